Source: an optimization exercise on an open RTL-to-GDS flow (aim: small area, a short achievable clock period and few clock cycles). Production flows keep margins and buffers that such runs may drop. In this exercise RTL edits were held to simulation tests only and were not proved equivalent to the original. Order is by start time. A run may have started before the one above it ended, and the first run may already hold edits. The series may have gaps, and a smaller design here may also do less where the tests do not look.

[flow/config.mk]
export PLATFORM = sky130hd
export DESIGN_NAME = parameterized_fft
export DESIGN_NICKNAME = parameterized_fft
export VERILOG_FILES = /design/flow/design.v
export SDC_FILE = /design/flow/constraint.sdc
export NUM_CORES = 4
export LEC_CHECK = 0
export CAP_MARGIN = 20
export CORE_MARGIN = 2
export CORE_UTILIZATION = 40
export SLEW_MARGIN = 20
[flow/constraint.sdc]
create_clock -name core_clock -period 25.0 [get_ports {clk}]
set_input_delay 5.0000 -clock core_clock [delete_from_list [all_inputs] [get_ports {clk}]]
set_output_delay 5.0000 -clock core_clock [all_outputs]
set_load 0.01 [all_outputs]
[flow/design.v]
module parameterized_fft #(
    parameter DATA_WIDTH = 16,
    parameter FFT_POINTS = 8,   
    parameter LOG2_FFT_POINTS = $clog2(FFT_POINTS)
)(
    input wire clk,
    input wire rst_n,
    input wire start,
    input wire [DATA_WIDTH-1:0] data_in_real,
    input wire [DATA_WIDTH-1:0] data_in_imag,
    input wire data_valid_in,
    output reg data_ready,
    output reg [(DATA_WIDTH*FFT_POINTS)-1:0] data_out_real,
    output reg [(DATA_WIDTH*FFT_POINTS)-1:0] data_out_imag,
    output reg data_valid_out,
    output reg busy
);
    localparam IDLE = 2'd0;
    localparam LOAD = 2'd1;
    localparam COMPUTE = 2'd2;
    localparam OUTPUT = 2'd3;
    reg [1:0] state;
    reg signed [DATA_WIDTH-1:0] samples_real [0:FFT_POINTS-1];
    reg signed [DATA_WIDTH-1:0] samples_imag [0:FFT_POINTS-1];
    reg [LOG2_FFT_POINTS-1:0] sample_count;
    reg [LOG2_FFT_POINTS-1:0] stage;
    reg [LOG2_FFT_POINTS-1:0] butterfly_count;
    reg [LOG2_FFT_POINTS-1:0] group;
    reg [LOG2_FFT_POINTS-1:0] butterfly_in_group;
    reg [LOG2_FFT_POINTS-1:0] idx1;
    reg [LOG2_FFT_POINTS-1:0] idx2;
    reg [LOG2_FFT_POINTS-1:0] twiddle_idx;
    reg signed [DATA_WIDTH-1:0] temp_real;
    reg signed [DATA_WIDTH-1:0] temp_imag;
    reg signed [2*DATA_WIDTH:0] prod_real;
    reg signed [2*DATA_WIDTH:0] prod_imag;
    reg signed [DATA_WIDTH:0] sum_real;
    reg signed [DATA_WIDTH:0] sum_imag;
    reg signed [DATA_WIDTH:0] diff_real;
    reg signed [DATA_WIDTH:0] diff_imag;
    localparam signed [DATA_WIDTH:0] SAT_MAX = (1 << (DATA_WIDTH-1)) - 1;
    localparam signed [DATA_WIDTH:0] SAT_MIN = -(1 << (DATA_WIDTH-1));
    wire signed [DATA_WIDTH-1:0] twiddle_real [0:FFT_POINTS/2-1];
    wire signed [DATA_WIDTH-1:0] twiddle_imag [0:FFT_POINTS/2-1];
    function [DATA_WIDTH-1:0] get_sample;
        input [(DATA_WIDTH*FFT_POINTS)-1:0] array;
        input [LOG2_FFT_POINTS-1:0] index;
        reg [31:0] full_index;
        begin
            full_index = {28'b0, index} + 1;
            get_sample = array[(full_index*DATA_WIDTH)-1 -: DATA_WIDTH];
        end
    endfunction
    task set_sample;
        inout [(DATA_WIDTH*FFT_POINTS)-1:0] array;
        input [LOG2_FFT_POINTS-1:0] index;
        input [DATA_WIDTH-1:0] value;
        reg [31:0] full_index;
        begin
            full_index = {28'b0, index} + 1;
            array[(full_index*DATA_WIDTH)-1 -: DATA_WIDTH] = value;
        end
    endtask
    integer i;
    assign twiddle_real[0] = 16'h7FFF;   
    assign twiddle_imag[0] = 16'h0000;   
    assign twiddle_real[1] = 16'h5A82;   
    assign twiddle_imag[1] = 16'hA57E;   
    assign twiddle_real[2] = 16'h0000;   
    assign twiddle_imag[2] = 16'h8000;   
    assign twiddle_real[3] = 16'hA57E;   
    assign twiddle_imag[3] = 16'hA57E;   
    /*verilator lint_off BLKSEQ*/
    function [LOG2_FFT_POINTS-1:0] bit_reverse;
        input [LOG2_FFT_POINTS-1:0] in;
        reg [LOG2_FFT_POINTS-1:0] out;
        integer j;
        begin
            out = 0;  
            for (j = 0; j < LOG2_FFT_POINTS; j = j + 1) begin
                out[LOG2_FFT_POINTS-1-j] = in[j];
            end
            bit_reverse = out;
        end
    endfunction
    /*verilator lint_on BLKSEQ*/
    function [DATA_WIDTH-1:0] sat;
        input signed [DATA_WIDTH:0] v;
        begin
            if (v > SAT_MAX)
                sat = SAT_MAX[DATA_WIDTH-1:0];
            else if (v < SAT_MIN)
                sat = SAT_MIN[DATA_WIDTH-1:0];
            else
                sat = v[DATA_WIDTH-1:0];
        end
    endfunction
    always @(*) begin
        group = {29'b0, butterfly_count} >> stage;
        butterfly_in_group = {29'b0, butterfly_count} & ((32'b1 << stage) - 1);
        idx1 = ({29'b0, group} << (stage + 1)) + {29'b0, butterfly_in_group};
        idx2 = ({29'b0, group} << (stage + 1)) + {29'b0, butterfly_in_group} + (32'b1 << stage);
        twiddle_idx = ({29'b0, butterfly_in_group} << (LOG2_FFT_POINTS-1)) >> stage;
        prod_real = samples_real[idx2] * twiddle_real[twiddle_idx[LOG2_FFT_POINTS-2:0]] -
                    samples_imag[idx2] * twiddle_imag[twiddle_idx[LOG2_FFT_POINTS-2:0]];
        prod_imag = samples_real[idx2] * twiddle_imag[twiddle_idx[LOG2_FFT_POINTS-2:0]] +
                    samples_imag[idx2] * twiddle_real[twiddle_idx[LOG2_FFT_POINTS-2:0]];
        temp_real = prod_real >>> (DATA_WIDTH-1);
        temp_imag = prod_imag >>> (DATA_WIDTH-1);
        sum_real  = samples_real[idx1] + temp_real;
        sum_imag  = samples_imag[idx1] + temp_imag;
        diff_real = samples_real[idx1] - temp_real;
        diff_imag = samples_imag[idx1] - temp_imag;
    end
    always @(posedge clk or negedge rst_n) begin
        if (!rst_n) begin
            state <= IDLE;
            sample_count <= 0;
            stage <= 0;
            butterfly_count <= 0;
            busy <= 0;
            data_ready <= 1;
            data_valid_out <= 0;
            for (i = 0; i < FFT_POINTS; i = i + 1) begin
                samples_real[i] <= 0;
                samples_imag[i] <= 0;
            end
            data_out_real <= 0;
            data_out_imag <= 0;
        end
        else begin
            case (state)
                IDLE: begin
                    if (start) begin
                        state <= LOAD;
                        sample_count <= 0;
                        busy <= 1;
                        data_ready <= 1;
                        data_valid_out <= 0;
                    end
                end
                LOAD: begin
                    if (data_valid_in) begin
                        samples_real[bit_reverse(sample_count)] <= data_in_real;
                        samples_imag[bit_reverse(sample_count)] <= data_in_imag;
                        if (sample_count == {LOG2_FFT_POINTS{1'b1}}) begin   
                            sample_count <= 0;
                            state <= COMPUTE;
                            stage <= 0;
                            butterfly_count <= 0;
                            data_ready <= 0;
                        end
                        else begin
                            sample_count <= sample_count + 1'b1;
                        end
                    end
                end
                COMPUTE: begin
                    if ({29'b0, stage} < LOG2_FFT_POINTS) begin
                        if ({29'b0, butterfly_count} < (FFT_POINTS >> 1)) begin
                            samples_real[idx1] <= sat(sum_real);
                            samples_imag[idx1] <= sat(sum_imag);
                            samples_real[idx2] <= sat(diff_real);
                            samples_imag[idx2] <= sat(diff_imag);
                            butterfly_count <= butterfly_count + 1'b1;
                        end
                        else begin
                            stage <= stage + 1'b1;
                            butterfly_count <= 0;
                        end
                    end
                    else begin
                        state <= OUTPUT;
                        sample_count <= 0;
                    end
                end
                OUTPUT: begin
                    for (i = 0; i < FFT_POINTS; i = i + 1) begin
                        data_out_real[(i+1)*DATA_WIDTH-1 -: DATA_WIDTH] <= samples_real[i];
                        data_out_imag[(i+1)*DATA_WIDTH-1 -: DATA_WIDTH] <= samples_imag[i];
                    end
                    data_valid_out <= 1;
                    busy <= 0;
                    state <= IDLE;
                    data_ready <= 1;
                end
            endcase
        end
    end
endmodule 
[flow/run.sh]
#!/bin/bash
# synth_recipe.tcl (not shown) runs the flow's synth.tcl, then flattens the netlist and writes it again
# the make line also repeats each setting of config.mk as NAME=value (left out here)
make -C /OpenROAD-flow-scripts/flow DESIGN_CONFIG=/design/flow/config.mk WORK_HOME=/design/flow/orfs CLKGATE_MAP_FILE= SYNTH_SCRIPT=/design/flow/synth_recipe.tcl finish
==> run_results.csv, run 1 <==
group,metric,value,unit
status,status,"complete, no violations",
critical_path,cpMostUsedCell,"inv_1",
synth,synth_ff_type,"dfrtp_1",
cts,numCtsBuffers,55,
synth,syn_inst,6265,
final_layout,drive_above_1_share,0.09900,
critical_path,crit_fanout,29,
critical_path,r2r_cells,57,
cts,ctsHoldBuffers,0,
critical_path,cp_slowest_stage_delay,0.93,ns
drt,drt-initial-drc-count,5302,
sta,rsz0062_at_grt,"false",
sta,tns,0,ns
critical_path,crit_type,"reg -> reg",
floorplan,dieArea,0.1546,mm^2
sta,worst_slew_pin_slew,1.321,ns
sta,max-slew-margin-rel,0.1157,
critical_path,end_kind,"flop",
min_path,min_from,"data_out_imag[57]",
drt,dr_wl_met3,21.84,mm
synth,synth.distinct_cells,96,
sta,finalCriticalPeriod,18.83,ns
critical_path,cp-startpoint,"stage[0]",
synth,syn-num-nets,7620,
sta,clock_skew,0.06196,ns
global_route,grt_pass1_vias,50523,
floorplan,dieWidth,393.2,um
final_layout,nNetsFinal,7803,
synth,async_reset_ff_frac,1.000,
flow_run,drv_cap,0,
floorplan,die_h,393.2,um
min_path,whs_path_depth,1,
synth,ys_warn_count,3,
floorplan,row_count,142,
drt,drt-pass1-iter-count,8,
global_route,track_usage,0.2983,
final_layout,syn_to_final_growth,12.53,%
critical_path,cp-start-kind,"flop",
synth,synth_edf_count,0,
drt,dr_wl_met2,99.78,mm
cts,clk_pin_slew,0.07,ns
critical_path,slowest_stage,"o31ai_1",
drt,detail_route.wl_per_cell,26.71,um
global_route,grt-ovfl-total,0,
cts,cts_tree,"done",
synth,ys_seq_elements,526,
drt,ant_nets,0,
floorplan,core_area,0.1501,mm^2
critical_path,required,25.52,ns
floorplan,start_util,0.4036,
cts,cts-root-buf,"clkbuf_16",
cts,clock_path_buffers,3,
final_layout,fin_util,0.4542,
sta,slew_viol_final,0,
cts,cts_sinks,526,
critical_path,r2r-start,"stage[0]",
cts,clk_latency,0.70,ns
drt,vias_per_cell,5.733,
placed_design,io_buffer_count,294,
synth,synth_area,0.06059,mm^2
sta,post-route-period-util,0.7534,
sta,finalSetupViolations,0,
min_path,min_path_type,"reg -> reg",
drt,m1WireLength,92.07,mm
cts,cts_setup_buffers,0,
global_route,antenna_found_initial,17,
global_route,grt_max_degree,161,
synth,yosysSeqAreaShare,0.2173,
drt,top_layer,"met5",
drt,vias,48805,
synth,synth_area_per_cell,9.671,um^2
floorplan,io-pin-count,295,
critical_path,crit_arrival,19.35,ns
final_layout,fill_cells,14338,
drt,routed_wl,227.4,mm
sta,finalHoldViolCount,0,
sta,fmax,53.09,MHz
drt,drc,0,
global_route,grt_first_pass_wirelength,339.2,mm
placed_design,detailed_place_hpwl,176.5,mm
cts,h-tree-depth,2,
cts,cts_resized,0,
placed_design,gp_congestion,0.9827,
per-layer routing:
metal	vias to the layer above	track usage
met4	2	0.1457
met2	2645	0.4568
li1	20854	-
met3	674	0.06193
met5	-	0
met1	24630	0.4021
synthesized netlist by cell type (all sizes together) (15+ instances only):
master	n	share of area
and3	27	0.0028
buf	52	0.0039
dfrtp	525	0.22
ha	494	0.10
a21o	27	0.0033
nand2b	57	0.0059
a21oi	242	0.020
o21ai	341	0.028
nand4	16	0.0017
o22a	19	0.0027
nand3	53	0.0044
o22ai	29	0.0030
xnor2	125	0.019
mux2	271	0.050
fa	825	0.27
o221ai	132	0.019
or3	15	0.0015
o31ai	19	0.0024
a31oi	55	0.0058
o21bai	25	0.0031
mux2i	57	0.0094
a41oi	17	0.0026
a211oi	26	0.0034
clkbuf	225	0.014
or2	49	0.0051
nor2	356	0.022
nor2b	30	0.0031
inv	1205	0.075
a221oi	65	0.0094
nor3	44	0.0039
and2	42	0.0044
o21a	30	0.0037
nand2	532	0.033
xor2	45	0.0066
mux4	36	0.013
o211ai	20	0.0025
a22o	19	0.0027
cell type report:
| type | count | area [um^2] | share of cell area |
|---|---|---|---|
| clock buffers | 66 | 1518 | 0.02226 |
| multi-input cells | 4257 | 42090 | 0.6172 |
| flip-flops and latches | 526 | 13160 | 0.1931 |
| repair buffers | 403 | 3781 | 0.05545 |
| clock inverters | 38 | 585.6 | 0.008588 |
| diodes | 2 | 5.005 | 0.00007340 |
| inverters | 1205 | 4523 | 0.06633 |
| well taps | 2016 | 2522 | 0.03699 |
state kept, by name, indices dropped and copies added, names as in the netlist:
signal,flops
sample_count,3
samples_real,128
data_valid_out,1
data_out_real,128
stage,3
data_out_imag,128
busy,1
data_ready,1
butterfly_count,3
state,2
samples_imag,128
worst max-delay path, delay by kind of cell, from the launching register on:
kind / cells / cell delay, ns
AO/OA/AOI/OAI: 15 / 5.30
flip-flops: 1 / 0.63
XOR/XNOR: 4 / 1.96
adder cells (fa/ha/maj): 14 / 6.14
AND/OR/NAND/NOR: 11 / 2.70
buffers and inverters: 13 / 1.86
cell families after synthesis:
logic type,count (synthesis),synth area share
buffers and inverters,1482,0.09245
adder cells (fa/ha/maj),1327,0.3759
AND/OR/NAND/NOR,1241,0.09059
AO/OA/AOI/OAI,1154,0.1254
flip-flops,526,0.2173
multiplexers,364,0.07316
XOR/XNOR,170,0.02513
other,1,0.00006189
through the flow:
| stage | hold slack, ns | area [um^2] | cells | setup slack (ns) |
|---|---|---|---|---|
| floorplan | 0.4792 | 60590 | 6265 | 10.11 |
| global placement | 0.4897 | 66000 | 8403 | 5.296 |
| detailed placement | 0.4942 | 66050 | 8406 | 6.254 |
| CTS | 0.5095 | 68150 | 8510 | 6.179 |
| global route | 0.5254 | 68180 | 8511 | 5.091 |
| finish | 0.5063 | 68190 | 8513 | 6.166 |
layout by cell type (no fill, tap or decap), types with 54 or more instances in the layout:
master,synthesis,routed
a21oi_1,240,238
a221oi_1,65,65
buf_4,3,105
clkbuf_16,0,55
clkdlybuf4s50_1,0,293
dfrtp_1,525,525
fa_1,825,823
ha_1,494,489
inv_1,1203,1202
mux2_2,271,271
mux2i_1,57,54
nand2_1,530,530
nand2b_1,57,57
nor2_1,355,352
o21ai_0,319,318
o221ai_1,132,132
xnor2_1,123,121
worst paths after layout:
path                                 endpoint  slack (ns)
max in group asynchronous    data_out_imag[1]       18.23
hold reg to reg             data_out_imag[57]        0.51
hold / removal              data_out_imag[57]        0.51
min in group asynchronous   data_out_real[82]        4.43
setup / recovery           samples_imag[0][6]        6.17
setup reg to reg           samples_imag[0][6]        6.17
Testbench counts, summed over its fixed seeds: cycles 8,328.
Power of run 1 is left out: the tool's default activity adds up to more than one toggle a clock period on the data nets, which glitch-free logic cannot reach.
==> inputs of run 2 (changes only) <==
==> flow/design.v (replaced) <==
module parameterized_fft #(
    parameter DATA_WIDTH = 16,
    parameter FFT_POINTS = 8,
    parameter LOG2_FFT_POINTS = $clog2(FFT_POINTS)
)(
    input wire clk,
    input wire rst_n,
    input wire start,
    input wire [DATA_WIDTH-1:0] data_in_real,
    input wire [DATA_WIDTH-1:0] data_in_imag,
    input wire data_valid_in,
    output reg data_ready,
    output wire [(DATA_WIDTH*FFT_POINTS)-1:0] data_out_real,
    output wire [(DATA_WIDTH*FFT_POINTS)-1:0] data_out_imag,
    output reg data_valid_out,
    output reg busy
);
    reg [15:0] sr [0:7];
    reg [15:0] si [0:7];
    genvar gk;
    generate for (gk = 0; gk < 8; gk = gk + 1) begin : g_out
        assign data_out_real[16*gk +: 16] = sr[gk];
        assign data_out_imag[16*gk +: 16] = si[gk];
    end endgenerate
    function [15:0] sat;
        input [16:0] v;
        sat = (v[16] ^ v[15]) ? {v[16], {15{~v[16]}}} : v[15:0];
    endfunction
    reg loading;             
    reg [2:0] cnt;           
    reg [1:0] pre;           
    reg [4:0] seq;           
    wire take = loading & data_valid_in;
    always @(posedge clk or negedge rst_n) begin
        if (!rst_n) begin
            loading <= 1'b0;
            cnt <= 3'd0;
            pre <= 2'd0;
            seq <= 5'd0;
            busy <= 1'b0;
            data_ready <= 1'b1;
            data_valid_out <= 1'b0;
        end else begin
            pre <= 2'd0;
            seq <= {seq[3:0], 1'b0};
            if (start) begin
                loading <= 1'b1;
                cnt <= 3'd0;
                busy <= 1'b1;
                data_valid_out <= 1'b0;
                seq <= 5'd0;
            end else if (take) begin
                cnt <= cnt + 3'd1;
                if (cnt == 3'd4) pre <= 2'd1;
                if (cnt == 3'd5) pre <= 2'd2;
                if (cnt == 3'd6) pre <= 2'd3;
                if (cnt == 3'd7) begin
                    loading <= 1'b0;
                    data_ready <= 1'b0;
                    seq <= 5'd1;
                end
            end
            if (seq[4]) begin
                busy <= 1'b0;
                data_ready <= 1'b1;
                data_valid_out <= 1'b1;
            end
        end
    end
    reg [2:0] ua, ub;
    reg u_w2;
    always @(*) begin
        ua = 3'd0; ub = 3'd1; u_w2 = 1'b0;
        case (1'b1)
            seq[0]: begin ua = 3'd0; ub = 3'd2; end
            seq[1]: begin ua = 3'd4; ub = 3'd6; end
            seq[2]: begin ua = 3'd0; ub = 3'd4; end
            seq[3]: begin ua = 3'd2; ub = 3'd6; u_w2 = 1'b1; end
            default: begin
                case (pre)
                    2'd2: begin ua = 3'd4; ub = 3'd5; end
                    2'd3: begin ua = 3'd2; ub = 3'd3; end
                    default: begin ua = 3'd0; ub = 3'd1; end
                endcase
            end
        endcase
    end
    wire u_en = seq[0] | seq[1] | seq[2] | seq[3] | (pre != 2'd0);
    reg [2:0] va, vb;
    reg v_w0, v_w2;
    always @(*) begin
        va = 3'd6; vb = 3'd7; v_w0 = 1'b1; v_w2 = 1'b0;
        case (1'b1)
            seq[1]: begin va = 3'd5; vb = 3'd7; v_w0 = 1'b0; v_w2 = 1'b1; end
            seq[2]: begin va = 3'd1; vb = 3'd3; v_w0 = 1'b0; v_w2 = 1'b1; end
            seq[3]: begin va = 3'd1; vb = 3'd5; v_w0 = 1'b0; end
            seq[4]: begin va = 3'd3; vb = 3'd7; v_w0 = 1'b0; end
            default: ;
        endcase
    end
    wire v_en = seq[0] | seq[1] | seq[2] | seq[3] | seq[4];
    function [63:0] bfly;
        input [15:0] ar, ai, br, bi;
        input w0, w2;
        reg [15:0] tr, ti;
        reg cr, ci, sw;
        reg [16:0] s1r, s1i, s2r, s2i;
        reg [15:0] o1r, o1i, o2r, o2i;
        begin
            tr = w2 ? bi : ((w0 & ~br[15] & (|br)) ? br - 16'd1 : br);
            ti = w2 ? br : ((w0 & ~bi[15] & (|bi)) ? bi - 16'd1 : bi);
            cr = ~w2 & w0 & (br == 16'h8000);
            ci = ~w2 & w0 & (bi == 16'h8000);
            sw = w2 & (br != 16'h8000);
            s1r = {ar[15], ar} + {tr[15], tr} + {16'd0, cr};
            s2r = {ar[15], ar} + {~tr[15], ~tr} + {16'd0, ~cr};
            s1i = {ai[15], ai} + {ti[15], ti} + {16'd0, ci};
            s2i = {ai[15], ai} + {~ti[15], ~ti} + {16'd0, ~ci};
            o1r = sat(s1r); o2r = sat(s2r);
            o1i = sw ? sat(s2i) : sat(s1i);
            o2i = sw ? sat(s1i) : sat(s2i);
            bfly = {o1r, o1i, o2r, o2i};
        end
    endfunction
    wire [63:0] uo = bfly(sr[ua], si[ua], sr[ub], si[ub], 1'b1, u_w2);
    wire [63:0] vo = bfly(sr[va], si[va], sr[vb], si[vb], v_w0, v_w2);
    localparam [33:0] C = 34'd23170;
    wire [15:0] pr = seq[2] ? sr[5] : sr[7];
    wire [15:0] pi = seq[2] ? si[5] : si[7];
    wire [16:0] pa = {pr[15], pr} + {pi[15], pi};        
    wire [16:0] pb = {pi[15], pi} - {pr[15], pr};        
    wire [16:0] m1 = seq[2] ? pa : pb;
    wire [16:0] m2 = seq[2] ? pb : pa;
    wire [33:0] p1 = {{17{m1[16]}}, m1} * C;
    wire [33:0] p2 = {{17{m2[16]}}, m2} * C;
    wire [15:0] t_re = p1[30:15];
    wire [15:0] p2n = ~p2[30:15] + {15'd0, (p2[14:0] == 15'd0)};
    wire [15:0] t_im = seq[2] ? p2[30:15] : p2n;
    wire p_en = seq[2] | seq[3];
    wire [2:0] pslot = seq[2] ? 3'd5 : 3'd7;
    wire [2:0] nslot = {cnt[0], cnt[1], cnt[2]};
    integer k;
    always @(posedge clk) begin
        for (k = 0; k < 8; k = k + 1) begin
            if (take && nslot == k[2:0]) begin
                sr[k] <= data_in_real; si[k] <= data_in_imag;
            end
            if (u_en && ua == k[2:0]) begin sr[k] <= uo[63:48]; si[k] <= uo[47:32]; end
            if (u_en && ub == k[2:0]) begin sr[k] <= uo[31:16]; si[k] <= uo[15:0]; end
            if (v_en && va == k[2:0]) begin sr[k] <= vo[63:48]; si[k] <= vo[47:32]; end
            if (v_en && vb == k[2:0]) begin sr[k] <= vo[31:16]; si[k] <= vo[15:0]; end
            if (p_en && pslot == k[2:0]) begin sr[k] <= t_re; si[k] <= t_im; end
        end
    end
endmodule
==> run_results.csv, run 2 <==
group,metric,value,unit
sta,finalSetupViolations,0,
placed_design,io_buffer_count,294,
placed_design,gp_congestion,1.074,
critical_path,cpMostUsedCell,"o21ai_0",
cts,clk_pin_slew,0.06,ns
global_route,grt-ovfl-total,0,
critical_path,crit_fanout,35,
cts,numCtsBuffers,37,
placed_design,detailed_place_hpwl,147.2,mm
drt,drt-pass1-iter-count,8,
cts,cts_sinks,270,
critical_path,slowest_stage,"nor3_2",
global_route,grt_max_degree,79,
critical_path,required,25.28,ns
final_layout,syn_to_final_growth,14.29,%
cts,cts_setup_buffers,0,
sta,finalHoldViolCount,0,
floorplan,dieWidth,311.8,um
final_layout,drive_above_1_share,0.06364,
cts,cts-root-buf,"clkbuf_16",
critical_path,r2r-start,"seq[2]",
sta,clock_skew,0.03192,ns
floorplan,start_util,0.4047,
synth,synth.distinct_cells,104,
final_layout,nNetsFinal,5320,
synth,syn_inst,4682,
global_route,met2_usage,0.5428,
critical_path,crit_type,"reg -> reg",
drt,drt-initial-drc-count,5941,
critical_path,end_kind,"flop",
final_layout,final_cell_mix,"nand2_1, o21ai_0, nor2_1, ha_1, a21oi_1",
sta,fmax,89.78,MHz
sta,fin_hold_ws,0.4914,ns
global_route,grt_pass1_vias,36844,
cts,cts_tree,"done",
drt,detail_route.wl_per_cell,30.98,um
sta,fin_ws,13.86,ns
critical_path,cp-startpoint,"seq[2]",
critical_path,cp-start-kind,"flop",
min_path,min_from,"data_valid_out",
global_route,met1_usage,0.5116,
sta,slew_viol_final,0,
global_route,grt_first_pass_wirelength,267.3,mm
floorplan,row_count,112,
status,status,"complete, no violations",
critical_path,cp_slowest_stage_delay,0.99,ns
synth,yosysMostFrequentCell,"nand2_1",
cts,clk_latency,0.59,ns
synth,synth_area_per_cell,8.092,um^2
synth,ys_warn_count,3,
cts,cts_resized,0,
drt,routed_wl,188.5,mm
critical_path,crit_family,"compound AO/OA/AOI/OAI gates",
sta,post-route-period-util,0.4455,
global_route,antenna_found_initial,14,
synth,synth_edf_count,256,
floorplan,die_h,311.8,um
floorplan,core_area,0.09361,mm^2
synth,synth_area_leaders,"edfxtp_1, ha_1, fa_1",
min_path,min_path_type,"reg -> reg",
synth,async_reset_ff_frac,0.05185,
drt,vias,40245,
sta,worst_slew_pin_slew,1.215,ns
drt,vias_per_cell,6.616,
synth,synth_top_area_frac,0.2029,
sta,rsz0062_at_grt,"false",
flow_run,drv_cap,0,
sta,tns,0,ns
sta,max-slew-margin-rel,0.1814,
critical_path,crit_arrival,11.42,ns
global_route,gr-usage-met3,0.09211,
synth,yosysSeqAreaShare,0.2122,
floorplan,dieArea,0.09719,mm^2
synth,netlist_top_cells_count,"nand2_1, o21ai_0, nor2_1",
cts,clock_path_buffers,3,
synth,synth_ff_type,"edfxtp_1",
drt,drc,0,
final_layout,layout_commonest_cell,"nand2_1",
synth,ys_seq_elements,270,
sta,finalCriticalPeriod,11.14,ns
global_route,busiest_layer,"met2",
cts,ctsHoldBuffers,0,
placed_design,pre_cts_ws,14.37,ns
critical_path,cp_num_buf_inv,3,
synth,yosysTopAreaCell,"edfxtp_1",
cts,h-tree-depth,2,
critical_path,critical_path.cell_chain,"buf_4 -> nor2_4 -> nor2_2 -> buf_4 -> a2bb2oi_1 -> nor2b_1 -> and4b_1 -> a311oi_2 -> nand3b_1 -> xor2_1 -> o21ai_0 -> ha_1 -> o21bai_1 -> o21ai_0 -> a31oi_1 -> a211o_1 -> nor3_2 -> a21oi_1 -> o21ai_0 -> a2111oi_2 -> buf_2 -> a21oi_1",
floorplan,io-pin-count,295,
synth,synth_area,0.03789,mm^2
drt,ant_nets,0,
synth,syn-num-nets,5206,
global_route,track_usage,0.3726,
final_layout,top_regs,"si x128, sr x128, seq x5",
[run 2: cell types whose count changed in the layout (fill, tap and decap cells not counted), sizes merged, moves of 62 or more]
cell    change
fa        -685
edfxtp    +256
mux2i      +62
a22oi      +78
o221ai     -92
a21oi      +69
mux2      -228
ha        -146
o21ai      +80
dfrtp     -512
inv       -938
[run 2: path summary, 6_finish.rpt]
| kind | to | slack (ns) | cells after the start |
|---|---|---|---|
| min | data_valid_out | 0.49 | 1 |
| max reg2reg | si[5][1] | 13.86 | 22 |
| max in group asynchronous | seq[2] | 19.55 | 1 |
| min in group asynchronous | data_valid_out | 4.87 | 1 |
| max | si[5][1] | 13.86 | 22 |
| min reg2reg | data_valid_out | 0.49 | 1 |
[run 2: final cells by class]
| cell class | instances | area, um^2 |
|---|---|---|
| antenna | 5 | 12.51 |
| clock buffer | 56 | 1059 |
| clock inverter | 11 | 83.83 |
| fill | 9414 | 50310 |
| inverter | 272 | 1021 |
| multi-input combinational | 3814 | 27770 |
| sequential | 270 | 8051 |
| tap | 1254 | 1569 |
| timing repair buffer | 401 | 3736 |
[run 2: kinds of logic (layout without fill, tap and decap cells)]
logic type      Yosys count  after routing  synth area share
compound gates         1529           1529            0.2671
simple gates           1394           1394            0.1701
buf+inv                 598            740           0.06106
fa+ha+maj               508            508            0.1942
flops                   270            270            0.2122
xor+xnor                221            221           0.05109
mux                     162            162           0.04432
other cells               0              5                 0
[run 2: stage by stage]
| stage | utilization | instances | cell area [um^2] |
|---|---|---|---|
| 2_1_floorplan | - | 4682 | 37890 |
| 5_1_grt | 0.4624 | 6078 | 43290 |
| 3_3_place_gp | 0.4498 | 6007 | 42110 |
| 3_5_place_dp | 0.4501 | 6009 | 42130 |
| 4_1_cts | 0.4623 | 6076 | 43270 |
| 6_report | 0.4626 | 6083 | 43300 |
[run 2: metal layers]
layer / vias to the layer above / part of all wire
li1: 17392 / -
met1: 19468 / 0.41
met2: 2805 / 0.41
met3: 556 / 0.12
met4: 24 / 0.061
met5: - / 0.00079
Testbench counts for the RTL of run 2, summed over its fixed seeds: cycles 4,488.
Power of run 2 is not shown: the default activity estimate is doubtful for this run.
==> inputs of run 3 (changes only) <==
==> flow/design.v (replaced) <==
module parameterized_fft #(
    parameter DATA_WIDTH = 16,
    parameter FFT_POINTS = 8,
    parameter LOG2_FFT_POINTS = $clog2(FFT_POINTS)
)(
    input wire clk,
    input wire rst_n,
    input wire start,
    input wire [DATA_WIDTH-1:0] data_in_real,
    input wire [DATA_WIDTH-1:0] data_in_imag,
    input wire data_valid_in,
    output reg data_ready,
    output wire [(DATA_WIDTH*FFT_POINTS)-1:0] data_out_real,
    output wire [(DATA_WIDTH*FFT_POINTS)-1:0] data_out_imag,
    output reg data_valid_out,
    output reg busy
);
    reg [15:0] sr [0:7];
    reg [15:0] si [0:7];
    reg [15:0] xr, xi;
    genvar gk;
    generate for (gk = 0; gk < 8; gk = gk + 1) begin : g_out
        assign data_out_real[16*gk +: 16] = sr[gk];
        assign data_out_imag[16*gk +: 16] = si[gk];
    end endgenerate
    function [15:0] sat;
        input [16:0] v;
        sat = (v[16] ^ v[15]) ? {v[16], {15{~v[16]}}} : v[15:0];
    endfunction
    reg loading;             
    reg [2:0] cnt;           
    reg got;                 
    reg [2:0] gcnt;          
    reg [5:1] seq;           
    wire take = loading & data_valid_in;
    always @(posedge clk) begin
        xr <= data_in_real;
        xi <= data_in_imag;
        gcnt <= cnt;
    end
    always @(posedge clk or negedge rst_n) begin
        if (!rst_n) begin
            loading <= 1'b0;
            cnt <= 3'd0;
            got <= 1'b0;
            seq <= 5'd0;
            busy <= 1'b0;
            data_ready <= 1'b1;
            data_valid_out <= 1'b0;
        end else begin
            got <= take;
            seq <= {seq[4:1], k1};
            if (start) begin
                loading <= 1'b1;
                cnt <= 3'd0;
                busy <= 1'b1;
                data_valid_out <= 1'b0;
            end else if (take) begin
                cnt <= cnt + 3'd1;
                if (cnt == 3'd7) begin
                    loading <= 1'b0;
                    data_ready <= 1'b0;
                end
            end
            if (seq[5]) begin
                busy <= 1'b0;
                data_ready <= 1'b1;
                data_valid_out <= 1'b1;
            end
        end
    end
    wire k1 = got & (gcnt == 3'd7);
    wire [2:0] pre = {got & (gcnt == 3'd6), got & (gcnt == 3'd5), got & (gcnt == 3'd4)};
    wire [3:0] ld = {4{got & ~gcnt[2]}} & {gcnt[1:0] == 2'd3, gcnt[1:0] == 2'd2, gcnt[1:0] == 2'd1, gcnt[1:0] == 2'd0};
    function [63:0] bfly;
        input [15:0] ar, ai, br, bi;
        input w0, w2;
        reg [15:0] tr, ti;
        reg cr, ci, sw;
        reg [16:0] s1r, s1i, s2r, s2i;
        reg [15:0] o1r, o1i, o2r, o2i;
        begin
            tr = w2 ? bi : ((w0 & ~br[15] & (|br)) ? br - 16'd1 : br);
            ti = w2 ? br : ((w0 & ~bi[15] & (|bi)) ? bi - 16'd1 : bi);
            cr = ~w2 & w0 & (br == 16'h8000);
            ci = ~w2 & w0 & (bi == 16'h8000);
            sw = w2 & (br != 16'h8000);
            s1r = {ar[15], ar} + {tr[15], tr} + {16'd0, cr};
            s2r = {ar[15], ar} + {~tr[15], ~tr} + {16'd0, ~cr};
            s1i = {ai[15], ai} + {ti[15], ti} + {16'd0, ci};
            s2i = {ai[15], ai} + {~ti[15], ~ti} + {16'd0, ~ci};
            o1r = sat(s1r); o2r = sat(s2r);
            o1i = sw ? sat(s2i) : sat(s1i);
            o2i = sw ? sat(s1i) : sat(s2i);
            bfly = {o1r, o1i, o2r, o2i};
        end
    endfunction
    wire u_k1 = k1, u_k2 = seq[1], u_k3 = seq[2], u_k4 = seq[3];
    wire u_en = u_k1 | u_k2 | u_k3 | u_k4 | (|pre);
    wire [15:0] uar = (pre[0] | u_k1 | u_k3) ? sr[0] : ((pre[1] | u_k2) ? sr[4] : sr[2]);
    wire [15:0] uai = (pre[0] | u_k1 | u_k3) ? si[0] : ((pre[1] | u_k2) ? si[4] : si[2]);
    wire [15:0] ubr = u_k1 ? sr[2] : ((u_k2 | u_k4) ? sr[6] : (u_k3 ? sr[4] : xr));
    wire [15:0] ubi = u_k1 ? si[2] : ((u_k2 | u_k4) ? si[6] : (u_k3 ? si[4] : xi));
    wire [63:0] uo = bfly(uar, uai, ubr, ubi, 1'b1, u_k4);
    wire [7:0] u_top = {1'b0, 1'b0, 1'b0, pre[1] | u_k2, 1'b0, pre[2] | u_k4, 1'b0, pre[0] | u_k1 | u_k3};
    wire [7:0] u_bot = {1'b0, u_k2 | u_k4, pre[1], u_k3, pre[2], u_k1, pre[0], 1'b0};
    wire v_k1 = k1, v_k2 = seq[1], v_k3 = seq[2], v_k5 = seq[4], v_k6 = seq[5];
    wire v_en = v_k1 | v_k2 | v_k3 | v_k5 | v_k6;
    wire [15:0] var_ = v_k1 ? sr[6] : (v_k2 ? sr[5] : ((v_k3 | v_k5) ? sr[1] : sr[3]));
    wire [15:0] vai  = v_k1 ? si[6] : (v_k2 ? si[5] : ((v_k3 | v_k5) ? si[1] : si[3]));
    wire [15:0] vbr = v_k1 ? xr : ((v_k2 | v_k6) ? sr[7] : (v_k3 ? sr[3] : sr[5]));
    wire [15:0] vbi = v_k1 ? xi : ((v_k2 | v_k6) ? si[7] : (v_k3 ? si[3] : si[5]));
    wire [63:0] vo = bfly(var_, vai, vbr, vbi, v_k1, v_k2 | v_k3);
    wire [7:0] v_top = {1'b0, v_k1, v_k2, 1'b0, v_k6, 1'b0, v_k3 | v_k5, 1'b0};
    wire [7:0] v_bot = {v_k1 | v_k2 | v_k6, 1'b0, v_k5, 1'b0, v_k3, 1'b0, 1'b0, 1'b0};
    reg [16:0] ma, mb;
    reg mw3;
    wire pa_w3 = seq[3];
    wire [15:0] pre_ = pa_w3 ? sr[7] : sr[5];
    wire [15:0] pim = pa_w3 ? si[7] : si[5];
    wire [15:0] px = pa_w3 ? ~pre_ : pre_;
    wire [15:0] py = pa_w3 ? ~pim : pim;
    always @(posedge clk) begin
        if (seq[2] | seq[3]) begin
            ma <= {pim[15], pim} + {px[15], px} + {16'd0, pa_w3};
            mb <= {~pre_[15], ~pre_} + {py[15], py} + 17'd1;
            mw3 <= pa_w3;
        end
    end
    wire [30:0] ea = {{14{ma[16]}}, ma};
    wire [30:0] eb = {{14{mb[16]}}, mb};
    wire [30:0] kc = mw3 ? 31'd23170 : 31'd0;
    wire [30:0] p1 = (ea << 14) + (ea << 12) + (ea << 11) + (ea << 9) + (ea << 7) + (ea << 1);
    wire [30:0] p2 = (eb << 14) + (eb << 12) + (eb << 11) + (eb << 9) + (eb << 7) + (eb << 1) + kc;
    wire [7:0] p_dst = {seq[4], 1'b0, seq[3], 5'b0};
    wire [7:0] ld_dst = {1'b0, ld[3], 1'b0, ld[1], 1'b0, ld[2], 1'b0, ld[0]};
    integer k;
    always @(posedge clk) begin
        for (k = 0; k < 8; k = k + 1) begin
            if (ld_dst[k]) begin sr[k] <= xr; si[k] <= xi; end
            if (u_top[k]) begin sr[k] <= uo[63:48]; si[k] <= uo[47:32]; end
            if (u_bot[k]) begin sr[k] <= uo[31:16]; si[k] <= uo[15:0]; end
            if (v_top[k]) begin sr[k] <= vo[63:48]; si[k] <= vo[47:32]; end
            if (v_bot[k]) begin sr[k] <= vo[31:16]; si[k] <= vo[15:0]; end
            if (p_dst[k]) begin sr[k] <= p1[30:15]; si[k] <= p2[30:15]; end
        end
    end
endmodule
==> run_results.csv, run 3 <==
group,metric,value,unit
status,status,"complete, no violations",
synth,synth_area_per_cell,8.439,um^2
sta,fmax,114.5,MHz
synth,yosysTopAreaCell,"edfxtp_1",
sta,worst_slew_pin_slew,1.225,ns
placed_design,detailed_place_hpwl,126.3,mm
critical_path,crit_fanout,49,
synth,synth_area_leaders,"edfxtp_1, ha_1, fa_1",
drt,detail_route.wl_per_cell,29.35,um
sta,tns,0,ns
cts,clock_path_buffers,3,
floorplan,dieWidth,305.4,um
final_layout,fill_cells,8877,
critical_path,cp-start-kind,"flop",
sta,rsz0062_at_grt,"false",
floorplan,dieArea,0.09329,mm^2
final_layout,nNetsFinal,4873,
final_layout,regArea,0.009779,mm^2
sta,finalHoldViolCount,0,
synth,async_reset_ff_frac,0.03835,
floorplan,io-pin-count,295,
synth,ys_seq_elements,339,
sta,slew_viol_final,0,
drt,drt-pass1-iter-count,6,
final_layout,layout_commonest_cell,"nor2_1",
critical_path,crit_type,"reg -> reg",
flow_run,drv_cap,0,
global_route,grt_pass1_vias,32548,
cts,cts_sinks,339,
global_route,track_usage,0.3461,
synth,yosysSeqAreaShare,0.2687,
critical_path,crit_arrival,9.12,ns
floorplan,row_count,110,
cts,cts_resized,0,
critical_path,critical_path.cell_chain,"or2_4 -> o21ai_0 -> mux2i_2 -> o211ai_2 -> or3_4 -> o21a_1 -> xnor2_1 -> o21a_1 -> inv_1 -> fa_1 -> fa_1 -> nor2b_1 -> o21ai_1 -> o211ai_1 -> a311o_1 -> a21oi_1 -> a21oi_1 -> maj3_1 -> nor2_1 -> a211oi_1 -> a221o_1",
floorplan,start_util,0.4038,
sta,post-route-period-util,0.3494,
global_route,grt_first_pass_wirelength,236.4,mm
cts,clk_latency,0.63,ns
global_route,grt_max_degree,138,
cts,cts-root-buf,"clkbuf_16",
drt,drt-initial-drc-count,4754,
global_route,antenna_found_initial,13,
cts,numCtsBuffers,44,
global_route,grt-ovfl-total,0,
synth,synth.distinct_cells,127,
drt,routed_wl,166.4,mm
drt,vias,35472,
critical_path,end_kind,"flop",
floorplan,core_area,0.09001,mm^2
synth,synth_ff_type,"edfxtp_1",
synth,synth_area,0.03635,mm^2
drt,vias_per_cell,6.256,
critical_path,slowest_stage,"a21oi_1",
cts,ctsHoldBuffers,0,
synth,syn-num-nets,4728,
sta,finalSetupViolations,0,
placed_design,gp_congestion,0.9992,
cts,h-tree-depth,2,
synth,synth_top_area_frac,0.2404,
cts,cts_tree,"done",
placed_design,io_buffer_count,294,
final_layout,drive_above_1_share,0.06729,
synth,synth_edf_count,291,
cts,clk_pin_slew,0.07,ns
final_layout,top_regs,"si x128, sr x128",
final_layout,final_cell_mix,"nor2_1, nand2_1, a21oi_1",
synth,syn_inst,4307,
sta,max-slew-margin-rel,0.1597,
synth,yosysMostFrequentCell,"nor2_1",
critical_path,cp_slowest_stage_delay,0.84,ns
drt,drc,0,
critical_path,required,25.38,ns
drt,ant_nets,0,
synth,ys_warn_count,3,
min_path,min_path_type,"reg -> reg",
final_layout,fin_util,0.4638,
floorplan,die_h,305.4,um
cts,cts_setup_buffers,0,
sta,finalCriticalPeriod,8.734,ns
synth,netlist_top_cells_count,"nor2_1, nand2_1, a21oi_1",
final_layout,syn_to_final_growth,14.85,%
sta,clock_skew,0.04387,ns
final_layout,multi_input_area,0.02453,mm^2
-- run 3: routing by layer --
layer	wire, um	global-route usage	vias up
li1	-	-	15591
met1	67900	0.4802	17020
met2	67510	0.4936	2408
met3	21170	0.09692	437
met4	9747	0.1649	16
met5	110	0	-
-- run 3: kinds of logic (layout without fill, tap and decap cells) --
group / count (synthesis) / in the layout / share of synthesized area
AND/OR/NAND/NOR: 1323 / 1323 / 0.1624
other: 0 / 6 / 0
buffers and inverters: 526 / 707 / 0.06148
AO/OA/AOI/OAI: 1277 / 1277 / 0.2244
XOR/XNOR: 203 / 203 / 0.04912
adder cells (fa/ha/maj): 423 / 423 / 0.1705
flip-flops: 339 / 339 / 0.2687
multiplexers: 216 / 216 / 0.06344
-- run 3: layout make-up --
class	count	share of cell area
Clock buffer	58	0.02961
Inverter	271	0.02449
Antenna cell	6	0.0003597
Clock inverter	24	0.006834
Sequential cell	339	0.2343
Timing Repair Buffer	354	0.08159
Tap cell	1176	0.03525
Multi-Input combinational cell	3442	0.5876
-- run 3: critical path: cells and delay by family, from the launching register on --
family                     cells  cell delay, ns
adders and majority gates      3            1.59
xor gates and xnor gates       1            0.21
muxes                          1            0.64
buffers and inverters          1            0.08
DFF                            1            0.81
and+or+nand+nor                4            1.62
AOI/OAI and AO/OA             11            3.45
-- run 3: final timing paths --
path,slack [ns],startpoint,endpoint,cells past startpoint
setup / recovery,16.27,seq[3],sr[5][11],21
hold / removal,0.40,cnt[1],gcnt[1],0
setup reg to reg,16.27,seq[3],sr[5][11],21
hold reg to reg,0.40,cnt[1],gcnt[1],0
max in group asynchronous,19.34,rst_n,seq[3],1
min in group asynchronous,4.93,rst_n,cnt[0],1
-- run 3: through the flow --
stage / hold slack, ns / cells / area, um^2 / setup slack (ns)
floorplan: 0.3709 / 4307 / 36350 / 18.64
global placement: 0.3849 / 5582 / 40190 / 16.48
detailed placement: 0.3918 / 5582 / 40200 / 16.41
CTS: 0.4035 / 5664 / 41730 / 16.34
global route: 0.4218 / 5666 / 41740 / 16.07
finish: 0.3963 / 5670 / 41750 / 16.27
Testbench counts for the RTL of run 3, summed over its fixed seeds: cycles 4,808.
Power of run 3 is not shown: the default activity estimate is doubtful for this run.
==> inputs of run 4 (changes only) <==
==> flow/design.v (replaced) <==
module parameterized_fft #(
    parameter DATA_WIDTH = 16,
    parameter FFT_POINTS = 8,
    parameter LOG2_FFT_POINTS = $clog2(FFT_POINTS)
)(
    input wire clk,
    input wire rst_n,
    input wire start,
    input wire [DATA_WIDTH-1:0] data_in_real,
    input wire [DATA_WIDTH-1:0] data_in_imag,
    input wire data_valid_in,
    output reg data_ready,
    output wire [(DATA_WIDTH*FFT_POINTS)-1:0] data_out_real,
    output wire [(DATA_WIDTH*FFT_POINTS)-1:0] data_out_imag,
    output reg data_valid_out,
    output reg busy
);
    reg [15:0] sr [0:7];
    reg [15:0] si [0:7];
    reg [15:0] xr, xi;
    reg h5r, h5i, h7r, h7i;
    genvar gk;
    generate for (gk = 0; gk < 8; gk = gk + 1) begin : g_out
        assign data_out_real[16*gk +: 16] = sr[gk];
        assign data_out_imag[16*gk +: 16] = si[gk];
    end endgenerate
    reg loading;             
    reg [2:0] cnt;           
    reg got;                 
    reg [2:0] gcnt;          
    reg [5:1] seq;           
    wire take = loading & data_valid_in;
    always @(posedge clk) begin
        xr <= data_in_real;
        xi <= data_in_imag;
        gcnt <= cnt;
    end
    wire k1 = got & (gcnt == 3'd7);
    always @(posedge clk or negedge rst_n) begin
        if (!rst_n) begin
            loading <= 1'b0;
            cnt <= 3'd0;
            got <= 1'b0;
            seq <= 5'd0;
            busy <= 1'b0;
            data_ready <= 1'b1;
            data_valid_out <= 1'b0;
        end else begin
            got <= take;
            seq <= {seq[4:1], k1};
            if (start) begin
                loading <= 1'b1;
                cnt <= 3'd0;
                busy <= 1'b1;
                data_valid_out <= 1'b0;
            end else if (take) begin
                cnt <= cnt + 3'd1;
                if (cnt == 3'd7) begin
                    loading <= 1'b0;
                    data_ready <= 1'b0;
                end
            end
            if (seq[5]) begin
                busy <= 1'b0;
                data_ready <= 1'b1;
                data_valid_out <= 1'b1;
            end
        end
    end
    wire k2 = seq[1], k3 = seq[2], k4 = seq[3], k5 = seq[4], k6 = seq[5];
    wire pre0 = got & (gcnt == 3'd4);
    wire pre1 = got & (gcnt == 3'd5);
    wire pre2 = got & (gcnt == 3'd6);
    wire ld0 = got & (gcnt == 3'd0);
    wire ld1 = got & (gcnt == 3'd1);
    wire ld2 = got & (gcnt == 3'd2);
    wire ld3 = got & (gcnt == 3'd3);
    function [15:0] sat;
        input [16:0] v;
        sat = (v[16] ^ v[15]) ? {v[16], {15{~v[16]}}} : v[15:0];
    endfunction
    wire u_sa0 = pre0 | k3 | k4, u_sa4 = pre1 | k2, u_sa2 = pre2;    
    wire u_sb6 = k2, u_sb2 = k3, u_sb4 = k4;                          
    wire [15:0] uar = u_sa0 ? sr[0] : u_sa4 ? sr[4] : u_sa2 ? sr[2] : sr[6];
    wire [15:0] uai = u_sa0 ? si[0] : u_sa4 ? si[4] : u_sa2 ? si[2] : si[6];
    wire [15:0] ubr = u_sb6 ? sr[6] : u_sb2 ? sr[2] : u_sb4 ? sr[4] : xr;
    wire [15:0] ubi = u_sb6 ? si[6] : u_sb2 ? si[2] : u_sb4 ? si[4] : xi;
    wire [15:0] utr = (~ubr[15] & (|ubr)) ? ubr - 16'd1 : ubr;
    wire [15:0] uti = (~ubi[15] & (|ubi)) ? ubi - 16'd1 : ubi;
    wire ucr = (ubr == 16'h8000), uci = (ubi == 16'h8000);
    wire [16:0] us1r = {uar[15], uar} + {utr[15], utr} + {16'd0, ucr};
    wire [16:0] us2r = {uar[15], uar} + {~utr[15], ~utr} + {16'd0, ~ucr};
    wire [16:0] us1i = {uai[15], uai} + {uti[15], uti} + {16'd0, uci};
    wire [16:0] us2i = {uai[15], uai} + {~uti[15], ~uti} + {16'd0, ~uci};
    wire [15:0] u1r = sat(us1r), u1i = sat(us1i), u2r = sat(us2r), u2i = sat(us2i);
    wire [7:0] u_top = {1'b0, k1, 1'b0, pre1 | k2, 1'b0, pre2, 1'b0, pre0 | k3 | k4};
    wire [7:0] u_bot = {k1, k2, pre1, k4, pre2, k3, pre0, 1'b0};
    wire v_w2 = k1 | k2 | k4;
    wire [15:0] var_ = (k1 | k6) ? sr[1] : k2 ? sr[5] : k3 ? si[5] : k4 ? sr[2] : sr[3];
    wire [15:0] vai  = (k1 | k6) ? si[1] : k2 ? si[5] : k3 ? si[7] : k4 ? si[2] : si[3];
    wire [15:0] vbr = k1 ? sr[3] : k2 ? sr[7] : (k3 | k6) ? sr[5] : k4 ? sr[6] : si[5];
    wire [15:0] vbi = k1 ? si[3] : k3 ? sr[7] : k4 ? si[6] : k6 ? si[5] : si[7];
    wire [15:0] vtr = v_w2 ? vbi : vbr;
    wire [15:0] vti = v_w2 ? vbr : vbi;
    wire vsw = v_w2 & (vbr != 16'h8000);
    wire [16:0] vs1r = {var_[15], var_} + {vtr[15], vtr};
    wire [16:0] vs2r = {var_[15], var_} - {vtr[15], vtr};
    wire [16:0] vs1i = {vai[15], vai} + {vti[15], vti};
    wire [16:0] vs2i = {vai[15], vai} - {vti[15], vti};
    wire [15:0] v1r = k3 ? vs1r[15:0] : sat(vs1r);
    wire [15:0] v2r = k3 ? vs2r[15:0] : sat(vs2r);
    wire [15:0] v1i = k3 ? vs1i[15:0] : (vsw ? sat(vs2i) : sat(vs1i));
    wire [15:0] v2i = k3 ? vs2i[15:0] : (vsw ? sat(vs1i) : sat(vs2i));
    wire [7:0] v_top = {1'b0, 1'b0, k2 | k3, 1'b0, k5, k4, k1 | k6, 1'b0};
    wire [7:0] v_bot = {k2 | k3 | k5, k4, k6, 1'b0, k1, 1'b0, 1'b0, 1'b0};
    wire [16:0] mx = k4 ? {h7i, si[7]} : {h5r, sr[5]};
    wire [16:0] myv = k4 ? {h5i, si[5]} : {h7r, sr[7]};
    wire [16:0] my = myv ^ {17{k4}};              
    wire [30:0] ex = {{14{mx[16]}}, mx};
    wire [30:0] ey = {{14{my[16]}}, my};
    wire [30:0] kc = k4 ? 31'd23170 : 31'd0;
    wire [30:0] px = (ex << 14) + (ex << 12) + (ex << 11) + (ex << 9) + (ex << 7) + (ex << 1);
    wire [30:0] py = (ey << 14) + (ey << 12) + (ey << 11) + (ey << 9) + (ey << 7) + (ey << 1) + kc;
    wire [15:0] tx = px[30:15], ty = py[30:15];
    integer k;
    always @(posedge clk) begin
        if (k3) begin
            h5r <= vs1r[16]; h5i <= vs1i[16]; h7r <= vs2r[16]; h7i <= vs2i[16];
        end
        for (k = 0; k < 8; k = k + 1) begin
            if (u_top[k]) begin sr[k] <= u1r; si[k] <= u1i; end
            if (u_bot[k]) begin sr[k] <= u2r; si[k] <= u2i; end
            if (v_top[k]) begin sr[k] <= v1r; si[k] <= v1i; end
            if (v_bot[k]) begin sr[k] <= v2r; si[k] <= v2i; end
        end
        if (ld0) begin sr[0] <= xr; si[0] <= xi; end
        if (ld1) begin sr[4] <= xr; si[4] <= xi; end
        if (ld2) begin sr[2] <= xr; si[2] <= xi; end
        if (ld3) begin sr[6] <= xr; si[6] <= xi; end
        if (k4) begin si[5] <= tx; si[7] <= ty; end
        if (k5) begin sr[5] <= tx; si[5] <= ty; end
    end
endmodule
==> run_results.csv, run 4 <==
group,metric,value,unit
flow_run,drv_cap,0,
cts,cts_resized,0,
drt,detail_route.wl_per_cell,30.91,um
drt,dr_wl_met3,22.69,mm
placed_design,gp_congestion,1.072,
sta,max-slew-margin-rel,0.1263,
critical_path,critical_path.cell_chain,"buf_12 -> mux2i_1 -> nor2_1 -> a21oi_1 -> nor2_1 -> a21oi_1 -> ha_1 -> and4_1 -> nand4_1 -> nand2_1 -> xor2_1 -> fa_1 -> fa_1 -> nor2_1 -> o311a_1 -> o21ai_0 -> o41ai_1 -> a31oi_1 -> mux2_2 -> o41ai_2 -> o21ai_0 -> o211ai_1 -> and3_1",
critical_path,slowest_stage,"o41ai_2",
final_layout,syn_to_final_growth,15.81,%
sta,tns,0,ns
sta,finalCriticalPeriod,8.393,ns
cts,cts_sinks,308,
cts,cts-root-buf,"clkbuf_16",
global_route,antenna_found_initial,10,
critical_path,cp_slowest_stage_delay,1.02,ns
global_route,grt_first_pass_wirelength,243.3,mm
sta,worst_slew_pin_slew,1.297,ns
final_layout,multi_input_area,0.02339,mm^2
floorplan,dieArea,0.08845,mm^2
critical_path,r2r-end,"si[5][13]",
synth,synth.distinct_cells,98,
status,status,"complete, no violations",
floorplan,dieWidth,297.4,um
critical_path,end_kind,"flop",
floorplan,io-pin-count,295,
synth,async_reset_ff_frac,0.04221,
min_path,min_from,"cnt[2]",
critical_path,crit_type,"reg -> reg",
critical_path,cpMostUsedCell,"nor2_1",
placed_design,detailed_place_hpwl,133.9,mm
final_layout,final_cell_mix,"nor2_1, nand2_1, a21oi_1",
synth,synth_edf_count,260,
sta,finalSetupViolations,0,
synth,yosysSeqAreaShare,0.2566,
critical_path,r2r-start,"seq[3]",
cts,cts_setup_buffers,0,
synth,ys_warn_count,3,
critical_path,crit_fanout,131,
cts,clk_latency,0.62,ns
sta,finalHoldViolCount,0,
synth,yosysTopAreaCell,"edfxtp_1",
final_layout,regArea,0.008848,mm^2
synth,synth_area_leaders,"edfxtp_1, ha_1, fa_1",
floorplan,core_area,0.08528,mm^2
drt,drt-pass1-iter-count,8,
drt,vias,35490,
min_path,whs_path_depth,0,
synth,synth_top_area_frac,0.2267,
sta,fmax,119.1,MHz
final_layout,drive_above_1_share,0.05778,
global_route,grt_max_degree,132,
sta,post-route-period-util,0.3357,
min_path,hold_end,"gcnt[2]",
drt,dr_wl_met2,69.41,mm
floorplan,start_util,0.4038,
final_layout,top_regs,"si x128, sr x128",
cts,clock_path_buffers,3,
synth,syn_inst,4276,
cts,ctsHoldBuffers,0,
floorplan,die_h,297.4,um
synth,netlist_top_cells_count,"nor2_1, nand2_1, a21oi_1",
drt,vias_per_cell,6.343,
drt,m1WireLength,69.51,mm
global_route,grt-ovfl-total,0,
drt,drc,0,
synth,synth_area,0.03443,mm^2
critical_path,cp-start-kind,"flop",
drt,routed_wl,172.9,mm
synth,yosysMostFrequentCell,"nor2_1",
cts,h-tree-depth,2,
final_layout,layout_commonest_cell,"nor2_1",
cts,cts_tree,"done",
final_layout,nNetsFinal,4794,
final_layout,fill_cells,8416,
drt,ant_nets,0,
sta,rsz0062_at_grt,"false",
critical_path,r2r_cells,23,
synth,synth_ff_type,"edfxtp_1",
drt,top_layer,"met5",
placed_design,io_buffer_count,294,
sta,clock_skew,0.02885,ns
critical_path,required,25.48,ns
synth,ys_seq_elements,308,
synth,synth_area_per_cell,8.053,um^2
global_route,track_usage,0.3767,
critical_path,rrSetupSlack,16.61,ns
critical_path,crit_arrival,8.87,ns
min_path,min_path_type,"reg -> reg",
cts,clk_pin_slew,0.06,ns
sta,slew_viol_final,0,
drt,drt-initial-drc-count,5273,
cts,numCtsBuffers,42,
synth,syn-num-nets,4655,
global_route,grt_pass1_vias,32268,
floorplan,row_count,107,
## run 4: metrics by stage
step / util / setup slack (ns) / std cells / hold WS [ns] / cell area (um^2)
3_5_place_dp: 0.4495 / 16.80 / 5515 / 0.4024 / 38330
6_report: 0.4676 / 16.61 / 5595 / 0.4131 / 39880
4_1_cts: 0.4674 / 16.74 / 5592 / 0.4155 / 39860
5_1_grt: 0.4675 / 16.09 / 5593 / 0.4316 / 39870
3_3_place_gp: 0.4495 / 16.78 / 5515 / 0.3919 / 38330
2_1_floorplan: - / 17.61 / 4276 / 0.3487 / 34430
## run 4: worst max-delay path by stage
| stage | start | end | slack [ns] | cells past startpoint |
|---|---|---|---|---|
| finish | seq[3] | si[5][13] | 16.61 | 23 |
| global route | seq[3] | sr[4][12] | 16.09 | 22 |
| CTS | seq[3] | si[5][5] | 16.74 | 22 |
| detailed placement | seq[3] | si[5][13] | 16.80 | 23 |
| global placement | seq[1] | si[5][4] | 16.78 | 20 |
| floorplan | seq[3] | si[5][14] | 17.61 | 31 |
## run 4: kinds of logic after synthesis
kind of cell | share of synthesized area
compound gates | 0.2390
xor+xnor | 0.03943
flops | 0.2566
simple gates | 0.1641
fa+ha+maj | 0.1591
mux | 0.07533
buf+inv | 0.06653
## run 4: final cells by class
class                           instances  area share
Sequential cell                       308      0.2219
Antenna cell                            3   0.0001883
Tap cell                             1144     0.03589
Multi-Input combinational cell       3382      0.5866
Inverter                              317     0.02984
Clock buffer                           47     0.02683
Timing Repair Buffer                  364     0.08729
Clock inverter                         30     0.01152
## run 4: worst max-delay path: cells and delay by family, from the launching register on
family / cells / cell delay [ns]
and+or+nand+nor: 7 / 1.13
muxes: 2 / 0.79
buffers and inverters: 1 / 0.63
adders and majority gates: 3 / 1.24
AOI/OAI and AO/OA: 9 / 3.34
xor gates and xnor gates: 1 / 0.14
DFF: 1 / 0.84
## run 4: layer usage
layer	vias to the layer above	GRT usage
met5	-	0
met4	10	0.2035
met3	466	0.1142
met2	2543	0.5257
met1	16971	0.5170
li1	15500	-
Testbench counts for the RTL of run 4, summed over its fixed seeds: cycles 4,808.
Power of run 4 is not shown: the default activity estimate is doubtful for this run.
==> inputs of run 5 (changes only) <==
==> flow/design.v (replaced) <==
module parameterized_fft #(
    parameter DATA_WIDTH = 16,
    parameter FFT_POINTS = 8,
    parameter LOG2_FFT_POINTS = $clog2(FFT_POINTS)
)(
    input wire clk,
    input wire rst_n,
    input wire start,
    input wire [DATA_WIDTH-1:0] data_in_real,
    input wire [DATA_WIDTH-1:0] data_in_imag,
    input wire data_valid_in,
    output reg data_ready,
    output wire [(DATA_WIDTH*FFT_POINTS)-1:0] data_out_real,
    output wire [(DATA_WIDTH*FFT_POINTS)-1:0] data_out_imag,
    output reg data_valid_out,
    output reg busy
);
    reg [15:0] sr [0:7];
    reg [15:0] si [0:7];
    reg [15:0] xr, xi;
    reg h5r, h5i, h7r, h7i;
    genvar gk;
    generate for (gk = 0; gk < 8; gk = gk + 1) begin : g_out
        assign data_out_real[16*gk +: 16] = sr[gk];
        assign data_out_imag[16*gk +: 16] = si[gk];
    end endgenerate
    reg loading;             
    reg [2:0] cnt;           
    reg got;                 
    reg [2:0] gcnt;          
    reg [5:1] seq;           
    wire take = loading & data_valid_in;
    always @(posedge clk) begin
        xr <= data_in_real;
        xi <= data_in_imag;
        gcnt <= cnt;
    end
    wire k1 = got & (gcnt == 3'd7);
    always @(posedge clk or negedge rst_n) begin
        if (!rst_n) begin
            loading <= 1'b0;
            cnt <= 3'd0;
            got <= 1'b0;
            seq <= 5'd0;
            busy <= 1'b0;
            data_ready <= 1'b1;
            data_valid_out <= 1'b0;
        end else begin
            got <= take;
            seq <= {seq[4:1], k1};
            if (start) begin
                loading <= 1'b1;
                cnt <= 3'd0;
                busy <= 1'b1;
                data_valid_out <= 1'b0;
            end else if (take) begin
                cnt <= cnt + 3'd1;
                if (cnt == 3'd7) begin
                    loading <= 1'b0;
                    data_ready <= 1'b0;
                end
            end
            if (seq[5]) begin
                busy <= 1'b0;
                data_ready <= 1'b1;
                data_valid_out <= 1'b1;
            end
        end
    end
    wire k2 = seq[1], k3 = seq[2], k4 = seq[3], k5 = seq[4], k6 = seq[5];
    wire pre0 = got & (gcnt == 3'd4);
    wire pre1 = got & (gcnt == 3'd5);
    wire pre2 = got & (gcnt == 3'd6);
    wire ld0 = got & (gcnt == 3'd0);
    wire ld1 = got & (gcnt == 3'd1);
    wire ld2 = got & (gcnt == 3'd2);
    wire ld3 = got & (gcnt == 3'd3);
    function [15:0] sat;
        input [16:0] v;
        sat = (v[16] ^ v[15]) ? {v[16], {15{~v[16]}}} : v[15:0];
    endfunction
    wire [15:0] u_ar =
        (pre0 | k3 | k4) ? sr[6] :
        (pre1 | k2) ? sr[3] :
        (pre2) ? sr[0] :
        sr[7];
    wire [15:0] u_ai =
        (pre0 | k3 | k4) ? si[6] :
        (pre1 | k2) ? si[3] :
        (pre2) ? si[0] :
        si[7];
    wire [15:0] u_br =
        (pre0 | pre1 | pre2 | k1) ? xr :
        (k2 | k4) ? sr[0] :
        sr[5];
    wire [15:0] u_bi =
        (pre0 | pre1 | pre2 | k1) ? xi :
        (k2 | k4) ? si[0] :
        si[5];
    wire [15:0] v_ar =
        (k1 | k6) ? sr[1] :
        (k2 | k4) ? sr[2] :
        (k3) ? si[2] :
        sr[7];
    wire [15:0] v_ai =
        (k1 | k6) ? si[1] :
        (k2 | k4) ? si[2] :
        (k3) ? si[3] :
        si[7];
    wire [15:0] v_br =
        (k1 | k2 | k4) ? sr[4] :
        (k3) ? sr[2] :
        (k5) ? si[5] :
        sr[5];
    wire [15:0] v_bi =
        (k1 | k2 | k4) ? si[4] :
        (k3) ? sr[3] :
        (k5) ? si[3] :
        si[5];
    wire [15:0] utr = (~u_br[15] & (|u_br)) ? u_br - 16'd1 : u_br;
    wire [15:0] uti = (~u_bi[15] & (|u_bi)) ? u_bi - 16'd1 : u_bi;
    wire ucr = (u_br == 16'h8000), uci = (u_bi == 16'h8000);
    wire [16:0] us1r = {u_ar[15], u_ar} + {utr[15], utr} + {16'd0, ucr};
    wire [16:0] us2r = {u_ar[15], u_ar} + {~utr[15], ~utr} + {16'd0, ~ucr};
    wire [16:0] us1i = {u_ai[15], u_ai} + {uti[15], uti} + {16'd0, uci};
    wire [16:0] us2i = {u_ai[15], u_ai} + {~uti[15], ~uti} + {16'd0, ~uci};
    wire [15:0] u1r = sat(us1r), u1i = sat(us1i), u2r = sat(us2r), u2i = sat(us2i);
    wire v_w2 = k1 | k2 | k4;
    wire [15:0] vtr = v_w2 ? v_bi : v_br;
    wire [15:0] vti = v_w2 ? v_br : v_bi;
    wire vsw = v_w2 & (v_br != 16'h8000);
    wire [16:0] vs1r = {v_ar[15], v_ar} + {vtr[15], vtr};
    wire [16:0] vs2r = {v_ar[15], v_ar} - {vtr[15], vtr};
    wire [16:0] vs1i = {v_ai[15], v_ai} + {vti[15], vti};
    wire [16:0] vs2i = {v_ai[15], v_ai} - {vti[15], vti};
    wire [15:0] v1r = k3 ? vs1r[15:0] : sat(vs1r);
    wire [15:0] v2r = k3 ? vs2r[15:0] : sat(vs2r);
    wire [15:0] v1i = k3 ? vs1i[15:0] : (vsw ? sat(vs2i) : sat(vs1i));
    wire [15:0] v2i = k3 ? vs2i[15:0] : (vsw ? sat(vs1i) : sat(vs2i));
    wire [16:0] mx = k4 ? {h7i, si[3]} : {h5r, sr[5]};
    wire [16:0] myv = k4 ? {h5i, si[5]} : {h7r, sr[3]};
    wire [16:0] my = myv ^ {17{k4}};              
    wire [30:0] ex = {{14{mx[16]}}, mx};
    wire [30:0] ey = {{14{my[16]}}, my};
    wire [30:0] kc = k4 ? 31'd23170 : 31'd0;
    wire [30:0] px = (ex << 14) + (ex << 12) + (ex << 11) + (ex << 9) + (ex << 7) + (ex << 1);
    wire [30:0] py = (ey << 14) + (ey << 12) + (ey << 11) + (ey << 9) + (ey << 7) + (ey << 1) + kc;
    wire [15:0] tx = px[30:15], ty = py[30:15];
    always @(posedge clk) begin
        if (k3) begin
            h5r <= vs1r[16]; h5i <= vs1i[16]; h7r <= vs2r[16]; h7i <= vs2i[16];
        end
        if (k1) begin sr[0] <= u1r; si[0] <= u1i; end
        if (k2) begin sr[0] <= u1r; si[0] <= u1i; end
        if (k4) begin sr[0] <= u1r; si[0] <= u1i; end
        if (pre0) begin sr[1] <= u2r; si[1] <= u2i; end
        if (k1) begin sr[1] <= v1r; si[1] <= v1i; end
        if (k6) begin sr[1] <= v1r; si[1] <= v1i; end
        if (pre1) begin sr[2] <= u2r; si[2] <= u2i; end
        if (k3) begin sr[2] <= u2r; si[2] <= u2i; end
        if (k2) begin sr[2] <= v1r; si[2] <= v1i; end
        if (k4) begin sr[2] <= v1r; si[2] <= v1i; end
        if (pre1) begin sr[3] <= u1r; si[3] <= u1i; end
        if (k2) begin sr[3] <= v2r; si[3] <= v2i; end
        if (k3) begin sr[3] <= v2r; si[3] <= v2i; end
        if (k5) begin sr[3] <= v1r; si[3] <= v1i; end
        if (pre2) begin sr[4] <= u2r; si[4] <= u2i; end
        if (k1) begin sr[4] <= u2r; si[4] <= u2i; end
        if (k2) begin sr[4] <= u2r; si[4] <= u2i; end
        if (k4) begin sr[4] <= u2r; si[4] <= u2i; end
        if (pre2) begin sr[5] <= u1r; si[5] <= u1i; end
        if (k3) begin sr[5] <= v1r; si[5] <= v1i; end
        if (k6) begin sr[5] <= v2r; si[5] <= v2i; end
        if (pre0) begin sr[6] <= u1r; si[6] <= u1i; end
        if (k3) begin sr[6] <= u1r; si[6] <= u1i; end
        if (k4) begin sr[6] <= v2r; si[6] <= v2i; end
        if (k1) begin sr[7] <= v2r; si[7] <= v2i; end
        if (k5) begin sr[7] <= v2r; si[7] <= v2i; end
        if (ld0) begin sr[6] <= xr; si[6] <= xi; end
        if (ld1) begin sr[3] <= xr; si[3] <= xi; end
        if (ld2) begin sr[0] <= xr; si[0] <= xi; end
        if (ld3) begin sr[7] <= xr; si[7] <= xi; end
        if (k4) begin si[5] <= tx; si[3] <= ty; end
        if (k5) begin sr[5] <= tx; si[5] <= ty; end
    end
endmodule
==> run_results.csv, run 5 <==
group,metric,value,unit
cts,clk_latency,0.62,ns
sta,fin_ws,17.18,ns
synth,synth_edf_count,260,
final_layout,drive_above_1_share,0.06194,
cts,cts_sinks,308,
floorplan,core_area,0.08016,mm^2
cts,cts_tree,"done",
drt,drt-initial-drc-count,5190,
synth,syn_inst,3839,
critical_path,cp_num_buf_inv,1,
drt,routed_wl,163.8,mm
placed_design,io_buffer_count,294,
min_path,min_path_type,"reg -> reg",
synth,yosysSeqAreaShare,0.2736,
final_layout,regArea,0.008846,mm^2
synth,synth_ff_type,"edfxtp_1",
global_route,track_usage,0.3855,
synth,synth_top_area_frac,0.2418,
synth,synth_area,0.03229,mm^2
sta,post-route-period-util,0.3126,
min_path,whs_path_depth,0,
drt,vias_per_cell,6.366,
synth,ys_seq_elements,308,
final_layout,final_cell_mix,"nand2_1, nor2_1, a21oi_1",
critical_path,crit_arrival,8.13,ns
final_layout,multi_input_area,0.02141,mm^2
floorplan,io-pin-count,295,
sta,fmax,128.0,MHz
sta,slew_viol_final,0,
drt,drc,0,
critical_path,end_kind,"flop",
flow_run,drv_cap,0,
sta,finalSetupViolations,0,
cts,clk_pin_slew,0.06,ns
global_route,grt_first_pass_wirelength,226.9,mm
critical_path,rrSetupSlack,17.18,ns
sta,finalHoldViolCount,0,
cts,cts_setup_buffers,0,
critical_path,slowest_stage,"o41a_1",
critical_path,cp-start-kind,"flop",
synth,async_reset_ff_frac,0.04221,
final_layout,fill_cells,7896,
floorplan,row_count,104,
final_layout,nNetsFinal,4383,
sta,tns,0,ns
critical_path,r2r_cells,20,
placed_design,detailed_place_hpwl,129.0,mm
cts,clock_path_buffers,3,
synth,yosysMostFrequentCell,"nand2_1",
critical_path,critical_path.cell_chain,"or2_4 -> mux2_2 -> o31ai_1 -> and3_1 -> a21oi_2 -> nand3_1 -> nor2_1 -> and2_1 -> xnor2_1 -> mux2_2 -> ha_1 -> inv_2 -> a21o_1 -> or3_1 -> or3_1 -> and3_1 -> o21ai_0 -> o41a_1 -> a21boi_0 -> o22ai_1",
drt,drt-pass1-iter-count,6,
synth,synth.distinct_cells,119,
global_route,antenna_found_initial,12,
sta,rsz0062_at_grt,"false",
final_layout,layout_commonest_cell,"nand2_1",
sta,worst_slew_pin_slew,1.318,ns
critical_path,cp_slowest_stage_delay,0.98,ns
critical_path,crit_cells,20,
placed_design,pre_cts_ws,17.44,ns
synth,yosysTopAreaCell,"edfxtp_1",
final_layout,syn_to_final_growth,16.02,%
cts,h-tree-depth,2,
final_layout,top_regs,"si x128, sr x128",
global_route,grt_max_degree,83,
synth,netlist_top_cells_count,"nand2_1, nor2_1, a21oi_1",
cts,cts_resized,0,
floorplan,dieArea,0.08301,mm^2
global_route,grt-ovfl-total,0,
status,status,"complete, no violations",
floorplan,start_util,0.4028,
sta,max-slew-margin-rel,0.1158,
drt,vias,32471,
critical_path,crit_family,"compound AO/OA/AOI/OAI gates",
synth,synth_area_leaders,"edfxtp_1, ha_1, fa_1",
cts,numCtsBuffers,41,
cts,cts-root-buf,"clkbuf_16",
sta,finalCriticalPeriod,7.815,ns
critical_path,required,25.32,ns
drt,ant_nets,0,
floorplan,die_h,288.1,um
critical_path,crit_type,"reg -> reg",
cts,ctsHoldBuffers,0,
sta,clock_skew,0.03547,ns
floorplan,dieWidth,288.1,um
drt,detail_route.wl_per_cell,32.12,um
global_route,grt_pass1_vias,29519,
synth,synth_area_per_cell,8.410,um^2
synth,ys_warn_count,3,
placed_design,gp_congestion,1.065,
critical_path,crit_fanout,53,
synth,syn-num-nets,4218,
## run 5: changes by cell type after synthesis, sizes merged, moves of 23 or more
cell / before / now
nor2: 536 / 370
clkbuf: 193 / 150
a21oi: 374 / 338
nand2: 438 / 411
mux2i: 213 / 176
o211ai: 49 / 26
a21o: 67 / 43
o21ai: 382 / 327
## run 5: cells by family after synthesis
group,count (synthesis),share of synthesized area
compound gates,1139,0.2255
simple gates,1117,0.1561
buf+inv,542,0.06642
fa+ha+maj,375,0.1713
flops,308,0.2736
mux,205,0.06553
xor+xnor,153,0.04150
## run 5: final cells by class
class,instances,area share
antenna,5,0.0003340
clock buffer,51,0.02923
clock inverter,24,0.006313
inverter,315,0.03156
multi-input combinational,2989,0.5714
sequential,308,0.2361
tap,1060,0.03541
timing repair buffer,349,0.08958
## run 5: stage by stage
step	instance area (um^2)	utilization	instances	hold slack (ns)
after CTS	37440	0.4671	5096	0.4038
after floorplan	32290	-	3839	0.3487
after global placement	36090	0.4502	5019	0.3812
after global routing	37450	0.4672	5096	0.4204
after detailed placement	36110	0.4505	5021	0.3911
final	37460	0.4673	5101	0.4040
## run 5: path summary, 6_finish.rpt
check | from | endpoint
hold reg to reg | cnt[1] | gcnt[1]
max in group asynchronous | rst_n | data_ready
hold / removal | cnt[1] | gcnt[1]
setup reg to reg | seq[1] | si[2][2]
min in group asynchronous | rst_n | seq[4]
setup / recovery | seq[1] | si[2][2]
## run 5: layer usage
layer / vias up / routed length, um / share of wire / GRT usage
li1: 14021 / - / - / -
met2: 2396 / 63700 / 0.39 / 0.5219
met3: 350 / 25440 / 0.16 / 0.1497
met4: 12 / 8383 / 0.051 / 0.1635
met5: - / 214 / 0.0013 / 0.01307
met1: 15692 / 66090 / 0.40 / 0.5392
Testbench counts for the RTL of run 5, summed over its fixed seeds: cycles 4,808.
Power of run 5 is not shown: the default activity estimate is doubtful for this run.
==> inputs of run 6 (changes only) <==
==> flow/flow/run.sh (new file) <==
#!/bin/bash
# Layout flow: the standard ORFS flow (standard.sh, unchanged synthesis,
# floorplan, power grid, placement, CTS and routing), with two settings:
#  - the port buffers are sky130_fd_sc_hd__buf_2 cells (every input and
#    output port still gets its own buffer);
#  - timing repair (after CTS and after global routing) aims at a setup
#    slack of MARGIN ns under the unchanged 25 ns clock, so it upsizes and
#    buffers the longest paths instead of stopping at slack 0.
# The full make output goes to flow.log; each ORFS step also writes its own
# log under orfs/logs/.
set -euo pipefail
MARGIN=18
bash standard.sh \
  SETUP_SLACK_MARGIN=$MARGIN \
  "BUFFER_PORTS_ARGS=-buffer_cell sky130_fd_sc_hd__buf_2" \
  finish > flow.log 2>&1
==> flow/standard.sh (new file) <==
#!/bin/bash
# synth_recipe.tcl (not shown) runs the flow's synth.tcl, then flattens the netlist and writes it again
# the make line also repeats each setting of config.mk as NAME=value (left out here)
make -C /OpenROAD-flow-scripts/flow DESIGN_CONFIG=/design/flow/config.mk WORK_HOME=/design/flow/orfs CLKGATE_MAP_FILE= SYNTH_SCRIPT=/design/flow/synth_recipe.tcl "${@:-finish}"
removed: flow/run.sh
==> run_results.csv, run 6 <==
group,metric,value,unit
placed_design,gp_congestion,1.040,
critical_path,r2r_cells,20,
synth,synth_area_per_cell,8.410,um^2
final_layout,drive_above_1_share,0.1373,
final_layout,layout_commonest_cell,"nand2_1",
synth,syn_inst,3839,
cts,h-tree-depth,2,
drt,drt-initial-drc-count,4932,
synth,netlist_top_cells_count,"nand2_1, nor2_1, a21oi_1",
min_path,min_from,"cnt[2]",
sta,post-route-period-util,0.2763,
cts,clk_latency,0.61,ns
cts,clk_pin_slew,0.07,ns
critical_path,rrSetupSlack,18.09,ns
critical_path,cp-start-kind,"flop",
floorplan,die_h,288.1,um
critical_path,end_kind,"flop",
sta,finalHoldViolCount,0,
min_path,hold_end,"gcnt[2]",
final_layout,nNetsFinal,4382,
final_layout,top_regs,"si x128, sr x128",
cts,cts-root-buf,"clkbuf_16",
synth,ys_seq_elements,308,
critical_path,crit_type,"reg -> reg",
critical_path,crit_fanout,37,
sta,worst_slew_pin_slew,1.221,ns
synth,yosysSeqAreaShare,0.2736,
global_route,grt_first_pass_wirelength,221.1,mm
synth,synth.distinct_cells,119,
drt,routed_wl,160.8,mm
sta,rsz0062_at_grt,"true",
global_route,track_usage,0.3740,
floorplan,core_area,0.08016,mm^2
floorplan,row_count,104,
cts,numCtsBuffers,40,
drt,drt-pass1-iter-count,8,
floorplan,dieWidth,288.1,um
synth,synth_area_leaders,"edfxtp_1, ha_1, fa_1",
placed_design,detailed_place_hpwl,126.7,mm
floorplan,io-pin-count,295,
critical_path,required,25.37,ns
synth,synth_area,0.03229,mm^2
cts,ctsHoldBuffers,0,
synth,synth_ff_type,"edfxtp_1",
synth,synth_edf_count,260,
drt,detail_route.wl_per_cell,31.52,um
sta,slew_viol_final,0,
placed_design,io_buffer_count,294,
global_route,antenna_found_initial,9,
sta,fin_hold_ws,0.4039,ns
floorplan,start_util,0.4028,
critical_path,r2r-start,"seq[1]",
global_route,grt_pass1_vias,29365,
synth,yosysMostFrequentCell,"nand2_1",
sta,tns,0,ns
global_route,grt-ovfl-total,0,
drt,ant_nets,0,
cts,cts_sinks,308,
status,status,"complete, no violations",
synth,ys_warn_count,3,
drt,vias_per_cell,6.449,
cts,clock_path_buffers,3,
sta,max-slew-margin-rel,0.1835,
min_path,min_path_type,"reg -> reg",
cts,cts_tree,"done",
sta,fmax,144.8,MHz
final_layout,final-instance-count-excl-fill,5102,
critical_path,r2r-end,"si[3][10]",
synth,async_reset_ff_frac,0.04221,
placed_design,placedCellCount,5015,
synth,yosysTopAreaCell,"edfxtp_1",
synth,syn-num-nets,4218,
flow_run,drv_cap,0,
critical_path,crit_arrival,7.28,ns
min_path,whs_path_depth,0,
synth,synth_top_area_frac,0.2418,
final_layout,final_cell_mix,"nand2_1, nor2_1, a21oi_1",
floorplan,dieArea,0.08301,mm^2
final_layout,syn_to_final_growth,11.96,%
sta,finalCriticalPeriod,6.907,ns
sta,clock_skew,0.04186,ns
drt,vias,32901,
drt,drc,0,
sta,finalSetupViolations,0,
global_route,grt_max_degree,71,
## run 6: layer usage
layer / track usage / wire length, um
met2: 0.4971 / 62350
met1: 0.5132 / 63480
met4: 0.1786 / 9014
met3: 0.1605 / 25750
met5: 0.01193 / 202
## run 6: how the worst max path moves through the flow
stage / end / startpoint
2_1_floorplan: si[5][14] / seq[3]
3_3_place_gp: sr[5][8] / seq[3]
3_5_place_dp: sr[5][8] / seq[3]
5_1_grt: si[5][14] / seq[1]
4_1_cts: sr[5][6] / seq[3]
6_report: si[3][10] / seq[1]
## run 6: area by class of cell
| cell class | instances | area [um^2] |
|---|---|---|
| antenna | 8 | 20.02 |
| clock buffer | 53 | 1126 |
| clock inverter | 20 | 239.0 |
| fill | 8091 | 44010 |
| inverter | 315 | 1184 |
| multi-input combinational | 2991 | 21470 |
| sequential | 308 | 8846 |
| tap | 1060 | 1326 |
| timing repair buffer | 347 | 1938 |
## run 6: cells by family after synthesis
logic type	count (synthesis)	share of synthesized area
compound gates	1139	0.2255
xor+xnor	153	0.04150
fa+ha+maj	375	0.1713
buf+inv	542	0.06642
flops	308	0.2736
mux	205	0.06553
simple gates	1117	0.1561
## run 6: per-stage QoR
step / worst slack [ns] / cell area, um^2 / utilization
6_report: 18.09 / 36150 / 0.4510
5_1_grt: 17.97 / 36130 / 0.4507
4_1_cts: 18.02 / 35980 / 0.4489
3_5_place_dp: 17.65 / 34580 / 0.4314
3_3_place_gp: 17.67 / 34580 / 0.4314
2_1_floorplan: 18.43 / 32290 / -
## run 6: critical path, stage by stage (launching register included)
cell	delay (ns)
dfrtp_1	0.32
buf_4	0.47
or2_4	0.49
mux2_2	0.45
o31ai_1	0.58
and3_1	0.31
a21oi_2	0.11
xor2_1	0.38
fa_1	0.27
inv_1	0.06
fa_1	0.46
a21o_1	0.20
a221oi_2	0.34
o31ai_2	0.17
a21oi_2	0.32
o21ai_1	0.19
o21bai_2	0.43
maj3_1	0.46
a221oi_1	0.15
o21bai_1	0.22
a31o_2	0.27
## run 6: repair_timing
action                     CTS  global route
gates resized for setup     14            26
setup buffers                0             3
setup endpoints to repair  132           200
pin swaps                    1             1
cloned                       1             1
Power of run 6 is not shown: the default activity estimate is doubtful for this run.
==> inputs of run 7 (changes only) <==
==> flow/design.v (replaced) <==
module parameterized_fft #(
    parameter DATA_WIDTH = 16,
    parameter FFT_POINTS = 8,
    parameter LOG2_FFT_POINTS = $clog2(FFT_POINTS)
)(
    input wire clk,
    input wire rst_n,
    input wire start,
    input wire [DATA_WIDTH-1:0] data_in_real,
    input wire [DATA_WIDTH-1:0] data_in_imag,
    input wire data_valid_in,
    output reg data_ready,
    output wire [(DATA_WIDTH*FFT_POINTS)-1:0] data_out_real,
    output wire [(DATA_WIDTH*FFT_POINTS)-1:0] data_out_imag,
    output reg data_valid_out,
    output reg busy
);
    reg [15:0] sr [0:7];
    reg [15:0] si [0:7];
    reg [15:0] xr, xi;
    reg h5r, h5i, h7r, h7i;
    genvar gk;
    generate for (gk = 0; gk < 8; gk = gk + 1) begin : g_out
        assign data_out_real[16*gk +: 16] = sr[gk];
        assign data_out_imag[16*gk +: 16] = si[gk];
    end endgenerate
    reg loading;             
    reg [2:0] cnt;           
    reg ld0, ld1, ld2, ld3, pre0, pre1, pre2, k1, k2, k3, k4, k5, k6;
    wire take = loading & data_valid_in;
    wire n_ld0 = take & (cnt == 3'd0);
    wire n_ld1 = take & (cnt == 3'd1);
    wire n_ld2 = take & (cnt == 3'd2);
    wire n_ld3 = take & (cnt == 3'd3);
    wire n_pre0 = take & (cnt == 3'd4);
    wire n_pre1 = take & (cnt == 3'd5);
    wire n_pre2 = take & (cnt == 3'd6);
    wire n_k1 = take & (cnt == 3'd7);
    wire n_k2 = k1, n_k3 = k2, n_k4 = k3, n_k5 = k4, n_k6 = k5;
    always @(posedge clk) begin
        xr <= data_in_real;
        xi <= data_in_imag;
    end
    always @(posedge clk or negedge rst_n) begin
        if (!rst_n) begin
            loading <= 1'b0;
            cnt <= 3'd0;
            {ld0, ld1, ld2, ld3, pre0, pre1, pre2} <= 7'd0;
            {k1, k2, k3, k4, k5, k6} <= 6'd0;
            rs0 <= 1'b0;
            rs1 <= 1'b0;
            rs2 <= 1'b0;
            rs3 <= 1'b0;
            rs4 <= 1'b0;
            rs5 <= 1'b0;
            rs6 <= 1'b0;
            rs7 <= 1'b0;
            rs8 <= 1'b0;
            rs9 <= 1'b0;
            rs10 <= 1'b0;
            busy <= 1'b0;
            data_ready <= 1'b1;
            data_valid_out <= 1'b0;
        end else begin
            {ld0, ld1, ld2, ld3} <= {n_ld0, n_ld1, n_ld2, n_ld3};
            {pre0, pre1, pre2} <= {n_pre0, n_pre1, n_pre2};
            {k1, k2, k3, k4, k5, k6} <= {n_k1, n_k2, n_k3, n_k4, n_k5, n_k6};
            rs0 <= n_k3 | n_k4 | n_pre0;
            rs1 <= n_k2 | n_pre1;
            rs2 <= n_pre2;
            rs3 <= n_k1;
            rs4 <= n_k1 | n_pre0 | n_pre1 | n_pre2;
            rs5 <= n_k2 | n_k4;
            rs6 <= n_k3;
            rs7 <= n_k1 | n_k6;
            rs8 <= n_k5;
            rs9 <= n_k1 | n_k2 | n_k4;
            rs10 <= n_k6;
            if (start) begin
                loading <= 1'b1;
                cnt <= 3'd0;
                busy <= 1'b1;
                data_valid_out <= 1'b0;
            end else if (take) begin
                cnt <= cnt + 3'd1;
                if (cnt == 3'd7) begin
                    loading <= 1'b0;
                    data_ready <= 1'b0;
                end
            end
            if (k6) begin
                busy <= 1'b0;
                data_ready <= 1'b1;
                data_valid_out <= 1'b1;
            end
        end
    end
    reg rs0;    
    reg rs1;    
    reg rs2;    
    reg rs3;    
    reg rs4;    
    reg rs5;    
    reg rs6;    
    reg rs7;    
    reg rs8;    
    reg rs9;    
    reg rs10;    
    function [15:0] sat;
        input [16:0] v;
        sat = (v[16] ^ v[15]) ? {v[16], {15{~v[16]}}} : v[15:0];
    endfunction
    function [15:0] satx;
        input [16:0] v;
        input en;
        satx = (en & (v[16] ^ v[15])) ? {v[16], {15{~v[16]}}} : v[15:0];
    endfunction
    wire [15:0] u_ar =
        ({16{rs0}} & sr[6]) |
        ({16{rs1}} & sr[3]) |
        ({16{rs2}} & sr[0]) |
        ({16{rs3}} & sr[7]);
    wire [15:0] u_ai =
        ({16{rs0}} & si[6]) |
        ({16{rs1}} & si[3]) |
        ({16{rs2}} & si[0]) |
        ({16{rs3}} & si[7]);
    wire [15:0] u_br =
        ({16{rs4}} & xr) |
        ({16{rs5}} & sr[0]) |
        ({16{rs6}} & sr[5]);
    wire [15:0] u_bi =
        ({16{rs4}} & xi) |
        ({16{rs5}} & si[0]) |
        ({16{rs6}} & si[5]);
    wire [15:0] v_ar =
        ({16{rs7}} & sr[1]) |
        ({16{rs5}} & sr[2]) |
        ({16{rs6}} & si[2]) |
        ({16{rs8}} & sr[7]);
    wire [15:0] v_ai =
        ({16{rs7}} & si[1]) |
        ({16{rs5}} & si[2]) |
        ({16{rs6}} & si[3]) |
        ({16{rs8}} & si[7]);
    wire [15:0] v_br =
        ({16{rs9}} & sr[4]) |
        ({16{rs6}} & sr[2]) |
        ({16{rs8}} & si[5]) |
        ({16{rs10}} & sr[5]);
    wire [15:0] v_bi =
        ({16{rs9}} & si[4]) |
        ({16{rs6}} & sr[3]) |
        ({16{rs8}} & si[3]) |
        ({16{rs10}} & si[5]);
    wire [15:0] utr = (~u_br[15] & (|u_br)) ? u_br - 16'd1 : u_br;
    wire [15:0] uti = (~u_bi[15] & (|u_bi)) ? u_bi - 16'd1 : u_bi;
    wire ucr = (u_br == 16'h8000), uci = (u_bi == 16'h8000);
    wire [16:0] us1r = {u_ar[15], u_ar} + {utr[15], utr} + {16'd0, ucr};
    wire [16:0] us2r = {u_ar[15], u_ar} + {~utr[15], ~utr} + {16'd0, ~ucr};
    wire [16:0] us1i = {u_ai[15], u_ai} + {uti[15], uti} + {16'd0, uci};
    wire [16:0] us2i = {u_ai[15], u_ai} + {~uti[15], ~uti} + {16'd0, ~uci};
    wire [15:0] u1r = sat(us1r), u1i = sat(us1i), u2r = sat(us2r), u2i = sat(us2i);
    wire v_w2 = k1 | k2 | k4;
    wire [15:0] vtr = v_w2 ? v_bi : v_br;
    wire [15:0] vti = v_w2 ? v_br : v_bi;
    wire vsw = v_w2 & (v_br != 16'h8000);
    wire [16:0] vs1r = {v_ar[15], v_ar} + {vtr[15], vtr};
    wire [16:0] vs2r = {v_ar[15], v_ar} - {vtr[15], vtr};
    wire [16:0] vs1i = {v_ai[15], v_ai} + {vti[15], vti};
    wire [16:0] vs2i = {v_ai[15], v_ai} - {vti[15], vti};
    wire [15:0] v1r = satx(vs1r, ~k3);
    wire [15:0] v2r = satx(vs2r, ~k3);
    wire [15:0] v1i = satx(vsw ? vs2i : vs1i, ~k3);
    wire [15:0] v2i = satx(vsw ? vs1i : vs2i, ~k3);
    wire [16:0] mx = k4 ? {h7i, si[3]} : {h5r, sr[5]};
    wire [16:0] myv = k4 ? {h5i, si[5]} : {h7r, sr[3]};
    wire [16:0] my = myv ^ {17{k4}};              
    wire [30:0] ex = {{14{mx[16]}}, mx};
    wire [30:0] ey = {{14{my[16]}}, my};
    wire [30:0] kc = k4 ? 31'd23170 : 31'd0;
    wire [30:0] px = (ex << 14) + (ex << 12) + (ex << 11) + (ex << 9) + (ex << 7) + (ex << 1);
    wire [30:0] py = (ey << 14) + (ey << 12) + (ey << 11) + (ey << 9) + (ey << 7) + (ey << 1) + kc;
    wire [15:0] tx = px[30:15], ty = py[30:15];
    wire wer0 = k1 | k2 | k4 | ld2;
    wire [15:0] wdr0 =
        ({16{(k1 | k2 | k4)}} & u1r) |
        ({16{ld2}} & xr);
    wire wei0 = k1 | k2 | k4 | ld2;
    wire [15:0] wdi0 =
        ({16{(k1 | k2 | k4)}} & u1i) |
        ({16{ld2}} & xi);
    wire wer1 = pre0 | k1 | k6;
    wire [15:0] wdr1 =
        ({16{pre0}} & u2r) |
        ({16{(k1 | k6)}} & v1r);
    wire wei1 = pre0 | k1 | k6;
    wire [15:0] wdi1 =
        ({16{pre0}} & u2i) |
        ({16{(k1 | k6)}} & v1i);
    wire wer2 = pre1 | k3 | k2 | k4;
    wire [15:0] wdr2 =
        ({16{(pre1 | k3)}} & u2r) |
        ({16{(k2 | k4)}} & v1r);
    wire wei2 = pre1 | k3 | k2 | k4;
    wire [15:0] wdi2 =
        ({16{(pre1 | k3)}} & u2i) |
        ({16{(k2 | k4)}} & v1i);
    wire wer3 = pre1 | k2 | k3 | k5 | ld1;
    wire [15:0] wdr3 =
        ({16{pre1}} & u1r) |
        ({16{(k2 | k3)}} & v2r) |
        ({16{k5}} & v1r) |
        ({16{ld1}} & xr);
    wire wei3 = pre1 | k2 | k3 | k5 | ld1 | k4;
    wire [15:0] wdi3 =
        ({16{pre1}} & u1i) |
        ({16{(k2 | k3)}} & v2i) |
        ({16{k5}} & v1i) |
        ({16{ld1}} & xi) |
        ({16{k4}} & ty);
    wire wer4 = pre2 | k1 | k2 | k4;
    wire [15:0] wdr4 = u2r;
    wire wei4 = pre2 | k1 | k2 | k4;
    wire [15:0] wdi4 = u2i;
    wire wer5 = pre2 | k3 | k6 | k5;
    wire [15:0] wdr5 =
        ({16{pre2}} & u1r) |
        ({16{k3}} & v1r) |
        ({16{k6}} & v2r) |
        ({16{k5}} & tx);
    wire wei5 = pre2 | k3 | k6 | k4 | k5;
    wire [15:0] wdi5 =
        ({16{pre2}} & u1i) |
        ({16{k3}} & v1i) |
        ({16{k6}} & v2i) |
        ({16{k4}} & tx) |
        ({16{k5}} & ty);
    wire wer6 = pre0 | k3 | k4 | ld0;
    wire [15:0] wdr6 =
        ({16{(pre0 | k3)}} & u1r) |
        ({16{k4}} & v2r) |
        ({16{ld0}} & xr);
    wire wei6 = pre0 | k3 | k4 | ld0;
    wire [15:0] wdi6 =
        ({16{(pre0 | k3)}} & u1i) |
        ({16{k4}} & v2i) |
        ({16{ld0}} & xi);
    wire wer7 = k1 | k5 | ld3;
    wire [15:0] wdr7 =
        ({16{(k1 | k5)}} & v2r) |
        ({16{ld3}} & xr);
    wire wei7 = k1 | k5 | ld3;
    wire [15:0] wdi7 =
        ({16{(k1 | k5)}} & v2i) |
        ({16{ld3}} & xi);
    always @(posedge clk) begin
        if (k3) begin
            h5r <= vs1r[16]; h5i <= vs1i[16]; h7r <= vs2r[16]; h7i <= vs2i[16];
        end
        if (wer0) sr[0] <= wdr0;
        if (wei0) si[0] <= wdi0;
        if (wer1) sr[1] <= wdr1;
        if (wei1) si[1] <= wdi1;
        if (wer2) sr[2] <= wdr2;
        if (wei2) si[2] <= wdi2;
        if (wer3) sr[3] <= wdr3;
        if (wei3) si[3] <= wdi3;
        if (wer4) sr[4] <= wdr4;
        if (wei4) si[4] <= wdi4;
        if (wer5) sr[5] <= wdr5;
        if (wei5) si[5] <= wdi5;
        if (wer6) sr[6] <= wdr6;
        if (wei6) si[6] <= wdi6;
        if (wer7) sr[7] <= wdr7;
        if (wei7) si[7] <= wdi7;
    end
endmodule
--- a/flow/flow/run.sh
+++ b/flow/flow/run.sh
@@ -9,7 +9,7 @@
 # The full make output goes to flow.log; each ORFS step also writes its own
 # log under orfs/logs/.
 set -euo pipefail
-MARGIN=18
+MARGIN=18.5
 bash standard.sh \
   SETUP_SLACK_MARGIN=$MARGIN \
   "BUFFER_PORTS_ARGS=-buffer_cell sky130_fd_sc_hd__buf_2" \
==> run_results.csv, run 7 <==
group,metric,value,unit
cts,ctsHoldBuffers,0,
global_route,grt_first_pass_wirelength,220.8,mm
critical_path,crit_family,"flip-flops",
floorplan,dieWidth,278.0,um
global_route,busiest_layer,"met2",
final_layout,drive_above_1_share,0.1631,
sta,max-slew-margin-rel,0.1459,
global_route,track_usage,0.4059,
critical_path,crit_type,"reg -> out",
critical_path,crit_arrival,1.59,ns
sta,post-route-period-util,0.2637,
floorplan,io-pin-count,295,
synth,synth_area,0.03004,mm^2
synth,ys_warn_count,3,
sta,tns,0,ns
cts,cts_sinks,318,
drt,ant_nets,0,
placed_design,io_buffer_count,294,
global_route,grt_max_degree,70,
global_route,met1_usage,0.4796,
status,status,"complete, no violations",
final_layout,final_cell_mix,"inv_1, buf_2, nand2_1",
synth,syn_inst,3309,
critical_path,cp-start-kind,"flop",
critical_path,rrSetupSlack,18.60,ns
critical_path,r2r-end,"sr[3][0]",
cts,cts_tree,"done",
final_layout,syn_to_final_growth,15.24,%
synth,synth.distinct_cells,84,
synth,async_reset_ff_frac,0.08176,
critical_path,crit_cells,1,
drt,drt-pass1-iter-count,13,
global_route,grt-ovfl-total,0,
global_route,antenna_found_initial,22,
critical_path,critical_path.cell_chain,"buf_2",
synth,synth_ff_type,"edfxtp_1",
sta,slew_viol_final,0,
critical_path,r2r-start,"rs8",
final_layout,layout_commonest_cell,"inv_1",
synth,synth_edf_count,260,
final_layout,fin_util,0.4650,
global_route,grt_pass1_vias,28405,
sta,rsz0062_at_grt,"true",
min_path,min_path_type,"reg -> reg",
cts,h-tree-depth,2,
floorplan,die_h,278.0,um
synth,synth_top_area_frac,0.2599,
drt,detail_route.wl_per_cell,35.41,um
sta,finalHoldViolCount,0,
critical_path,cp-startpoint,"si[5][2]",
sta,worst_slew_pin_slew,1.272,ns
drt,vias,31136,
drt,drt-initial-drc-count,5726,
critical_path,required,20.00,ns
sta,fmax,151.7,MHz
drt,vias_per_cell,6.797,
cts,cts-root-buf,"clkbuf_16",
cts,clk_pin_slew,0.06,ns
floorplan,dieArea,0.07730,mm^2
critical_path,cp-endpoint,"data_out_imag[82]",
critical_path,cp_slowest_stage_delay,0.74,ns
global_route,met2_usage,0.5765,
placed_design,detailed_place_hpwl,120.7,mm
sta,finalSetupViolations,0,
synth,synth_area_per_cell,9.077,um^2
final_layout,nNetsFinal,3964,
critical_path,r2r_cells,14,
critical_path,slowest_stage,"edfxtp_1",
cts,clock_path_buffers,3,
floorplan,core_area,0.07445,mm^2
synth,ys_seq_elements,318,
placed_design,gp_congestion,1.040,
floorplan,row_count,100,
critical_path,crit_fanout,7,
global_route,gr-usage-met3,0.1771,
drt,routed_wl,162.2,mm
sta,clock_skew,0.03750,ns
cts,clk_latency,0.62,ns
drt,drc,0,
synth,yosysSeqAreaShare,0.3030,
flow_run,drv_cap,0,
synth,synth_area_leaders,"edfxtp_1, ha_1, fa_1",
synth,yosysTopAreaCell,"edfxtp_1",
cts,numCtsBuffers,39,
sta,finalCriticalPeriod,6.592,ns
floorplan,start_util,0.4035,
final_layout,top_regs,"si x128, sr x128",
synth,yosysMostFrequentCell,"inv_1",
critical_path,end_kind,"output pin",
synth,netlist_top_cells_count,"inv_1, nand2_1, edfxtp_1",
critical_path,cp_num_buf_inv,1,
synth,syn-num-nets,3696,
[run 7: timing repair]
| action | in CTS | in global routing |
|---|---|---|
| gates resized for setup | 41 | 40 |
| endpoints found under the setup margin | 227 | 211 |
| pin swaps | 10 | 7 |
| buffers inserted | 31 | 44 |
| cloned | 0 | 1 |
[run 7: cell families after synthesis]
family / synth area share
and+or+nand+nor: 0.1147
adders and majority gates: 0.1827
AOI/OAI and AO/OA: 0.2685
xor gates and xnor gates: 0.04870
DFF: 0.3030
buffers and inverters: 0.06598
muxes: 0.01645
[run 7: worst min path at each step]
stage	from	end	slack (ns)	depth (start not counted)
floorplan	k2	k3	0.35	0
global placement	data_ready	data_ready	0.47	2
detailed placement	data_ready	data_ready	0.48	2
CTS	data_ready	data_ready	0.49	2
global route	data_ready	data_ready	0.50	2
finish	data_ready	data_ready	0.48	2
[run 7: cell type report]
class / instances / area (um^2)
Antenna cell: 7 / 17.52
Timing Repair Buffer: 420 / 2564
Clock inverter: 19 / 163.9
Tap cell: 969 / 1212
Clock buffer: 50 / 1039
Multi-Input combinational cell: 2469 / 19260
Fill cell: 7210 / 39830
Inverter: 329 / 1240
Sequential cell: 318 / 9119
[run 7: through the flow]
step	area (um^2)	worst slack [ns]	hold WS [ns]	std cells
3_3_place_gp	32340	17.00	0.4719	4423
3_5_place_dp	32360	16.86	0.4781	4424
6_report	34610	18.41	0.4818	4581
5_1_grt	34600	18.45	0.5016	4575
2_1_floorplan	30040	18.83	0.3519	3309
4_1_cts	34000	18.49	0.4872	4524
[run 7: metal layers]
metal  part of all wire  up-vias  routed length [um]
li1                   -    12811                   -
met1               0.34    14869               55420
met2               0.40     2688               65070
met3               0.15      744               24730
met4               0.10       24               16710
met5             0.0017        -                 281
Testbench counts for the RTL of run 7, summed over its fixed seeds: cycles 4,808.
Power of run 7 is not shown: the default activity estimate is doubtful for this run.
==> inputs of run 8 (changes only) <==
--- a/flow/design.v
+++ b/flow/design.v
@@ -220,9 +220,11 @@
         ({16{ld1}} & xi) |
         ({16{k4}} & ty);
     wire wer4 = pre2 | k1 | k2 | k4;
-    wire [15:0] wdr4 = u2r;
+    wire [15:0] wdr4 =
+        ({16{(pre2 | k1 | k2 | k4)}} & u2r);
     wire wei4 = pre2 | k1 | k2 | k4;
-    wire [15:0] wdi4 = u2i;
+    wire [15:0] wdi4 =
+        ({16{(pre2 | k1 | k2 | k4)}} & u2i);
     wire wer5 = pre2 | k3 | k6 | k5;
     wire [15:0] wdr5 =
         ({16{pre2}} & u1r) |
@@ -258,21 +260,21 @@
         if (k3) begin
             h5r <= vs1r[16]; h5i <= vs1i[16]; h7r <= vs2r[16]; h7i <= vs2i[16];
         end
-        if (wer0) sr[0] <= wdr0;
-        if (wei0) si[0] <= wdi0;
-        if (wer1) sr[1] <= wdr1;
-        if (wei1) si[1] <= wdi1;
-        if (wer2) sr[2] <= wdr2;
-        if (wei2) si[2] <= wdi2;
-        if (wer3) sr[3] <= wdr3;
-        if (wei3) si[3] <= wdi3;
-        if (wer4) sr[4] <= wdr4;
-        if (wei4) si[4] <= wdi4;
-        if (wer5) sr[5] <= wdr5;
-        if (wei5) si[5] <= wdi5;
-        if (wer6) sr[6] <= wdr6;
-        if (wei6) si[6] <= wdi6;
-        if (wer7) sr[7] <= wdr7;
-        if (wei7) si[7] <= wdi7;
+        sr[0] <= wdr0 | ({16{~wer0}} & sr[0]);
+        si[0] <= wdi0 | ({16{~wei0}} & si[0]);
+        sr[1] <= wdr1 | ({16{~wer1}} & sr[1]);
+        si[1] <= wdi1 | ({16{~wei1}} & si[1]);
+        sr[2] <= wdr2 | ({16{~wer2}} & sr[2]);
+        si[2] <= wdi2 | ({16{~wei2}} & si[2]);
+        sr[3] <= wdr3 | ({16{~wer3}} & sr[3]);
+        si[3] <= wdi3 | ({16{~wei3}} & si[3]);
+        sr[4] <= wdr4 | ({16{~wer4}} & sr[4]);
+        si[4] <= wdi4 | ({16{~wei4}} & si[4]);
+        sr[5] <= wdr5 | ({16{~wer5}} & sr[5]);
+        si[5] <= wdi5 | ({16{~wei5}} & si[5]);
+        sr[6] <= wdr6 | ({16{~wer6}} & sr[6]);
+        si[6] <= wdi6 | ({16{~wei6}} & si[6]);
+        sr[7] <= wdr7 | ({16{~wer7}} & sr[7]);
+        si[7] <= wdi7 | ({16{~wei7}} & si[7]);
     end
 endmodule
==> run_results.csv, run 8 <==
group,metric,value,unit
synth,netlist_top_cells_count,"inv_1, a22oi_1, nand2_1",
floorplan,io-pin-count,295,
critical_path,crit_family,"flip-flops",
floorplan,core_area,0.07161,mm^2
sta,post-route-period-util,0.2637,
critical_path,required,20.00,ns
drt,drt-pass1-iter-count,12,
synth,ys_seq_elements,318,
sta,fmax,151.7,MHz
critical_path,r2r_cells,17,
sta,fin_ws,18.41,ns
synth,async_reset_ff_frac,0.08176,
synth,yosysTopAreaCell,"dfxtp_1",
min_path,min_from,"data_ready",
cts,clock_path_buffers,3,
drt,vias,32067,
synth,synth_edf_count,36,
global_route,gr-usage-met3,0.1507,
sta,finalSetupViolations,0,
cts,cts_sinks,318,
sta,max-slew-margin-rel,0.09340,
status,status,"complete, no violations",
critical_path,end_kind,"output pin",
flow_run,drv_cap,0,
global_route,grt-ovfl-total,0,
drt,vias_per_cell,6.867,
floorplan,start_util,0.4053,
synth,synth_area_leaders,"dfxtp_1, ha_1, fa_1",
floorplan,dieWidth,273.4,um
sta,worst_slew_pin_slew,1.346,ns
min_path,min_path_type,"reg -> reg",
drt,detail_route.wl_per_cell,34.77,um
sta,tns,0,ns
drt,ant_nets,0,
critical_path,r2r-end,"sr[7][4]",
global_route,antenna_found_initial,19,
critical_path,cp_slowest_stage_delay,0.75,ns
critical_path,slowest_stage,"dfxtp_1",
sta,finalCriticalPeriod,6.592,ns
cts,cts_tree,"done",
placed_design,gp_congestion,1.052,
cts,clk_latency,0.59,ns
critical_path,cp_num_buf_inv,1,
critical_path,crit_type,"reg -> out",
drt,routed_wl,162.4,mm
placed_design,pre_cts_ws,16.86,ns
placed_design,io_buffer_count,294,
global_route,met2_usage,0.6048,
cts,clk_pin_slew,0.07,ns
final_layout,final_cell_mix,"inv_1, a22oi_1, buf_2",
sta,slew_viol_final,0,
synth,syn_inst,3465,
sta,clock_skew,0.03087,ns
sta,rsz0062_at_grt,"false",
drt,drt-initial-drc-count,6034,
placed_design,detailed_place_hpwl,121.8,mm
final_layout,syn_to_final_growth,15.46,%
critical_path,rrSetupSlack,18.63,ns
final_layout,nNetsFinal,4069,
floorplan,die_h,273.4,um
synth,syn-num-nets,3852,
drt,drc,0,
global_route,grt_pass1_vias,29591,
global_route,grt_first_pass_wirelength,223.5,mm
final_layout,drive_above_1_share,0.1727,
critical_path,crit_fanout,6,
global_route,track_usage,0.4196,
sta,finalHoldViolCount,0,
synth,synth.distinct_cells,92,
global_route,met1_usage,0.4986,
synth,synth_top_area_frac,0.1766,
final_layout,layout_commonest_cell,"inv_1",
synth,yosysMostFrequentCell,"inv_1",
global_route,grt_max_degree,74,
synth,synth_area_per_cell,8.376,um^2
critical_path,r2r-start,"k4",
floorplan,row_count,98,
critical_path,crit_cells,1,
synth,synth_ff_type,"dfxtp_1",
critical_path,cp-start-kind,"flop",
synth,ys_warn_count,3,
cts,cts-root-buf,"clkbuf_16",
critical_path,crit_arrival,1.59,ns
synth,yosysSeqAreaShare,0.2363,
floorplan,dieArea,0.07473,mm^2
critical_path,critical_path.cell_chain,"buf_2",
cts,numCtsBuffers,40,
global_route,busiest_layer,"met2",
final_layout,final_cell_area,0.03351,mm^2
min_path,hold_end,"data_ready",
synth,synth_area,0.02902,mm^2
cts,h-tree-depth,2,
min_path,whs_path_depth,2,
placed_design,placed_area,0.03134,mm^2
[run 8: cell types whose count changed in the layout (fill, tap and decap cells not counted), sizes merged, moves of 30 or more]
cell and change:
o21ai +38, o2bb2ai -30, a222oi +31, dfxtp +224, a22o -33, edfxtp -224
a21oi -30, a22oi +69
[run 8: cell type report]
| cell class | instances | area (um^2) |
|---|---|---|
| sequential | 318 | 6918 |
| clock inverter | 20 | 285.3 |
| fill | 7192 | 38100 |
| clock buffer | 51 | 1124 |
| antenna | 9 | 22.52 |
| multi-input combinational | 2610 | 20460 |
| inverter | 321 | 1216 |
| timing repair buffer | 391 | 2296 |
| tap | 950 | 1189 |
[run 8: worst max path at each step]
stage               startpoint           endpoint  slack [ns]
floorplan                   k4          si[3][14]       18.74
global placement            k3           sr[2][2]       17.06
detailed placement          k3           sr[1][5]       16.86
CTS                         k3           sr[2][2]       18.50
global route               rs5           si[1][1]       18.45
finish                si[3][2]  data_out_imag[50]       18.41
[run 8: cell families (layout without fill, tap and decap cells)]
logic type               after synthesis  after routing  share of synthesized area
AO/OA/AOI/OAI                       1240           1240                     0.3097
AND/OR/NAND/NOR                      795            795                     0.1284
buffers and inverters                537            783                    0.07174
adder cells (fa/ha/maj)              353            353                     0.1836
flip-flops                           318            318                     0.2363
XOR/XNOR                             163            163                    0.04919
multiplexers                          59             59                    0.02108
other                                  0              9                          0
[run 8: repair_timing]
item / in CTS / in global routing
setup endpoints to repair: 235 / 164
hold buffers: 0 / 0
buffers inserted: 17 / 12
gates cloned: 0 / 1
gates resized for setup: 74 / 52
pin swaps: 17 / 10
[run 8: routing by layer]
layer | vias up | wire, um
met4 | 20 | 16320
met2 | 2656 | 66530
met3 | 724 | 22490
met5 | - | 137
met1 | 15400 | 56890
li1 | 13267 | -
[run 8: through the flow]
| stage | hold WS, ns | utilization | std cells |
|---|---|---|---|
| after floorplan | 0.3645 | - | 3465 |
| after global placement | 0.4657 | 0.4377 | 4556 |
| after detailed placement | 0.4683 | 0.4377 | 4556 |
| after CTS | 0.4779 | 0.4623 | 4644 |
| after global routing | 0.5006 | 0.4677 | 4663 |
| final | 0.4830 | 0.4680 | 4670 |
Testbench counts for the RTL of run 8, summed over its fixed seeds: cycles 4,808.
Power of run 8 is not shown: the default activity estimate is doubtful for this run.
==> inputs of run 9 (changes only) <==
--- a/flow/flow/run.sh
+++ b/flow/flow/run.sh
@@ -5,12 +5,14 @@
 #    output port still gets its own buffer);
 #  - timing repair (after CTS and after global routing) aims at a setup
 #    slack of MARGIN ns under the unchanged 25 ns clock, so it upsizes and
-#    buffers the longest paths instead of stopping at slack 0.
+#    buffers the longest paths instead of stopping at slack 0; only the
+#    worst paths are repaired (TNS_END_PERCENT 0).
 # The full make output goes to flow.log; each ORFS step also writes its own
 # log under orfs/logs/.
 set -euo pipefail
-MARGIN=18.5
+MARGIN=19
 bash standard.sh \
   SETUP_SLACK_MARGIN=$MARGIN \
+  TNS_END_PERCENT=0 \
   "BUFFER_PORTS_ARGS=-buffer_cell sky130_fd_sc_hd__buf_2" \
   finish > flow.log 2>&1
==> run_results.csv, run 9 <==
group,metric,value,unit
status,status,"complete, no violations",
drt,detail_route.wl_per_cell,33.65,um
final_layout,final_cell_mix,"inv_1, a22oi_1, buf_2",
synth,synth_area_leaders,"dfxtp_1, ha_1, fa_1",
final_layout,regArea,0.007047,mm^2
critical_path,r2r-end,"sr[6][9]",
drt,routed_wl,157.9,mm
placed_design,io_buffer_count,294,
critical_path,slowest_stage,"dfxtp_1",
drt,drt-initial-drc-count,6088,
synth,ys_warn_count,3,
global_route,grt-ovfl-total,0,
cts,cts_tree,"done",
sta,worst_slew_pin_slew,1.293,ns
sta,post-route-period-util,0.2549,
placed_design,detailed_place_hpwl,117.9,mm
critical_path,end_kind,"output pin",
synth,synth_edf_count,36,
floorplan,die_h,273.4,um
min_path,whs_path_depth,2,
min_path,hold_end,"data_ready",
synth,syn_inst,3465,
sta,fmax,156.9,MHz
cts,clk_pin_slew,0.06,ns
cts,numCtsBuffers,40,
critical_path,crit_fanout,3,
cts,clk_latency,0.61,ns
sta,finalCriticalPeriod,6.372,ns
sta,finalSetupViolations,0,
critical_path,r2r-start,"k4",
critical_path,cp-startpoint,"si[1][1]",
final_layout,multi_input_area,0.02053,mm^2
sta,clock_skew,0.03481,ns
critical_path,critical_path.cell_chain,"buf_2",
floorplan,io-pin-count,295,
synth,synth_area_per_cell,8.376,um^2
synth,netlist_top_cells_count,"inv_1, a22oi_1, nand2_1",
sta,finalHoldViolCount,0,
global_route,grt_first_pass_wirelength,220.6,mm
synth,yosysMostFrequentCell,"inv_1",
cts,h-tree-depth,2,
drt,vias_per_cell,6.839,
floorplan,core_area,0.07161,mm^2
sta,slew_viol_final,0,
final_layout,layout_commonest_cell,"inv_1",
floorplan,dieArea,0.07473,mm^2
cts,cts-root-buf,"clkbuf_16",
critical_path,r2r_cells,19,
final_layout,drive_above_1_share,0.1924,
cts,clock_path_buffers,3,
critical_path,crit_type,"reg -> out",
synth,ys_seq_elements,318,
synth,synth_ff_type,"dfxtp_1",
floorplan,dieWidth,273.4,um
synth,yosysSeqAreaShare,0.2363,
critical_path,cp_num_buf_inv,1,
floorplan,row_count,98,
drt,ant_nets,0,
critical_path,cp_slowest_stage_delay,0.56,ns
sta,tns,0,ns
sta,rsz0062_at_grt,"true",
drt,drt-pass1-iter-count,11,
synth,yosysTopAreaCell,"dfxtp_1",
synth,async_reset_ff_frac,0.08176,
final_layout,fill_cells,7121,
min_path,min_path_type,"reg -> reg",
synth,synth_area,0.02902,mm^2
final_layout,syn_to_final_growth,16.29,%
placed_design,gp_congestion,1.071,
critical_path,crit_arrival,1.37,ns
global_route,grt_max_degree,82,
cts,cts_sinks,318,
sta,max-slew-margin-rel,0.1287,
floorplan,start_util,0.4053,
global_route,antenna_found_initial,23,
global_route,grt_pass1_vias,29737,
global_route,track_usage,0.4132,
synth,synth_top_area_frac,0.1766,
critical_path,cp-start-kind,"flop",
critical_path,rrSetupSlack,18.79,ns
drt,drc,0,
synth,syn-num-nets,3852,
synth,synth.distinct_cells,92,
critical_path,crit_family,"flip-flops",
critical_path,required,20.00,ns
min_path,min_from,"data_ready",
final_layout,nNetsFinal,4085,
flow_run,drv_cap,0,
drt,vias,32087,
[run 9: cell counts after synthesis]
No cell type changed its count.
[run 9: kinds of logic (layout without fill, tap and decap cells)]
kind of cell,after synthesis,count (layout),synth area share
fa+ha+maj,353,353,0.1836
simple gates,795,795,0.1284
compound gates,1240,1240,0.3097
other cells,0,15,0
flops,318,318,0.2363
buf+inv,537,799,0.07174
xor+xnor,163,163,0.04919
mux,59,59,0.02108
[run 9: worst max path at each step]
stage	endpoint	cells past startpoint	slack [ns]
6_report	data_out_imag[17]	1	18.63
5_1_grt	si[5][14]	20	18.58
4_1_cts	data_out_imag[66]	1	18.71
3_5_place_dp	si[3][8]	20	17.80
3_3_place_gp	sr[1][12]	20	17.94
2_1_floorplan	rs4	5	18.94
[run 9: layer usage]
| metal | track usage | up-vias | share of wire |
|---|---|---|---|
| met5 | 0.01476 | - | 0.0019 |
| met4 | 0.3197 | 24 | 0.10 |
| li1 | - | 13305 | - |
| met2 | 0.5911 | 2726 | 0.40 |
| met3 | 0.1780 | 789 | 0.14 |
| met1 | 0.4833 | 15243 | 0.35 |
[run 9: layout make-up]
type | count | area share
multi-input cells | 2610 | 0.6082
flip-flops and latches | 318 | 0.2088
repair buffers | 407 | 0.07192
inverters | 321 | 0.03603
well taps | 950 | 0.03522
clock buffers | 60 | 0.03518
clock inverters | 11 | 0.003522
diodes | 15 | 0.001112
[run 9: tightest hold or removal path: cells and delay by family, from the launching register on]
family	cells	cell delay, ns
flops	1	0.37
simple gates	1	0.05
compound gates	1	0.06
[run 9: repair_timing]
| item | in CTS | in global routing |
|---|---|---|
| cloned | 1 | 0 |
| setup buffers | 31 | 21 |
| endpoints found under the hold margin | 0 | 0 |
| endpoints found under the setup margin | 482 | 492 |
| pin swaps | 18 | 11 |
| hold buffers | 0 | 0 |
| gates resized for setup | 153 | 60 |
[run 9: through the flow]
stage / cell area [um^2] / hold WS (ns) / setup WS, ns / util / instances
finish: 33750 / 0.4844 / 18.63 / 0.4713 / 4692
detailed placement: 31300 / 0.4804 / 17.80 / 0.4371 / 4548
floorplan: 29040 / 0.3645 / 18.94 / - / 3465
global route: 33720 / 0.5005 / 18.58 / 0.4709 / 4681
global placement: 31300 / 0.4646 / 17.94 / 0.4370 / 4548
CTS: 33210 / 0.4870 / 18.71 / 0.4638 / 4651
Power of run 9 is not shown: the default activity estimate is doubtful for this run.
==> inputs of run 10 (changes only) <==
--- a/flow/flow/run.sh
+++ b/flow/flow/run.sh
@@ -10,7 +10,7 @@
 # The full make output goes to flow.log; each ORFS step also writes its own
 # log under orfs/logs/.
 set -euo pipefail
-MARGIN=19
+MARGIN=19.4
 bash standard.sh \
   SETUP_SLACK_MARGIN=$MARGIN \
   TNS_END_PERCENT=0 \
==> run_results.csv, run 10 <==
group,metric,value,unit
synth,synth_top_area_frac,0.1766,
cts,cts-root-buf,"clkbuf_16",
synth,ys_warn_count,3,
synth,yosysTopAreaCell,"dfxtp_1",
flow_run,drv_cap,0,
placed_design,gp_congestion,1.061,
floorplan,io-pin-count,295,
cts,h-tree-depth,2,
synth,synth_ff_type,"dfxtp_1",
floorplan,dieWidth,273.4,um
synth,ys_seq_elements,318,
cts,numCtsBuffers,39,
status,status,"complete, no violations",
critical_path,cp_num_buf_inv,1,
sta,finalHoldViolCount,0,
drt,vias_per_cell,6.954,
critical_path,crit_family,"flip-flops",
critical_path,cp_slowest_stage_delay,0.57,ns
synth,netlist_top_cells_count,"inv_1, a22oi_1, nand2_1",
cts,cts_tree,"done",
global_route,grt_first_pass_wirelength,229.5,mm
global_route,grt-ovfl-total,0,
final_layout,drive_above_1_share,0.2014,
critical_path,crit_fanout,3,
drt,drt-initial-drc-count,5922,
global_route,grt_pass1_vias,30055,
final_layout,fill_cells,7086,
critical_path,crit_arrival,1.39,ns
cts,clock_path_buffers,3,
sta,post-route-period-util,0.2555,
sta,finalSetupViolations,0,
drt,drt-pass1-iter-count,13,
critical_path,required,20.00,ns
floorplan,start_util,0.4053,
drt,detail_route.wl_per_cell,35.54,um
synth,yosysSeqAreaShare,0.2363,
synth,synth_area_leaders,"dfxtp_1, ha_1, fa_1",
critical_path,cp-start-kind,"flop",
sta,max-slew-margin-rel,0.1557,
synth,yosysMostFrequentCell,"inv_1",
floorplan,dieArea,0.07473,mm^2
final_layout,syn_to_final_growth,17.38,%
cts,clk_pin_slew,0.06,ns
final_layout,final_cell_mix,"inv_1, a22oi_1, buf_2",
critical_path,end_kind,"output pin",
min_path,min_path_type,"reg -> reg",
final_layout,nNetsFinal,4096,
sta,tns,0,ns
drt,vias,32707,
drt,drc,0,
synth,syn_inst,3465,
floorplan,row_count,98,
sta,slew_viol_final,0,
global_route,antenna_found_initial,25,
placed_design,detailed_place_hpwl,121.9,mm
critical_path,slowest_stage,"dfxtp_1",
sta,finalCriticalPeriod,6.388,ns
cts,clk_latency,0.62,ns
cts,cts_sinks,318,
critical_path,critical_path.cell_chain,"buf_2",
placed_design,io_buffer_count,294,
synth,synth_area_per_cell,8.376,um^2
synth,synth_area,0.02902,mm^2
final_layout,layout_commonest_cell,"inv_1",
sta,worst_slew_pin_slew,1.266,ns
synth,async_reset_ff_frac,0.08176,
global_route,grt_max_degree,64,
synth,synth.distinct_cells,92,
global_route,track_usage,0.4343,
critical_path,crit_type,"reg -> out",
drt,routed_wl,167.1,mm
synth,syn-num-nets,3852,
sta,rsz0062_at_grt,"true",
floorplan,core_area,0.07161,mm^2
sta,fmax,156.6,MHz
drt,ant_nets,0,
synth,synth_edf_count,36,
sta,clock_skew,0.03085,ns
floorplan,die_h,273.4,um
-- run 10: cell counts after synthesis --
Identical to the previous run, type by type.
-- run 10: repair_timing --
| action | in CTS | in global routing |
|---|---|---|
| gates cloned | 1 | 1 |
| pin swaps | 20 | 8 |
| gates resized for setup | 212 | 58 |
| buffers inserted | 39 | 18 |
| setup endpoints to repair | 515 | 510 |
| hold buffers | 0 | 0 |
-- run 10: metal layers --
layer  track usage  up-vias  share of wire  wire (um)
met4        0.3591       18           0.11      17620
met2        0.6167     2877           0.40      67430
met1        0.4990    15626           0.34      57030
met3        0.1927      865           0.15      24780
met5       0.01733        -         0.0017        279
li1              -    13321              -          -
-- run 10: logic make-up (layout without fill, tap and decap cells) --
family / count (synthesis) / after routing / synth area share
xor+xnor: 163 / 163 / 0.04919
other cells: 0 / 14 / 0
buf+inv: 537 / 811 / 0.07174
flops: 318 / 318 / 0.2363
fa+ha+maj: 353 / 353 / 0.1836
simple gates: 795 / 795 / 0.1284
compound gates: 1240 / 1240 / 0.3097
mux: 59 / 59 / 0.02108
-- run 10: tightest hold or removal path, delay by kind of cell, from the launching register on --
family          cells  cell delay [ns]
simple gates        1             0.05
flops               1             0.36
compound gates      1             0.06
-- run 10: final cells by class --
class | count | area, um^2 | area share
tap | 950 | 1189 | 0.03489
timing repair buffer | 419 | 2618 | 0.07683
inverter | 321 | 1216 | 0.03570
clock buffer | 47 | 1056 | 0.03100
sequential | 318 | 7123 | 0.2091
clock inverter | 24 | 275.3 | 0.008080
antenna | 14 | 35.03 | 0.001028
multi-input combinational | 2610 | 20560 | 0.6034
-- run 10: final timing paths --
check,cells past startpoint,slack (ns),endpoint,start
worst max-delay path,1,18.61,data_out_imag[17],si[1][1]
worst min-delay path,2,0.48,data_ready,data_ready
worst max register to register,16,18.78,sr[5][13],k4
worst min register to register,2,0.48,data_ready,data_ready
max in group asynchronous,1,20.03,rs5,rst_n
min in group asynchronous,1,4.43,busy,rst_n
-- run 10: per-stage QoR --
stage	std cells	hold slack, ns	utilization	worst slack [ns]	cell area, um^2
2_1_floorplan	3465	0.3645	-	19.00	29070
3_3_place_gp	4555	0.4719	0.4381	17.89	31370
3_5_place_dp	4555	0.4736	0.4381	17.69	31370
4_1_cts	4666	0.4855	0.4682	18.72	33520
5_1_grt	4689	0.5100	0.4753	18.66	34030
6_report	4703	0.4833	0.4757	18.61	34070
Power of run 10 is not shown: the default activity estimate is doubtful for this run.

==> afterwards: timing with drivers on the ports <==
How much do the figures lean on ideal ports? The routed layouts below were timed once more, with nothing changed but the port constraints.
Step 1: set_driving_cell puts a clkbuf_16 on clk and a buf_2 on each other input, an assumption about the parent block.
Step 2 also shifts input and output timing later by t, the mid clock arrival at the registers, as if the neighbouring blocks saw the same clock.
a / b / c = ideal / step 1 / step 2; a / b = the first two.
| run | shift t [ns] | setup slack, ns | worst setup path after step 2 | worst slew at a driven data input, ns | cell pins on the clock port's net |
|---|---|---|---|---|---|
| run 1 | 0.724 | 6.166 / 6.166 / 6.166 | register to register | 0.07 | 1 |
| run 2 | 0.649 | 13.862 / 13.862 / 13.862 | register to register | 0.11 | 1 |
| run 3 | 0.672 | 16.266 / 16.266 / 16.266 | register to register | 0.05 | 1 |
| run 4 | 0.673 | 16.607 / 16.607 / 16.607 | register to register | 0.05 | 1 |
| run 5 | 0.669 | 17.185 / 17.185 / 17.185 | register to register | 0.05 | 1 |
| run 6 | 0.656 | 18.093 / 18.093 / 18.093 | register to register | 0.03 | 1 |
| run 7 | 0.663 | 18.409 / 18.344 / 18.600 | register to register | 0.04 | 1 |
| run 8 | 0.635 | 18.409 / 18.345 / 18.472 | input to register | 0.05 | 1 |
| run 9 | 0.660 | 18.628 / 18.561 / 18.487 | input to register | 0.05 | 1 |
| run 10 | 0.672 | 18.612 / 18.550 / 18.725 | input to register | 0.07 | 1 |
After both steps setup and hold are still met in every run listed. For run 9, which loses most, drivers alone change the setup slack by -0.067 ns; drivers and shift together by -0.141 ns.
